Source: an optimization exercise on an open RTL-to-GDS flow (aim: small area). Production flows keep margins and buffers that such runs may drop. The RTL was checked by simulation tests, not by an equivalence proof against the original design. Order is by start time. A run may have started before the one above it ended, and the first run may already hold edits. The series may have gaps, and a smaller design here may also do less where the tests do not look. The flow treats the clock pin as an ideal source, which a real chip does not have. No activity file was given, so power comes from the tool's default toggle rates.

`run.sh`:
```
#!/bin/bash
# synth_recipe.tcl (not shown) runs the flow's synth.tcl, then flattens the netlist and writes it again
# the make line also repeats each setting of config.mk as NAME=value (left out here)
make -C /OpenROAD-flow-scripts/flow DESIGN_CONFIG=/design/flow/config.mk WORK_HOME=/design/flow/orfs CLKGATE_MAP_FILE= SYNTH_SCRIPT=/design/flow/synth_recipe.tcl finish
```
`config.mk`:
```
export PLATFORM = sky130hd
export DESIGN_NAME = UltrasoundDME
export DESIGN_NICKNAME = UltrasoundDME
export VERILOG_FILES = /design/flow/design.v
export SDC_FILE = /design/flow/constraint.sdc
export NUM_CORES = 4
export LEC_CHECK = 0
export CAP_MARGIN = 20
export CORE_MARGIN = 2
export CORE_UTILIZATION = 40
export SLEW_MARGIN = 20
```
`constraint.sdc`:
```
create_clock -name core_clock -period 100.0 [get_ports {clk}]
set_input_delay 20.0000 -clock core_clock [delete_from_list [all_inputs] [get_ports {clk}]]
set_output_delay 20.0000 -clock core_clock [all_outputs]
set_load 0.01 [all_outputs]
```
`design.v`:
```
`timescale 1ns / 1ps
module D0_display(  
    input [3:0] D0_bits,
    input [3:0] D0_NUM,
    output reg [6:0] D0_a_to_g,
    output D0_dot,
    output [3:0] D0_led_bits
);
    assign D0_dot = D0_led_bits[1];
    assign D0_led_bits = D0_bits;
    always @(*) begin
        case(D0_NUM)
            0:D0_a_to_g=7'b1111110;
            1:D0_a_to_g=7'b0110000;
            2:D0_a_to_g=7'b1101101;
            3:D0_a_to_g=7'b1111001;
            4:D0_a_to_g=7'b0110011;
            5:D0_a_to_g=7'b1011011;
            6:D0_a_to_g=7'b1011111;
            7:D0_a_to_g=7'b1110000;
            8:D0_a_to_g=7'b1111111;
            9:D0_a_to_g=7'b1111011;
            default: D0_a_to_g=7'b1111110;
        endcase
    end
endmodule
module UltrasoundDME(
    input   clk,
    input   rst,                         
    input   start,
    input   receive,
    output  reg signal_1,
    output  reg signal_2,
    output  [6:0] a_to_g,
    output  dot,
    output  [3:0] led_bits ,
    output  reg receive_detect,          
    output  reg start_detect,            
    output  reg flag_square_detect,      
    output  reg flag_button_detect       
    );
    localparam [31:0] ultrasound_speed = 280;
    localparam [31:0] delay            = 1000;  
    localparam [6:0]  waves            = 40;    
    localparam [22:0] T_MAX            = 23'h7fffff;
    reg [3:0]   t_led_bits      ;
    reg [31:0]  clk_cnt         ;
    reg         flag_button     ;  
    reg         flag_square     ;  
    reg [6:0]   waves_cnt       ;
    reg         flag_receive    ;             
    reg [22:0]  t               ;  
    reg         t_rst           ;
    reg [31:0]  distance        ;
    reg [3:0]   num             ;
    reg [31:0]  d               ;  
    always@(posedge clk) begin  
        if (rst) begin
            clk_cnt             <=      0   ;
            flag_button         <=      0   ;
            flag_square         <=      0   ;
            d                   <=      0   ;
            waves_cnt           <=      0   ;
            flag_receive        <=      0   ;
            distance            <=      0   ;
            t                   <=      0   ;  
            t_rst               <=      0   ;
            signal_1            <=      0   ;
            signal_2            <=      0   ;
        end else begin
            clk_cnt <= clk_cnt + 1;   
            if (t_rst) begin
                t <= 0;
                t_rst <= 0;
            end else if (t != T_MAX)
                t <= t + 1;
            if (start && (~flag_button)) begin   
                flag_button <= 1;
                flag_square <= 1;
                flag_receive <= 0;
                t_rst <= 1;
                d <= 0;
            end
            if (flag_square)  
                if (d == 1250) begin  
                    d <= 0;
                    signal_1 <= signal_2;
                    signal_2 <= ~signal_2;
                    waves_cnt <= waves_cnt + 1;
                end else begin
                    d <= d+1;
                    signal_1 <= signal_1;
                    signal_2 <= signal_2;
                end
            if (waves_cnt >= waves) begin
                flag_square <= 0;
                waves_cnt <= 0;
            end
            if (flag_button && t >= delay * 1000) begin  
                flag_button <= 0;
            end
            if (receive) begin  
                if (~flag_receive) begin
                    flag_receive <= 1;
                    distance <= ultrasound_speed * {9'd0, t} / 200000;
                end
            end
        end
    end
    always@(*) begin  
        case (clk_cnt[15:14])
            0: begin
                num = distance % 10;
                t_led_bits = 4'b0001;
            end
            1: begin
                num = distance / 10 % 10;
                t_led_bits = 4'b0010;
            end
            2: begin
                num = distance / 100 % 10;
                t_led_bits = 4'b0100;
            end
            default: begin
                num = distance / 1000 % 10;
                t_led_bits = 4'b1000;
            end
        endcase
    end
    always@(*)  begin    
        receive_detect = flag_receive;
        start_detect = start;
        flag_square_detect = flag_square;
        flag_button_detect = flag_button;
    end
    D0_display myD0_display(.D0_bits(t_led_bits),.D0_NUM(num),.D0_a_to_g(a_to_g),.D0_dot(dot),.D0_led_bits(led_bits)) ;
endmodule
```
==> impl_metrics.ini, run 1 <==
[logic_synthesis]
syn_avg_cell_area_um2 = 6.86
ys_types = 169
ys.warnings.count = 2
synth_seq_area_share = 0.0558
async_flop_share = 0
netlist_area_mm2 = 0.0355
yosysTopAreaCell = ha_1
synth_seq_cells = 99
synth-main-ff-cell = dfxtp_1
synth_top_area_frac = 0.113
syn_inst = 5182
synth-edff-count = 0
synth.area.top_cells = ha_1, xnor2_1, nor2_1

[power_and_ir_drop]
p_int_w = 0.000107
p_leak_nw = 16.1
pwr-share-seq = 0.210
combinationalPowerShare = 0.589
powerDensity_mw_per_mm2 = 5.27
p_switching_w = 0.0000879
irDropWorstVdd_mv = 0.0156
netSwitchingFraction = 0.450
clkPwrFrac = 0.201

[routing]
totalWireLength_um = 108000
ant_nets = 0
wl_per_cell_um = 17.3
vias_per_cell = 6.06
drc_errors = 0
drt_iter0_drc = 2921
num_vias = 38000
first_pass_iters = 8

[timing]
clock_skew_ns = 0.0244
relSlewSlack = 0.289
period_share = 0.940
worst_slew_pin_slew_ns = 1.06
hold_violations = 0
finalSetupViolCount = 0
fin_crit_ns = 93.97
whs_ns = 0.456
slew_viol_final = 0
max_freq_ghz = 0.0106

[critical_path]
cp-startpoint = clk_cnt[14]
max_stage_delay_ns = 0.70
cp_common_cell = ha_1
cp_max_fo = 31
cp_slowest_cell = or4_4
crit_family = compound AO/OA/AOI/OAI gates
arrival_ns = 73.97
endpoint_kind = primary output
cp-start-kind = flip-flop
crit_type = flip-flop to primary output
crit_required_ns = 80.00
r2r-start = t[6]
crit_buf_inv = 14

[layout]
diodes = 0
area_delta_synth_final_pct = 4.38
postLayoutCoreUtil = 0.420
fin_nets = 5442
drive_above_1_share = 0.0684
final_common_cell = nor2_1
layout_common_cells = nor2_1, nand2_1, a21oi_1

[grt]
grt_max_degree = 70
grt_pass1_wl_um = 177000
grt_antenna_before_repair = 0
grt_use_total = 0.228
grt_pass1_vias = 34500
grt-ovfl-total = 0

[die]
rows = 109
dieHeight_um = 302
io_pins = 22
die_x_um = 302
dieArea_mm2 = 0.0912
initial_utilization = 0.403
core-area_mm2 = 0.0882

[outcome]
outcome = finished clean

[clock_tree]
htree_num_levels = 3
cts_max_path_buffers = 2
cts_root_buf = clkbuf_16
holdBufCountCts = 0
tritoncts = done
clock_sinks = 99
clock_latency_ns = 0.40
path_clk_slew_ns = 0.09
numCtsBuffers = 9

[placement]
dp_hpwl_um = 85500
io_buffers = 21
gp_congestion = 0.950

[min_path]
hold_path.class = flip-flop to flip-flop
worstHoldStart = clk_cnt[0]

[run]
drv_cap = 0
## through the flow
stage	power, W	TNS (ns)	std cells	cell area [µm²]	setup slack [ns]
after floorplan	0.000127	0	5199	35600	13.92
after global placement	0.000156	0	6243	36600	6.05
after detailed placement	0.000155	0	6243	36600	4.11
after CTS	0.000196	0	6259	36900	3.51
after global routing	0.000211	-0.0490	6268	37100	-0.0490
final	0.000195	0	6268	37100	6.03
## power groups by stage
stage	registers [W]	logic [W]	clock network (W)
floorplan	0.0000415	0.0000850	0
finish	0.0000410	0.000115	0.0000393
detailed placement	0.0000419	0.000113	0
global placement	0.0000419	0.000114	0
global route	0.0000411	0.000128	0.0000420
CTS	0.0000410	0.000114	0.0000413
## synthesized netlist by cell type, types with 19 or more instances
library cell / instances
or2_2: 52
mux2i_1: 86
fa_1: 19
dfxtp_1: 99
nor2_1: 587
o21a_1: 70
nand2_1: 469
a22oi_1: 28
o211ai_1: 59
o31a_1: 21
xnor2_1: 262
a211o_1: 25
or3_1: 70
o21ai_1: 41
nor4_1: 37
nor3b_1: 24
a311oi_1: 20
nor2b_1: 51
a211oi_1: 49
a21oi_1: 379
o22ai_1: 23
a31oi_1: 70
nor3_1: 157
or4_1: 20
o21ai_0: 321
o31ai_1: 51
a21boi_0: 27
nand2b_1: 84
xor2_1: 110
mux2_2: 50
nand4_1: 85
ha_1: 321
clkbuf_1: 96
nand3_1: 166
and2_1: 75
buf_4: 36
and3_1: 79
and4_1: 25
a21o_1: 89
inv_1: 293
o21bai_1: 27
## cell type report
| class | instances | area, µm² |
|---|---|---|
| Clock inverter | 7 | 91.3 |
| Clock buffer | 9 | 225 |
| Timing Repair Buffer | 61 | 505 |
| Sequential cell | 99 | 1980 |
| Inverter | 295 | 1110 |
| Tap cell | 1165 | 1460 |
| Multi-Input combinational cell | 4632 | 31700 |
| Fill cell | 9282 | 51200 |
## cells by family (layout without fill, tap and decap cells)
logic type               Yosys count  count (layout)  synth area share
AND/OR/NAND/NOR                 2121            2121             0.308
AO/OA/AOI/OAI                   1623            1623             0.315
buffers and inverters            468             372            0.0574
XOR/XNOR                         374             374            0.0926
adder cells (fa/ha/maj)          350             350             0.127
multiplexers                     146             146            0.0448
flip-flops                        99              99            0.0558
other                              1              18          0.000106
## worst reg2reg max path, delay by kind of cell (launching register included)
family          cells  cell delay [ns]
simple gates       20             6.97
buf+inv             4             0.60
xor+xnor            5             2.14
compound gates     52            14.49
flops               1             0.45
mux                 3             0.99
fa+ha+maj           4             1.38
## sequential cells by signal, summed over array words and instances (netlist names)
signal,cells
t,23
distance,15
d,32
signal_2,1
signal_1,1
flag_button,1
waves_cnt,7
t_rst,1
flag_receive,1
clk_cnt,16
flag_square,1
## path summary, 6_finish.rpt
kind	to	slack (ns)	depth (start not counted)
worst min-delay path	clk_cnt[0]	0.46	1
worst max register to register	distance[1]	72.86	88
worst max-delay path	a_to_g[2]	6.03	294
worst min register to register	clk_cnt[0]	0.46	1
## metal layers
metal  wire length (µm)  GRT usage
met1              52800      0.324
met2              48200      0.375
met3               4770     0.0134
met4               2410     0.0589
met5                  0          0
## what timing repair did
| item | 4_1_cts | 5_1_grt |
|---|---|---|
| setup endpoints to repair | 0 | 7 |
| buffers inserted | 0 | 9 |
| resized for setup | 0 | 20 |
==> run 2, diff against run 1 <==
==> design.v (replaced) <==
module UltrasoundDME(
    input   clk,
    input   rst,                         
    input   start,
    input   receive,
    output  reg signal_1,
    output  reg signal_2,
    output  reg [6:0] a_to_g,
    output  dot,
    output  reg [3:0] led_bits,
    output  receive_detect,
    output  start_detect,
    output  flag_square_detect,
    output  flag_button_detect
    );
    reg [15:0]  clk_cnt;
    reg         flag_button;
    reg         flag_square;
    reg         flag_receive;
    reg         t_rst;
    reg [9:0]   c;               
    reg [2:0]   p;               
    reg [3:0]   q0, q1, q2, q3;  
    reg         q4;              
    reg [3:0]   r0, r1, r2, r3;  
    reg [10:0]  d;               
    reg [4:0]   w;               
    wire press   = start & ~flag_button;
    wire d_end   = d[10] & d[7] & d[6] & d[5] & d[1];       
    wire w_end   = w[4] & w[2];                             
    wire c_end   = (c == 10'd0);
    wire q_sat   = q4 & q3[0] & q2[2] & q2[1] & q2[0] & q1[2] & q0[2];  
    wire q_1400  = q4 | q3[3] | q3[2] | q3[1] | (q3[0] & (q2[3] | q2[2]));
    wire capture = receive & ~flag_receive;
    wire q_inc   = c_end & ~q_sat;
    wire c0 = q_inc & (q0 == 4'd9);
    wire c1 = c0 & (q1 == 4'd9);
    wire c2 = c1 & (q2 == 4'd9);
    wire c3 = c2 & (q3 == 4'd9);
    always @(posedge clk) begin
        if (rst) begin
            clk_cnt      <= 0;
            flag_button  <= 0;
            flag_square  <= 0;
            flag_receive <= 0;
            t_rst        <= 0;
            w            <= 0;
            signal_1     <= 0;
            signal_2     <= 0;
            r0 <= 0; r1 <= 0; r2 <= 0; r3 <= 0;
        end else begin
            clk_cnt <= clk_cnt + 1'b1;
            t_rst   <= press;
            if (press) begin
                flag_button  <= 1;
                flag_receive <= 0;
            end
            if (flag_button & q_1400)
                flag_button <= 0;
            if (w_end) begin
                flag_square <= 0;
                w <= 0;
            end else begin
                if (press)
                    flag_square <= 1;
                if (flag_square & d_end) begin
                    signal_1 <= signal_2;
                    signal_2 <= ~signal_2;
                    if (signal_2)
                        w <= w + 1'b1;
                end
            end
            if (capture) begin
                flag_receive <= 1;
                r0 <= q0; r1 <= q1; r2 <= q2; r3 <= q3;
            end
        end
    end
    always @(posedge clk)
        if (~flag_square | d_end) d <= 0;
        else                      d <= d + 1'b1;
    always @(posedge clk) begin
        if (rst | t_rst) begin
            c <= 10'd714;
            p <= 0;
            q0 <= 0; q1 <= 0; q2 <= 0; q3 <= 0; q4 <= 0;
        end else begin
            if (c_end) begin
                c <= (p == 3'd2 || p == 3'd6) ? 10'd714 : 10'd713;
                p <= (p == 3'd6) ? 3'd0 : p + 1'b1;
            end else
                c <= c - 1'b1;
            if (q_inc) q0 <= (q0 == 4'd9) ? 4'd0 : q0 + 1'b1;
            if (c0)    q1 <= (q1 == 4'd9) ? 4'd0 : q1 + 1'b1;
            if (c1)    q2 <= (q2 == 4'd9) ? 4'd0 : q2 + 1'b1;
            if (c2)    q3 <= (q3 == 4'd9) ? 4'd0 : q3 + 1'b1;
            if (c3)    q4 <= 1'b1;
        end
    end
    reg [3:0] num;
    always @(*) begin
        case (clk_cnt[15:14])
            2'd0: begin num = r0; led_bits = 4'b0001; end
            2'd1: begin num = r1; led_bits = 4'b0010; end
            2'd2: begin num = r2; led_bits = 4'b0100; end
            default: begin num = r3; led_bits = 4'b1000; end
        endcase
        case (num)
            4'd0: a_to_g = 7'b1111110;
            4'd1: a_to_g = 7'b0110000;
            4'd2: a_to_g = 7'b1101101;
            4'd3: a_to_g = 7'b1111001;
            4'd4: a_to_g = 7'b0110011;
            4'd5: a_to_g = 7'b1011011;
            4'd6: a_to_g = 7'b1011111;
            4'd7: a_to_g = 7'b1110000;
            4'd8: a_to_g = 7'b1111111;
            4'd9: a_to_g = 7'b1111011;
            default: a_to_g = 7'b1111110;
        endcase
    end
    assign dot                = led_bits[1];
    assign receive_detect     = flag_receive;
    assign start_detect       = start;
    assign flag_square_detect = flag_square;
    assign flag_button_detect = flag_button;
endmodule
==> impl_metrics.ini, run 2 <==
[power_and_ir_drop]
combinationalPowerShare = 0.048
powerDensity_mw_per_mm2 = 13.7
p_leak_nw = 1.51
clkPwrFrac = 0.392
p_int_w = 0.0000468
netSwitchingFraction = 0.242
p_switching_w = 0.0000149
pwr-share-seq = 0.559
irDropWorstVdd_mv = 0.00631

[clock_tree]
cts_max_path_buffers = 2
clock_sinks = 84
htree_num_levels = 3
numCtsBuffers = 9
cts_setup_buffers = 0
ctsResizeCount = 0
path_clk_slew_ns = 0.08
cts_root_buf = clkbuf_8
clock_latency_ns = 0.35
tritoncts = done
holdBufCountCts = 0

[critical_path]
timing.rr.end = q2[3]
crit_buf_inv = 2
arrival_ns = 21.01
r2r-start = c[0]
r2r_cells = 6
r2r_slack_ns = 97.87
crit_family = buffers and inverters
cp_common_cell = clkdlybuf4s50_1
max_stage_delay_ns = 0.54
path_cells = clkdlybuf4s50_1, clkdlybuf4s50_1
cp_slowest_cell = clkdlybuf4s50_1
crit_type = input port to primary output
cp-start-kind = input port
crit_required_ns = 80.00
endpoint_kind = primary output
cp.depth = 2
cp_max_fo = 2

[placement]
dp_hpwl_um = 5200
gp_congestion = 0.763
place_area_mm2 = 0.00430
io_buffers = 21

[logic_synthesis]
yosysMostFrequentCell = dfxtp_1
synth_common_cells = dfxtp_1, nand2_1, nor2_1, a21oi_1, xnor2_1
syn_avg_cell_area_um2 = 8.72
ys_types = 59
synth_top_area_frac = 0.417
synth_seq_area_share = 0.417
ys.warnings.count = 1
synth.area.top_cells = dfxtp_1, nand2_1, nor2_1
netlist_area_mm2 = 0.00404
async_flop_share = 0
yosysTopAreaCell = dfxtp_1
synth_seq_cells = 84
synth-edff-count = 0
syn_inst = 463
synth-main-ff-cell = dfxtp_1

[timing]
clock_skew_ns = 0.00765
worst_slew_pin_slew_ns = 1.07
fin_crit_ns = 41.01
hold_violations = 0
slew_viol_final = 0
rsz0062_at_grt = false
relSlewSlack = 0.286
finalSetupViolCount = 0
period_share = 0.410
setup_tns_ns = 0
max_freq_ghz = 0.0244

[routing]
first_pass_iters = 4
drt_iter0_drc = 116
vias_per_cell = 5.15
ant_nets = 0
totalWireLength_um = 7540
num_vias = 3142
drc_errors = 0
wl_per_cell_um = 12.4

[grt]
grt_use_total = 0.148
busiest_layer = met2
use_met3 = 0.0457
grt_antenna_before_repair = 0
grt_pass1_wl_um = 13500
grt_pass1_vias = 2960
grt_use_met1 = 0.188
grt-ovfl-total = 0
use_met2 = 0.242
grt_max_degree = 48

[layout]
fin_nets = 487
area_delta_synth_final_pct = 11.4
layout_common_cells = dfxtp_1, nand2_1, nor2_1
diodes = 0
drive_above_1_share = 0.0818
final_area_mm2 = 0.00449
top_regs = clk_cnt x16, d x11, c x10
final_common_cell = dfxtp_1
top_register = clk_cnt
largest_reg_flops = 16

[die]
dieArea_mm2 = 0.0109
dieHeight_um = 104
io_pins = 22
rows = 36
core-area_mm2 = 0.00977
die_x_um = 104
initial_utilization = 0.413

[min_path]
worstHoldStart = r0[0]
holdPathStages = 2
hold_end = r0[0]
hold_path.class = flip-flop to flip-flop

[outcome]
outcome = finished clean

[run]
drv_cap = 0
[run 2: worst max-delay path by stage]
stage / start / end / slack, ns
after global placement: start / start_detect / 58.99
after global routing: start / start_detect / 58.97
after detailed placement: start / start_detect / 58.98
final: start / start_detect / 58.99
after CTS: start / start_detect / 58.98
after floorplan: start / start_detect / 59.88
[run 2: cells by family (layout without fill, tap and decap cells)]
| logic type | after synthesis | after routing | share of synthesized area |
|---|---|---|---|
| flops | 84 | 84 | 0.417 |
| xor+xnor | 30 | 30 | 0.0651 |
| simple gates | 217 | 217 | 0.287 |
| fa+ha+maj | 11 | 11 | 0.0341 |
| mux | 8 | 8 | 0.0326 |
| buf+inv | 35 | 49 | 0.0406 |
| compound gates | 78 | 78 | 0.124 |
[run 2: per-layer routing]
metal	vias up	wire length [µm]
met1	1436	3700
met2	46	3470
met4	0	76
met3	8	291
met5	-	0
li1	1652	-
[run 2: layout make-up]
class | instances | area, µm²
fill | 998 | 5280
sequential | 84 | 1680
inverter | 11 | 41.3
multi-input combinational | 344 | 2190
timing repair buffer | 22 | 218
tap | 133 | 166
clock inverter | 7 | 73.8
clock buffer | 9 | 124
[run 2: through the flow]
| stage | setup WS, ns | power (W) | utilization | instances | hold WS (ns) |
|---|---|---|---|---|---|
| detailed placement | 58.98 | 0.0000384 | 0.440 | 594 | 0.447 |
| floorplan | 59.88 | 0.0000374 | - | 463 | 0.418 |
| global placement | 58.99 | 0.0000383 | 0.440 | 594 | 0.431 |
| global route | 58.97 | 0.0000647 | 0.460 | 610 | 0.479 |
| finish | 58.99 | 0.0000617 | 0.460 | 610 | 0.458 |
| CTS | 58.98 | 0.0000629 | 0.460 | 610 | 0.459 |
[run 2: power by group through the flow]
stage | logic (W) | registers (W) | clock network, W
after global placement | 0.00000300 | 0.0000353 | 0
after floorplan | 0.00000215 | 0.0000353 | 0
after detailed placement | 0.00000301 | 0.0000353 | 0
after global routing | 0.00000338 | 0.0000347 | 0.0000266
final | 0.00000298 | 0.0000345 | 0.0000242
after CTS | 0.00000303 | 0.0000346 | 0.0000253
[run 2: tightest hold or removal path, stage by stage (launching register included)]
cell and delay [ns]:
dfxtp_1 0.31, nand2_1 0.05, a21oi_1 0.05
==> run 3, diff against run 2 <==
==> design.v (replaced) <==
module UltrasoundDME(
    input   clk,
    input   rst,                         
    input   start,
    input   receive,
    output  reg signal_1,
    output  reg signal_2,
    output  reg [6:0] a_to_g,
    output  dot,
    output  reg [3:0] led_bits,
    output  receive_detect,
    output  start_detect,
    output  flag_square_detect,
    output  flag_button_detect
    );
    localparam [13:0] PRE_INV = 14'b10101010101010;
    localparam [9:0]  C_INV   = 10'b1010101010;
    localparam [10:0] D_INV   = 11'b01010101010;
    reg  [13:0] pre_r;
    reg  [1:0]  sel;             
    wire [13:0] pre = pre_r ^ PRE_INV;
    wire pre_z   = ~|pre[12:0];
    wire pre_end = pre[13] & pre_z;
    always @(posedge clk) begin
        if (rst) begin
            pre_r <= PRE_INV;
            sel   <= 2'b00;
        end else begin
            pre_r <= {pre[12:0], pre[13] ^ pre[12] ^ pre[11] ^ pre[1] ^ pre_z} ^ PRE_INV;
            if (pre_end) sel <= {sel[0], ~sel[1]};
        end
    end
    reg flag_button, flag_square, flag_receive, t_rst;
    wire press   = start & ~flag_button;
    wire capture = receive & ~flag_receive;
    wire q_1400;
    wire w_end;
    always @(posedge clk) begin
        if (rst) begin
            flag_button  <= 0;
            flag_square  <= 0;
            flag_receive <= 0;
            t_rst        <= 0;
        end else begin
            t_rst        <= press;
            flag_button  <= flag_button ? ~q_1400 : start;
            flag_receive <= flag_receive ? ~press : receive;
            flag_square  <= (flag_square | press) & ~w_end;
        end
    end
    reg  [10:0] d_r;
    reg  [4:0]  w;
    wire [10:0] d = d_r ^ D_INV;
    wire d_end = d[0] & d[1] & ~d[2] & d[3] & d[4] & ~d[5] & ~d[8] & ~d[10];
    assign w_end = w[4] & ~w[2] & ~w[1] & ~w[0];
    wire toggle = flag_square & d_end;
    always @(posedge clk)
        if (~flag_square | d_end) d_r <= D_INV;
        else                      d_r <= {d[9:0], ~(d[10] ^ d[1])} ^ D_INV;
    always @(posedge clk) begin
        if (rst | w_end)
            w <= 0;
        else if (toggle & signal_2)
            w <= {w[3:0], ~(w[4] ^ w[3])};
        if (rst) begin
            signal_1 <= 0;
            signal_2 <= 0;
        end else if (toggle) begin
            signal_1 <= signal_2;
            signal_2 <= ~signal_2;
        end
    end
    reg  [9:0]  c_r;             
    reg  [2:0]  p;               
    reg  [3:0]  q0, q1, q2, q3;  
    reg         q4;              
    wire [9:0]  c = c_r ^ C_INV;
    wire c_end  = ~c[0] & c[1] & ~c[2] & c[3] & c[4] & ~c[5] & ~c[7] & ~c[9];  
    wire next_long = (p[2] ^ p[1]) & ~(p[1] ^ p[0]);    
    wire q_sat  = q4 & q3[0] & q2[2] & q2[1] & q2[0] & q1[2] & q0[2];  
    assign q_1400 = q4 | q3[3] | q3[2] | q3[1] | (q3[0] & (q2[3] | q2[2]));
    wire i0 = c_end & ~q_sat;
    wire i1 = i0 & q0[3] & q0[0];
    wire i2 = i1 & q1[3] & q1[0];
    wire i3 = i2 & q2[3] & q2[0];
    wire i4 = i3 & q3[3] & q3[0];
    function [3:0] bcd_inc(input [3:0] v);
        bcd_inc = (v[3] & v[0]) ? 4'd0 : v + 1'b1;
    endfunction
    always @(posedge clk) begin
        if (rst | t_rst) begin
            c_r <= C_INV;
            p   <= 0;
            q0 <= 0; q1 <= 0; q2 <= 0; q3 <= 0; q4 <= 0;
        end else begin
            if (c_end) begin
                c_r <= {9'd0, ~next_long} ^ C_INV;
                p   <= {p[1:0], ~(p[2] ^ p[1])};
            end else
                c_r <= {c[8:0], ~(c[9] ^ c[6])} ^ C_INV;
            if (i0) q0 <= bcd_inc(q0);
            if (i1) q1 <= bcd_inc(q1);
            if (i2) q2 <= bcd_inc(q2);
            if (i3) q3 <= bcd_inc(q3);
            if (i4) q4 <= 1'b1;
        end
    end
    reg [3:0] r0, r1, r2, r3;
    always @(posedge clk) begin
        if (rst) begin
            r0 <= 0; r1 <= 0; r2 <= 0; r3 <= 0;
        end else if (capture) begin
            r0 <= q0; r1 <= q1; r2 <= q2; r3 <= q3;
        end
    end
    reg [3:0] num;
    always @(*) begin
        case (sel)
            2'b00: begin num = r0; led_bits = 4'b0001; end
            2'b01: begin num = r1; led_bits = 4'b0010; end
            2'b11: begin num = r2; led_bits = 4'b0100; end
            default: begin num = r3; led_bits = 4'b1000; end
        endcase
        case (num)
            4'd0: a_to_g = 7'b1111110;
            4'd1: a_to_g = 7'b0110000;
            4'd2: a_to_g = 7'b1101101;
            4'd3: a_to_g = 7'b1111001;
            4'd4: a_to_g = 7'b0110011;
            4'd5: a_to_g = 7'b1011011;
            4'd6: a_to_g = 7'b1011111;
            4'd7: a_to_g = 7'b1110000;
            4'd8: a_to_g = 7'b1111111;
            4'd9: a_to_g = 7'b1111011;
            default: a_to_g = 7'b1111110;
        endcase
    end
    assign dot                = led_bits[1];
    assign receive_detect     = flag_receive;
    assign start_detect       = start;
    assign flag_square_detect = flag_square;
    assign flag_button_detect = flag_button;
endmodule
--- a/config.mk
+++ b/config.mk
@@ -5,6 +5,7 @@
 export SDC_FILE = /design/flow/constraint.sdc
 export NUM_CORES = 4
 export LEC_CHECK = 0
+export ABC_AREA = 1
 export CAP_MARGIN = 20
 export CORE_MARGIN = 2
 export CORE_UTILIZATION = 40
==> impl_metrics.ini, run 3 <==
[die]
die_x_um = 96.5
rows = 33
core-area_mm2 = 0.00826
dieArea_mm2 = 0.00931
io_pins = 22
dieHeight_um = 96.5
initial_utilization = 0.414

[grt]
grt-ovfl-total = 0
grt_pass1_vias = 2567
grt_use_total = 0.153
grt_max_degree = 28
grt_antenna_before_repair = 0
grt_pass1_wl_um = 11100

[power_and_ir_drop]
p_int_w = 0.0000463
pwr-share-seq = 0.562
netSwitchingFraction = 0.253
p_leak_nw = 1.67
p_switching_w = 0.0000157
powerDensity_mw_per_mm2 = 15.9
combinationalPowerShare = 0.080
irDropWorstVdd_mv = 0.00563
power_w = 0.0000620
clkPwrFrac = 0.358

[logic_synthesis]
yosysTopAreaCell = dfxtp_1
ys_types = 40
synth-main-ff-cell = dfxtp_1
synth_top_area_frac = 0.491
synth-edff-count = 0
async_flop_share = 0
synth_common_cells = dfxtp_1, nand2_1, nor2_1, inv_1, o21ai_0
synth_seq_cells = 84
syn_avg_cell_area_um2 = 7.94
yosysMostFrequentCell = dfxtp_1
ys.warnings.count = 1
syn_inst = 431
netlist_area_mm2 = 0.00342
synth_seq_area_share = 0.491
synth.area.top_cells = dfxtp_1, nand2_1, nor2_1

[critical_path]
cp_max_fo = 2
crit_type = input port to primary output
crit_required_ns = 80.00
crit_family = buffers and inverters
r2r_slack_ns = 98.35
max_stage_delay_ns = 0.53
cp-start-kind = input port
crit_buf_inv = 2
cp_common_cell = clkdlybuf4s50_1
path_cells = clkdlybuf4s50_1, clkdlybuf4s50_1
arrival_ns = 21.01
cp_slowest_cell = clkdlybuf4s50_1
endpoint_kind = primary output

[min_path]
hold_path.class = flip-flop to flip-flop

[clock_tree]
cts_root_buf = clkbuf_8
cts_setup_buffers = 0
clock_sinks = 84
numCtsBuffers = 9
tritoncts = done
htree_num_levels = 3
path_clk_slew_ns = 0.08
ctsResizeCount = 0
cts_max_path_buffers = 2
holdBufCountCts = 0
clock_latency_ns = 0.35

[layout]
final_area_mm2 = 0.00390
postLayoutCoreUtil = 0.473
drive_above_1_share = 0.102
largest_reg_flops = 14
area_delta_synth_final_pct = 14.1
top_regs = pre_r x14, d_r x11, c_r x10
top_register = pre_r
final_common_cell = dfxtp_1
fin_nets = 469
diodes = 0
layout_common_cells = dfxtp_1, nand2_1, nor2_1

[timing]
slew_viol_final = 0
relSlewSlack = 0.516
setup_tns_ns = 0
fin_ws_ns = 58.99
hold_violations = 0
max_freq_ghz = 0.0244
clock_skew_ns = 0.00863
worst_slew_pin_slew_ns = 0.718
finalSetupViolCount = 0
fin_crit_ns = 41.01
period_share = 0.410
rsz0062_at_grt = false

[routing]
vias_per_cell = 4.78
ant_nets = 0
first_pass_iters = 4
totalWireLength_um = 6350
drc_errors = 0
drt_iter0_drc = 91
wl_per_cell_um = 11.2
num_vias = 2700

[placement]
preCtsSetupSlack_ns = 59.00
dp_hpwl_um = 4660
gp_congestion = 0.765
place_area_mm2 = 0.00372
io_buffers = 21

[run]
drv_cap = 0

[outcome]
outcome = finished clean
run 3: cell count changes after synthesis, moves of 9 or more:
cell | previous run | this run
clkbuf_1 | 14 | 4
inv_1 | 11 | 42
nand2_1 | 61 | 80
nand2b_1 | 11 | 0
nor2_1 | 52 | 75
nor2b_1 | 9 | 0
o21ai_0 | 14 | 33
or3_1 | 9 | 0
xnor2_1 | 17 | 4
xor2_1 | 13 | 3
run 3: layout make-up:
| type | count | area, µm² |
|---|---|---|
| well taps | 105 | 131 |
| inverters | 48 | 185 |
| flip-flops and latches | 84 | 1680 |
| fillers | 848 | 4350 |
| clock inverters | 6 | 45.0 |
| clock buffers | 10 | 138 |
| repair buffers | 22 | 218 |
| multi-input cells | 290 | 1510 |
run 3: layer usage:
layer | vias to the layer above | part of all wire | GRT usage
li1 | 1429 | - | -
met1 | 1247 | 0.49 | 0.188
met2 | 18 | 0.48 | 0.259
met3 | 6 | 0.023 | 0.0396
met4 | 0 | 0.0091 | 0.0563
met5 | - | 0 | 0
run 3: power groups by stage:
stage	Sequential (W)	Combinational, W	Clock, W
after floorplan	0.0000355	0.00000323	0
after global placement	0.0000357	0.00000492	0
after detailed placement	0.0000357	0.00000499	0
after CTS	0.0000349	0.00000502	0.0000231
after global routing	0.0000350	0.00000565	0.0000245
final	0.0000349	0.00000494	0.0000222
run 3: kinds of logic after synthesis:
family          synth area share
compound gates             0.111
xor+xnor                  0.0179
fa+ha+maj                 0.0366
buf+inv                   0.0687
flops                      0.491
simple gates               0.274
run 3: worst paths after layout:
check             startpoint           end  cells after the start
setup / recovery       start  start_detect                      2
hold / removal        d_r[6]        d_r[7]                      1
setup reg to reg      c_r[9]         q3[1]                      9
hold reg to reg       d_r[6]        d_r[7]                      1
run 3: through the flow:
stage | hold WS, ns | std cells
after global placement | 0.356 | 549
after detailed placement | 0.359 | 549
after floorplan | 0.351 | 431
after CTS | 0.388 | 565
final | 0.382 | 565
after global routing | 0.402 | 565
==> run 4, diff against run 3 <==
==> flow/run.sh (new file) <==
#!/bin/bash
# Layout flow: the standard flow (standard.sh) with two changes.
#  1. Synthesis is the standard flow's synthesis script, except that Yosys's abc call maps the
#     logic with flow/area.abc (an area-oriented ABC script) instead of ORFS's
#     delay-oriented script. Every other synthesis step is unchanged, so the
#     registers, their names and their cells are those of the standard synthesis.
#  2. Port buffers are sky130_fd_sc_hd__buf_1 cells.
# Each tool's output goes to a log file in this folder (and ORFS's own logs under orfs/logs).
set -euo pipefail
W=$(pwd)
F=$W/flow
SD=$FLOW_HOME/scripts

# synthesis script: ORFS synth.tcl with only the abc call changed
sed 's#log_cmd abc {\*}\$abc_args#log_cmd abc -script '"$F"'/area.abc {*}$lib_args {*}$lib_dont_use_args#' \
    "$SD/synth.tcl" > "$W/synth_area.tcl"
grep -q 'area.abc' "$W/synth_area.tcl"
sed 's#source \$::env(SCRIPTS_DIR)/synth.tcl#source '"$W"'/synth_area.tcl#' "$W/synth_recipe.tcl" > "$W/flow_synth.tcl"
grep -q 'synth_area.tcl' "$W/flow_synth.tcl"

# standard.sh, with the synthesis script above
sed 's#SYNTH_SCRIPT=[^ ]*synth_recipe.tcl#SYNTH_SCRIPT='"$W"'/flow_synth.tcl#' "$W/standard.sh" > "$W/flow_standard.sh"
grep -q 'flow_synth.tcl' "$W/flow_standard.sh"

export BUFFER_PORTS_ARGS="-buffer_cell sky130_fd_sc_hd__buf_1"
bash "$W/flow_standard.sh" synth > "$W/synth.log" 2>&1
bash "$W/flow_standard.sh" > "$W/layout.log" 2>&1
test -s "$W/out/final.def"
==> flow/area.abc (new file) <==
strash
dch -f
amap
==> standard.sh (new file) <==
#!/bin/bash
# synth_recipe.tcl (not shown) runs the flow's synth.tcl, then flattens the netlist and writes it again
# the make line also repeats each setting of config.mk as NAME=value (left out here)
make -C /OpenROAD-flow-scripts/flow DESIGN_CONFIG=/design/flow/config.mk WORK_HOME=/design/flow/orfs CLKGATE_MAP_FILE= SYNTH_SCRIPT=/design/flow/synth_recipe.tcl "${@:-finish}"
--- a/config.mk
+++ b/config.mk
@@ -5,7 +5,6 @@
 export SDC_FILE = /design/flow/constraint.sdc
 export NUM_CORES = 4
 export LEC_CHECK = 0
-export ABC_AREA = 1
 export CAP_MARGIN = 20
 export CORE_MARGIN = 2
 export CORE_UTILIZATION = 40
removed: run.sh
==> impl_metrics.ini, run 4 <==
[routing]
dr_wl_met2_um = 2470
ant_nets = 0
drc_errors = 0
topRoutingLayerUsed = met4
wl_met1_um = 3100
first_pass_iters = 5
wl_met3_um = 223
num_vias = 2317
vias_per_cell = 5.11
drt_iter0_drc = 78
wl_per_cell_um = 13.0
totalWireLength_um = 5900

[logic_synthesis]
yosysTopAreaCell = dfxtp_1
syn_inst = 317
yosysMostFrequentCell = dfxtp_1
synth_seq_area_share = 0.553
netlist_area_mm2 = 0.00304
ys_types = 36
synth_seq_cells = 84
synth_common_cells = dfxtp_1, nor2_1, nand2_1, clkinv_1, o221a_1
synth.area.top_cells = dfxtp_1, o221a_1, nor2_1
ys.warnings.count = 1
synth-main-ff-cell = dfxtp_1
async_flop_share = 0
syn_avg_cell_area_um2 = 9.59
synth_top_area_frac = 0.553
synth-edff-count = 0

[layout]
diodes = 0
fin_nets = 363
largest_reg_flops = 14
area_delta_synth_final_pct = 12.7
layout_common_cells = dfxtp_1, nor2_1, nand2_1
final_common_cell = dfxtp_1
top_register = pre_r
top_regs = pre_r x14, d_r x11, c_r x10
drive_above_1_share = 0.0452
n_fill_cell = 738
postLayoutCoreUtil = 0.470

[clock_tree]
ctsResizeCount = 0
clock_sinks = 84
path_clk_slew_ns = 0.08
cts_max_path_buffers = 2
holdBufCountCts = 0
cts_setup_buffers = 0
htree_num_levels = 3
tritoncts = done
clock_latency_ns = 0.35
cts_root_buf = clkbuf_8
numCtsBuffers = 9

[grt]
grt_max_degree = 24
grt-ovfl-total = 0
grt_pass1_vias = 2271
grt_antenna_before_repair = 0
grt_pass1_wl_um = 10500
grt_use_total = 0.156

[critical_path]
max_stage_delay_ns = 0.16
r2r_cells = 12
cp_slowest_cell = buf_1
cp.depth = 2
crit_required_ns = 80.00
path_cells = buf_1, buf_1
endpoint_kind = primary output
crit_buf_inv = 2
cp_common_cell = buf_1
arrival_ns = 20.26
cp_max_fo = 2
cp-start-kind = input port
crit_type = input port to primary output
crit_family = buffers and inverters

[timing]
hold_violations = 0
slew_viol_final = 0
fin_crit_ns = 40.26
worst_slew_pin_slew_ns = 0.835
rsz0062_at_grt = false
relSlewSlack = 0.438
clock_skew_ns = 0.00557
fin_ws_ns = 59.74
setup_tns_ns = 0
finalSetupViolCount = 0
max_freq_ghz = 0.0248
period_share = 0.403

[min_path]
hold_path.class = flip-flop to flip-flop
holdPathStages = 1

[die]
rows = 31
io_pins = 22
core-area_mm2 = 0.00729
initial_utilization = 0.417
die_x_um = 91.2
dieHeight_um = 91.2
dieArea_mm2 = 0.00831

[placement]
preCtsSetupSlack_ns = 59.75
io_buffers = 21
dp_hpwl_um = 3920
gp_congestion = 0.782

[run]
drv_cap = 0

[power_and_ir_drop]
irDropWorstVdd_mv = 0.00836
powerDensity_mw_per_mm2 = 18.1
p_leak_nw = 1.25

[outcome]
outcome = finished clean
## run 4: changes by cell type in the layout (fill, tap and decap cells not counted), moves of 25 or more
cell	delta
o21ai_0	-25
clkinv_1	+28
nor2_1	-25
nand2_1	-45
inv_1	-42
## run 4: kinds of logic (layout without fill, tap and decap cells)
| kind of cell | count (synthesis) | in the layout | share of synthesized area |
|---|---|---|---|
| AND/OR/NAND/NOR | 115 | 115 | 0.164 |
| flip-flops | 84 | 84 | 0.553 |
| AO/OA/AOI/OAI | 77 | 77 | 0.201 |
| buffers and inverters | 31 | 68 | 0.0407 |
| adder cells (fa/ha/maj) | 10 | 10 | 0.0412 |
## run 4: worst paths after layout
| path | start | to | slack (ns) |
|---|---|---|---|
| max reg2reg | c_r[5] | q3[2] | 97.17 |
| max | start | start_detect | 59.74 |
| min | d_r[6] | d_r[7] | 0.37 |
| min reg2reg | d_r[6] | d_r[7] | 0.37 |
## run 4: stage by stage
step	hold slack (ns)	power, W	instances	cell area (µm²)
after floorplan	0.343	0.0000384	317	3040
after global placement	0.344	0.0000397	437	3240
after detailed placement	0.348	0.0000398	437	3240
after CTS	0.368	0.0000627	453	3430
after global routing	0.393	0.0000650	453	3430
final	0.366	0.0000620	453	3430
## run 4: layout make-up
class	count	area (µm²)	share of cell area
flip-flops and latches	84	1680	0.491
multi-input cells	202	1230	0.360
clock buffers	11	131	0.0383
well taps	99	124	0.0361
inverters	29	109	0.0318
repair buffers	23	93.8	0.0274
clock inverters	5	52.6	0.0153
## run 4: layer usage
layer  global-route usage  vias up
li1                     -     1221
met1                0.209     1053
met2                0.233       34
met3               0.0423        9
met4               0.0745        0
met5                    0        -
## run 4: power by group
group	switching [W]	internal (W)
logic	0.00000252	0.00000151
registers	0.000000604	0.0000344
clock network	0.0000116	0.0000114
total	0.0000147	0.0000473
==> run 5, diff against run 4 <==
--- a/flow/run.sh
+++ b/flow/run.sh
@@ -5,6 +5,7 @@
 #     delay-oriented script. Every other synthesis step is unchanged, so the
 #     registers, their names and their cells are those of the standard synthesis.
 #  2. Port buffers are sky130_fd_sc_hd__buf_1 cells.
+#  3. Clock tree synthesis runs with the arguments in flow/cts_args.
 # Each tool's output goes to a log file in this folder (and ORFS's own logs under orfs/logs).
 set -euo pipefail
 W=$(pwd)
@@ -23,6 +24,8 @@
 grep -q 'flow_synth.tcl' "$W/flow_standard.sh"
 
 export BUFFER_PORTS_ARGS="-buffer_cell sky130_fd_sc_hd__buf_1"
+# clock tree: small buffers, no dummy loads
+export CTS_ARGS="$(cat "$F/cts_args")"
 bash "$W/flow_standard.sh" synth > "$W/synth.log" 2>&1
 bash "$W/flow_standard.sh" > "$W/layout.log" 2>&1
 test -s "$W/out/final.def"
==> flow/cts_args (new file) <==
-sink_clustering_enable -repair_clock_nets -dont_use_dummy_load -buf_list sky130_fd_sc_hd__clkbuf_4 -root_buf sky130_fd_sc_hd__clkbuf_4 -sink_clustering_size 30
==> impl_metrics.ini, run 5 <==
[clock_tree]
path_clk_slew_ns = 0.12
holdBufCountCts = 0
clock_latency_ns = 0.41
cts_root_buf = clkbuf_4
clock_sinks = 84
ctsResizeCount = 0
cts_max_path_buffers = 2
tritoncts = done
numCtsBuffers = 9
htree_num_levels = 3
cts_setup_buffers = 0

[power_and_ir_drop]
pwr-share-seq = 0.663
irDropWorstVdd_mv = 0.00804
netSwitchingFraction = 0.240
p_leak_nw = 1.20
powerDensity_mw_per_mm2 = 15.9
power_w = 0.0000527
p_switching_w = 0.0000126
p_int_w = 0.0000401
combinationalPowerShare = 0.076
clkPwrFrac = 0.261

[logic_synthesis]
yosysMostFrequentCell = dfxtp_1
ys.warnings.count = 1
synth-main-ff-cell = dfxtp_1
synth_seq_area_share = 0.553
synth.area.top_cells = dfxtp_1, o221a_1, nor2_1
async_flop_share = 0
synth-edff-count = 0
syn_avg_cell_area_um2 = 9.59
synth_seq_cells = 84
yosysTopAreaCell = dfxtp_1
ys_types = 36
synth_common_cells = dfxtp_1, nor2_1, nand2_1, clkinv_1, o221a_1
netlist_area_mm2 = 0.00304
syn_inst = 317
synth_top_area_frac = 0.553

[min_path]
hold_path.class = flip-flop to flip-flop
holdPathStages = 1

[critical_path]
crit_family = buffers and inverters
r2r_cells = 12
cp.depth = 2
max_stage_delay_ns = 0.16
arrival_ns = 20.26
crit_required_ns = 80.00
cp_common_cell = buf_1
cp_slowest_cell = buf_1
cp-start-kind = input port
path_cells = buf_1, buf_1
crit_buf_inv = 2
endpoint_kind = primary output
cp_max_fo = 2
crit_type = input port to primary output

[timing]
setup_tns_ns = 0
fin_crit_ns = 40.26
worst_slew_pin_slew_ns = 0.788
hold_violations = 0
finalSetupViolCount = 0
period_share = 0.403
clock_skew_ns = 0.0262
max_freq_ghz = 0.0248
rsz0062_at_grt = false
slew_viol_final = 0
relSlewSlack = 0.470

[grt]
grt_pass1_wl_um = 10200
grt-ovfl-total = 0
grt_pass1_vias = 2228
grt_use_total = 0.151
grt_max_degree = 24
grt_antenna_before_repair = 0

[die]
dieArea_mm2 = 0.00831
rows = 31
initial_utilization = 0.417
core-area_mm2 = 0.00729
io_pins = 22
die_x_um = 91.2
dieHeight_um = 91.2

[layout]
final_area_mm2 = 0.00331
drive_above_1_share = 0.0317
final_common_cell = dfxtp_1
area_delta_synth_final_pct = 8.89
postLayoutCoreUtil = 0.454
layout_common_cells = dfxtp_1, nor2_1, nand2_1
top_register = pre_r
diodes = 0
top_regs = pre_r x14, d_r x11, c_r x10
largest_reg_flops = 14
fin_nets = 363
final_cells = 446

[routing]
vias_per_cell = 5.14
drt_iter0_drc = 107
totalWireLength_um = 5700
ant_nets = 0
wl_per_cell_um = 12.8
num_vias = 2294
first_pass_iters = 4
drc_errors = 0

[outcome]
outcome = finished clean

[placement]
io_buffers = 21
place_area_mm2 = 0.00324
place_inst = 437
dp_hpwl_um = 3920
gp_congestion = 0.782

[run]
drv_cap = 0
## run 5: stage by stage
| stage | setup slack, ns | hold WS [ns] |
|---|---|---|
| 2_1_floorplan | 59.88 | 0.343 |
| 3_3_place_gp | 59.76 | 0.344 |
| 3_5_place_dp | 59.75 | 0.348 |
| 4_1_cts | 59.74 | 0.378 |
| 5_1_grt | 59.72 | 0.403 |
| 6_report | 59.74 | 0.374 |
## run 5: final cells by class
class	instances	area (µm²)
Fill cell	747	3980
Sequential cell	84	1680
Multi-Input combinational cell	202	1230
Tap cell	99	124
Inverter	29	109
Timing Repair Buffer	23	93.8
Clock buffer	9	67.6
## run 5: cells by family after synthesis
| family | synth area share |
|---|---|
| simple gates | 0.164 |
| buf+inv | 0.0407 |
| fa+ha+maj | 0.0412 |
| flops | 0.553 |
| compound gates | 0.201 |
## run 5: power groups by stage
stage	clock, W	combinational [W]	sequential, W
after floorplan	0	0.00000285	0.0000356
after global placement	0	0.00000400	0.0000357
after detailed placement	0	0.00000404	0.0000357
after CTS	0.0000144	0.00000405	0.0000350
after global routing	0.0000160	0.00000453	0.0000351
final	0.0000137	0.00000401	0.0000350
## run 5: metal layers
metal  vias to the layer above  GRT usage  share of wire
met2                        35      0.222           0.42
met3                         9     0.0448          0.035
met5                         -          0              0
met1                      1041      0.204           0.53
li1                       1209          -              -
met4                         0     0.0682          0.016
## run 5: final timing paths
path	slack [ns]	from	end
worst max-delay path	59.74	start	start_detect
worst min-delay path	0.37	d_r[6]	d_r[7]
worst max register to register	97.20	c_r[5]	q3[2]
worst min register to register	0.37	d_r[6]	d_r[7]
==> run 6, diff against run 5 <==
==> flow/cts_args (replaced) <==
-sink_clustering_enable -repair_clock_nets -dont_use_dummy_load -buf_list sky130_fd_sc_hd__clkbuf_2 -root_buf sky130_fd_sc_hd__clkbuf_4 -sink_clustering_size 20
==> impl_metrics.ini, run 6 <==
[outcome]
outcome = finished clean

[logic_synthesis]
synth-main-ff-cell = dfxtp_1
ys.warnings.count = 1
synth.area.top_cells = dfxtp_1, o221a_1, nor2_1
synth_common_cells = dfxtp_1, nor2_1, nand2_1, clkinv_1, o221a_1
syn_inst = 317
synth_seq_area_share = 0.553
synth_seq_cells = 84
synth_top_area_frac = 0.553
syn_avg_cell_area_um2 = 9.59
synth-edff-count = 0
async_flop_share = 0
netlist_area_mm2 = 0.00304
yosysTopAreaCell = dfxtp_1
ys_types = 36
yosysMostFrequentCell = dfxtp_1

[layout]
final_common_cell = dfxtp_1
n_fill_cell = 747
area_delta_synth_final_pct = 8.89
fin_nets = 363
top_register = pre_r
largest_reg_flops = 14
top_regs = pre_r x14, d_r x11, c_r x10
diodes = 0
layout_common_cells = dfxtp_1, nor2_1, nand2_1
postLayoutCoreUtil = 0.454
drive_above_1_share = 0.0317

[run]
drv_cap = 0

[routing]
wl_per_cell_um = 12.8
first_pass_iters = 4
drt_iter0_drc = 107
ant_nets = 0
num_vias = 2294
drc_errors = 0
vias_per_cell = 5.14
totalWireLength_um = 5700

[timing]
worst_slew_pin_slew_ns = 0.788
clock_skew_ns = 0.0262
setup_tns_ns = 0
slew_viol_final = 0
relSlewSlack = 0.470
period_share = 0.403
fin_ws_ns = 59.74
rsz0062_at_grt = false
whs_ns = 0.374
finalSetupViolCount = 0
hold_violations = 0
max_freq_ghz = 0.0248
fin_crit_ns = 40.26

[critical_path]
arrival_ns = 20.26
cp_max_fo = 2
cp-start-kind = input port
cp_slowest_cell = buf_1
cp.depth = 2
max_stage_delay_ns = 0.16
crit_family = buffers and inverters
endpoint_kind = primary output
cp_common_cell = buf_1
timing.rr.end = q3[2]
crit_buf_inv = 2
path_cells = buf_1, buf_1
r2r-start = c_r[5]
r2r_cells = 12
crit_required_ns = 80.00
r2r_slack_ns = 97.20
crit_type = input port to primary output

[placement]
preCtsSetupSlack_ns = 59.75
gp_congestion = 0.782
io_buffers = 21
dp_hpwl_um = 3920

[min_path]
holdPathStages = 1
worstHoldStart = d_r[6]
hold_path.class = flip-flop to flip-flop
hold_end = d_r[7]

[grt]
grt_pass1_vias = 2228
grt_antenna_before_repair = 0
grt_max_degree = 24
grt_use_total = 0.151
grt-ovfl-total = 0
grt_pass1_wl_um = 10200

[clock_tree]
clock_sinks = 84
numCtsBuffers = 9
ctsResizeCount = 0
htree_num_levels = 3
tritoncts = done
holdBufCountCts = 0
cts_max_path_buffers = 2
path_clk_slew_ns = 0.12
clock_latency_ns = 0.41
cts_root_buf = clkbuf_4
cts_setup_buffers = 0

[die]
initial_utilization = 0.417
die_x_um = 91.2
io_pins = 22
dieArea_mm2 = 0.00831
rows = 31
core-area_mm2 = 0.00729
dieHeight_um = 91.2

[power_and_ir_drop]
irDropWorstVdd_mv = 0.00804
powerDensity_mw_per_mm2 = 15.9
p_leak_nw = 1.20
-- run 6: power by group --
part	switching, W	leakage (nW)	internal, W
Clock	0.00000954	0.0414	0.00000420
Combinational	0.00000250	0.474	0.00000151
Sequential	0.000000599	0.683	0.0000344
-- run 6: cell families (layout without fill, tap and decap cells) --
kind of cell / Yosys count / after routing / share of synthesized area
and+or+nand+nor: 115 / 115 / 0.164
DFF: 84 / 84 / 0.553
adders and majority gates: 10 / 10 / 0.0412
buffers and inverters: 31 / 61 / 0.0407
AOI/OAI and AO/OA: 77 / 77 / 0.201
-- run 6: per-layer routing --
layer  global-route usage  routed length (µm)  up-vias
met3               0.0448                 200        9
met4               0.0682                  94        0
li1                     -                   -     1209
met1                0.204                3040     1041
met2                0.222                2370       35
met5                    0                   0        -
-- run 6: worst reg2reg max path, stage by stage, from the launching register on --
cell and delay, ns:
dfxtp_1 0.34, nand2_1 0.06, nor3_1 0.12, nand4_1 0.36, clkinv_1 0.24, o31ai_1 0.14, clkinv_1 0.15, nand3_1 0.14
nor2_1 0.38, nand2_1 0.22, clkinv_1 0.12, nand2_1 0.07, a2111oi_0 0.35
-- run 6: through the flow --
| step | cells | instance area, µm² | total power [W] |
|---|---|---|---|
| finish | 446 | 3310 | 0.0000527 |
| global route | 446 | 3310 | 0.0000556 |
| CTS | 446 | 3310 | 0.0000534 |
| detailed placement | 437 | 3240 | 0.0000398 |
| global placement | 437 | 3240 | 0.0000397 |
| floorplan | 317 | 3040 | 0.0000384 |
-- run 6: cell type report --
type / instances / area, µm² / area share
Clock buffer: 9 / 67.6 / 0.0204
Inverter: 29 / 109 / 0.0329
Multi-Input combinational cell: 202 / 1230 / 0.373
Timing Repair Buffer: 23 / 93.8 / 0.0283
Sequential cell: 84 / 1680 / 0.508
Tap cell: 99 / 124 / 0.0374
-- run 6: worst max-delay path by stage --
stage	start	endpoint
6_report	start	start_detect
2_1_floorplan	start	start_detect
3_5_place_dp	start	start_detect
5_1_grt	start	start_detect
4_1_cts	start	start_detect
3_3_place_gp	start	start_detect
==> run 7, diff against run 6 <==
==> design.v (replaced) <==
module UltrasoundDME(
    input   clk,
    input   rst,                         
    input   start,
    input   receive,
    output  reg signal_1,
    output  reg signal_2,
    output  reg [6:0] a_to_g,
    output  dot,
    output  [3:0] led_bits,
    output  receive_detect,
    output  start_detect,
    output  flag_square_detect,
    output  flag_button_detect
    );
    reg  [14:0] pre;
    reg  [1:0]  sel;             
    wire pre_end = ~pre[0] & pre[3] & ~pre[4] & pre[5] & ~pre[6] & pre[7] & pre[11] & ~pre[12] & pre[13] & ~pre[14];
    always @(posedge clk) begin
        if (rst | pre_end) pre <= 15'd0;
        else               pre <= {~pre[13:0], pre[14] ^ pre[6]};
        if (rst)           sel <= 2'b00;
        else if (pre_end)  sel <= {sel[0], ~sel[1]};
    end
    reg  flag_button, flag_square, flag_receive, t_rst;
    wire press   = start & ~flag_button;
    wire capture = receive & ~flag_receive;
    wire q_1400;                 
    wire w_end;                  
    always @(posedge clk) begin
        if (rst) begin
            flag_button  <= 1'b0;
            flag_square  <= 1'b0;
            flag_receive <= 1'b0;
            t_rst        <= 1'b0;
        end else begin
            t_rst        <= press;
            flag_button  <= flag_button ? ~q_1400 : start;
            flag_receive <= flag_receive ? ~press : receive;
            flag_square  <= (flag_square | press) & ~w_end;
        end
    end
    reg  [10:0] d;
    reg  [4:0]  w;
    wire d_end  = ~d[0] & ~d[1] & ~d[2] & d[4] & d[6] & ~d[7] & ~d[8] & d[10];
    assign w_end = w[0] & w[1] & w[2];
    wire toggle = flag_square & d_end;
    always @(posedge clk) begin
        if (~flag_square | d_end) d <= 11'd0;
        else                      d <= {~d[9:0], d[10] ^ d[7]};
        if (rst | w_end)              w <= 5'd0;
        else if (toggle & signal_2)   w <= {~w[3:0], w[4] ^ w[1]};
        if (rst) begin
            signal_1 <= 1'b0;
            signal_2 <= 1'b0;
        end else if (toggle) begin
            signal_1 <= signal_2;
            signal_2 <= ~signal_2;
        end
    end
    reg  [9:0]  c;
    reg  [2:0]  p;
    wire p_long = (~p[1] & ~p[2]);
    wire c_end  = c[0] & ~c[1] & c[2] & ~c[3] & c[4] & ~c[9] & (p_long ? ~c[5] : c[8]);
    wire t_clr  = rst | t_rst;
    always @(posedge clk) begin
        if (t_clr | c_end) c <= 10'd0;
        else               c <= {~c[8:0], c[9] ^ c[2]};
        if (t_clr)         p <= 3'd0;
        else if (c_end)    p <= {~p[1:0], p[2] ^ p[0]};
    end
    reg  [3:0]  q0, q1, q2, q3;
    reg         q4;
    wire q_sat  = q4 & ((q3[0])) & ((q2[0] & q2[1] & q2[2])) & ((q1[2])) & ((q0[2]));    
    assign q_1400 = q4 | ((q3[3]) | (q3[2]) | (q3[1])) | (((q3[0] & ~q3[1] & ~q3[2] & ~q3[3])) & ((q2[3]) | (q2[2])));
    wire i0 = c_end & ~q_sat;
    wire i1 = i0 & ((q0[0] & q0[3]));
    wire i2 = i1 & ((q1[0] & q1[3]));
    wire i3 = i2 & ((q2[0] & q2[3]));
    wire i4 = i3 & ((q3[0] & q3[3]));
    wire [3:0] q0_inc = {((q0[0] & q0[1] & q0[2]) | (~q0[0] & q0[3])), ((~q0[0] & q0[2]) | (q0[0] & q0[1] & ~q0[2]) | (~q0[1] & q0[2])), ((~q0[0] & q0[1]) | (q0[0] & ~q0[1] & ~q0[3])), ((~q0[0]))};
    wire [3:0] q1_inc = {((q1[0] & q1[1] & q1[2]) | (~q1[0] & q1[3])), ((~q1[0] & q1[2]) | (q1[0] & q1[1] & ~q1[2]) | (~q1[1] & q1[2])), ((~q1[0] & q1[1]) | (q1[0] & ~q1[1] & ~q1[3])), ((~q1[0]))};
    wire [3:0] q2_inc = {((q2[0] & q2[1] & q2[2]) | (~q2[0] & q2[3])), ((~q2[0] & q2[2]) | (q2[0] & q2[1] & ~q2[2]) | (~q2[1] & q2[2])), ((~q2[0] & q2[1]) | (q2[0] & ~q2[1] & ~q2[3])), ((~q2[0]))};
    wire [3:0] q3_inc = {((q3[0] & q3[1] & q3[2]) | (~q3[0] & q3[3])), ((~q3[0] & q3[2]) | (q3[0] & q3[1] & ~q3[2]) | (~q3[1] & q3[2])), ((~q3[0] & q3[1]) | (q3[0] & ~q3[1] & ~q3[3])), ((~q3[0]))};
    always @(posedge clk) begin
        if (t_clr) begin
            q0 <= 4'd0; q1 <= 4'd0; q2 <= 4'd0; q3 <= 4'd0; q4 <= 1'b0;
        end else begin
            if (i0) q0 <= q0_inc;
            if (i1) q1 <= q1_inc;
            if (i2) q2 <= q2_inc;
            if (i3) q3 <= q3_inc;
            if (i4) q4 <= 1'b1;
        end
    end
    reg  [3:0] r0, r1, r2, r3;
    always @(posedge clk) begin
        if (rst) begin
            r0 <= 4'd0; r1 <= 4'd0; r2 <= 4'd0; r3 <= 4'd0;
        end else if (capture) begin
            r0 <= q0; r1 <= q1; r2 <= q2; r3 <= q3;
        end
    end
    assign led_bits = {sel == 2'b10, sel == 2'b11, sel == 2'b01, sel == 2'b00};
    reg [3:0] num;
    always @(*) begin
        case (sel)
            2'b00:   num = r0;
            2'b01:   num = r1;
            2'b11:   num = r2;
            default: num = r3;
        endcase
        a_to_g = {((num[3]) | (num[0] & num[2]) | (~num[0] & ~num[2]) | (num[1])),
                  ((~num[0] & ~num[1]) | (~num[2]) | (num[0] & num[1])),
                  ((~num[1]) | (num[2]) | (num[0])),
                  ((num[1] & ~num[2]) | (~num[0] & ~num[2]) | (~num[0] & num[1]) | (num[0] & ~num[1] & num[2]) | (num[3])),
                  ((~num[0] & ~num[2]) | (~num[0] & num[1])),
                  ((~num[1] & num[2]) | (~num[0] & num[2]) | (~num[0] & ~num[1]) | (num[3])),
                  ((~num[0] & num[2]) | (num[1] & ~num[2]) | (~num[1] & num[2]) | (num[3]))};
    end
    assign dot                = led_bits[1];
    assign receive_detect     = flag_receive;
    assign start_detect       = start;
    assign flag_square_detect = flag_square;
    assign flag_button_detect = flag_button;
endmodule
==> flow/cts_args (replaced) <==
-sink_clustering_enable -repair_clock_nets -dont_use_dummy_load -buf_list sky130_fd_sc_hd__clkbuf_4 -root_buf sky130_fd_sc_hd__clkbuf_4
--- a/config.mk
+++ b/config.mk
@@ -7,5 +7,6 @@
 export LEC_CHECK = 0
 export CAP_MARGIN = 20
 export CORE_MARGIN = 2
-export CORE_UTILIZATION = 40
+export CORE_UTILIZATION = 65
+export PLACE_DENSITY = 0.8
 export SLEW_MARGIN = 20
==> impl_metrics.ini, run 7 <==
[layout]
fin_nets = 330
drive_above_1_share = 0.0340
final_cells = 376
postLayoutCoreUtil = 0.715
area_delta_synth_final_pct = 7.44
top_register = pre
final_common_cell = dfxtp_1
largest_reg_flops = 15
top_regs = pre x15, d x11, c x10
diodes = 0
layout_common_cells = dfxtp_1, nor2_1, clkinv_1
final_area_mm2 = 0.00307

[min_path]
hold_end = pre[11]
hold_path.class = flip-flop to flip-flop
holdPathStages = 1
worstHoldStart = pre[10]

[grt]
use_met2 = 0.368
grt_use_met1 = 0.318
grt_pass1_vias = 2068
busiest_layer = met2
grt_antenna_before_repair = 0
grt_max_degree = 19
grt_pass1_wl_um = 9260
grt_use_total = 0.238
use_met3 = 0.0433
grt-ovfl-total = 0

[routing]
ant_nets = 0
drt_iter0_drc = 113
vias_per_cell = 5.76
num_vias = 2165
wl_per_cell_um = 14.1
first_pass_iters = 4
drc_errors = 0
totalWireLength_um = 5320

[critical_path]
crit_buf_inv = 2
cp-start-kind = input port
crit_required_ns = 80.00
endpoint_kind = primary output
r2r-start = c[2]
crit_family = buffers and inverters
timing.rr.end = q3[3]
cp_max_fo = 2
path_cells = buf_1, buf_1
cp_common_cell = buf_1
max_stage_delay_ns = 0.15
cp_slowest_cell = buf_1
crit_type = input port to primary output
r2r_cells = 13
r2r_slack_ns = 96.68
arrival_ns = 20.24

[die]
dieHeight_um = 70.3
rows = 24
dieArea_mm2 = 0.00494
die_x_um = 70.3
core-area_mm2 = 0.00429
io_pins = 22
initial_utilization = 0.666

[logic_synthesis]
synth_common_cells = dfxtp_1, nor2_1, clkinv_1, o221a_1, nand2_1
syn_inst = 294
synth-compound-area-share = 0.201
netlist_area_mm2 = 0.00286
ys_types = 33
synth_top_family_by_area = compound AO/OA/AOI/OAI gates
synth-edff-count = 0
synth_seq_cells = 85
synthXorXnorAreaFrac = 0
yosys.area_share.simple = 0.160
synthMuxAreaShare = 0
synthAdderAreaFrac = 0
synth-main-ff-cell = dfxtp_1
synth_seq_area_share = 0.595
syn_avg_cell_area_um2 = 9.72
yosysTopAreaCell = dfxtp_1
async_flop_share = 0
synth_top_area_frac = 0.595
synth.area.top_cells = dfxtp_1, nor2_1, o221a_1
ys.warnings.count = 1
yosysMostFrequentCell = dfxtp_1

[placement]
io_buffers = 21
dp_hpwl_um = 3710
preCtsSetupSlack_ns = 59.76
place_inst = 367
place_area_mm2 = 0.00300
gp_congestion = 0.778

[power_and_ir_drop]
p_int_w = 0.0000414
netSwitchingFraction = 0.237
p_switching_w = 0.0000129
p_leak_nw = 1.14
clkPwrFrac = 0.251
combinationalPowerShare = 0.073
pwr-share-seq = 0.676
powerDensity_mw_per_mm2 = 17.7
irDropWorstVdd_mv = 0.0139

[timing]
finalSetupViolCount = 0
slew_viol_final = 0
max_freq_ghz = 0.0249
worst_slew_pin_slew_ns = 0.707
period_share = 0.402
fin_crit_ns = 40.24
relSlewSlack = 0.522
clock_skew_ns = 0.0344
hold_violations = 0
setup_tns_ns = 0
fin_ws_ns = 59.76
rsz0062_at_grt = false

[clock_tree]
cts_root_buf = clkbuf_4
numCtsBuffers = 9
cts_setup_buffers = 0
clock_sinks = 85
path_clk_slew_ns = 0.12
tritoncts = done
htree_num_levels = 3
clock_latency_ns = 0.40
cts_max_path_buffers = 2
holdBufCountCts = 0
ctsResizeCount = 0

[run]
drv_cap = 0

[outcome]
outcome = finished clean
## run 7: changes by cell type after synthesis, sizes merged, moves of 3 or more
cell	delta
a211oi	+3
a221oi	+3
nand2	-20
or2	+3
ha	-10
nand3	-9
a21oi	-3
nor2	+17
o22ai	-3
## run 7: routing by layer
| metal | routed length, µm | part of all wire | up-vias |
|---|---|---|---|
| met3 | 192 | 0.036 | 13 |
| li1 | - | - | 1114 |
| met5 | 0 | 0 | - |
| met4 | 136 | 0.026 | 0 |
| met1 | 2610 | 0.49 | 989 |
| met2 | 2380 | 0.45 | 49 |
## run 7: final cells by class
type / instances / area (µm²)
Clock buffer: 9 / 67.6
Timing Repair Buffer: 23 / 93.8
Multi-Input combinational cell: 178 / 1030
Inverter: 29 / 109
Tap cell: 52 / 65.1
Sequential cell: 85 / 1700
Fill cell: 339 / 1220
## run 7: worst max path at each step
stage | cells past startpoint | from | slack, ns | to
4_1_cts | 2 | start | 59.76 | start_detect
3_3_place_gp | 2 | start | 59.76 | start_detect
2_1_floorplan | 1 | start | 59.88 | start_detect
3_5_place_dp | 2 | start | 59.76 | start_detect
5_1_grt | 2 | start | 59.73 | start_detect
6_report | 2 | start | 59.76 | start_detect
## run 7: power by group through the flow
stage / logic [W] / registers [W] / clock network [W]
finish: 0.00000395 / 0.0000367 / 0.0000136
global route: 0.00000449 / 0.0000369 / 0.0000153
CTS: 0.00000397 / 0.0000367 / 0.0000140
detailed placement: 0.00000395 / 0.0000374 / 0
global placement: 0.00000384 / 0.0000374 / 0
floorplan: 0.00000284 / 0.0000372 / 0
## run 7: logic make-up (layout without fill, tap and decap cells)
family,after synthesis,in the layout
AOI/OAI and AO/OA,72,72
DFF,85,85
and+or+nand+nor,106,106
buffers and inverters,31,61
## run 7: stage by stage
step	power [W]	hold slack (ns)
6_report	0.0000543	0.348
5_1_grt	0.0000567	0.365
4_1_cts	0.0000547	0.357
3_5_place_dp	0.0000414	0.374
3_3_place_gp	0.0000412	0.370
2_1_floorplan	0.0000400	0.368
==> run 8, diff against run 7 <==
==> flow/run.sh (replaced) <==
#!/bin/bash
# Layout flow: the standard flow (standard.sh) with these changes.
#  1. Synthesis is the standard flow's synthesis script, except that Yosys's abc call maps the
#     logic with an area-oriented ABC script instead of ORFS's delay-oriented one.
#     Synthesis is tried once with each flow/abc*.abc script (in synth_*/), and the
#     script giving the least cell area is used for the layout. Every other synthesis step is unchanged, so the registers,
#     their names and their cells are those of the standard synthesis.
#  2. Port buffers are sky130_fd_sc_hd__buf_1 cells.
#  3. Clock tree synthesis runs with the arguments in flow/cts_args (clkbuf_4 cells,
#     no dummy loads); flow/post_cts.tcl then makes any clock buffer with a slow
#     output slew a clkbuf_8.
# Each tool's output goes to a log file in this folder (and ORFS's own logs under
# orfs/logs and synth_*/logs).
set -euo pipefail
W=$(pwd)
F=$W/flow
SD=$FLOW_HOME/scripts
RES=orfs/results/$FLOW_PLATFORM/UltrasoundDME/base
grep -q 'WORK_HOME=[^ ]*/orfs ' "$W/standard.sh"
grep -q 'SYNTH_SCRIPT=[^ ]*synth_recipe.tcl' "$W/standard.sh"

best=""; best_area=""
for abc in "$F"/abc*.abc; do
    n=$(basename "$abc" .abc)
    sed 's#log_cmd abc {\*}\$abc_args#log_cmd abc -script '"$abc"' {*}$lib_args {*}$lib_dont_use_args#' \
        "$SD/synth.tcl" > "$W/synth_$n.tcl"
    grep -q "$abc" "$W/synth_$n.tcl"
    sed 's#source \$::env(SCRIPTS_DIR)/synth.tcl#source '"$W/synth_$n.tcl"'#' \
        "$W/synth_recipe.tcl" > "$W/flow_synth_$n.tcl"
    grep -q "synth_$n.tcl" "$W/flow_synth_$n.tcl"
    sed -e 's#SYNTH_SCRIPT=[^ ]*synth_recipe.tcl#SYNTH_SCRIPT='"$W/flow_synth_$n.tcl"'#' \
        -e 's#WORK_HOME=[^ ]*/orfs #WORK_HOME='"$W/synth_$n"' #' "$W/standard.sh" > "$W/standard_$n.sh"
    if bash "$W/standard_$n.sh" synth > "$W/synth_$n.log" 2>&1; then
        a=$(grep 'Chip area for module' "$W/synth_$n/reports/$FLOW_PLATFORM/UltrasoundDME/base/synth_stat.txt" \
            | tail -n 1 | awk '{print $NF}')
        echo "synthesis with $n: area $a" | tee -a "$W/synth_choice.log"
        if [[ -z "$best" ]] || awk -v a="$a" -v b="$best_area" 'BEGIN{exit !(a < b)}'; then
            best=$n; best_area=$a
        fi
    else
        echo "synthesis with $n failed" | tee -a "$W/synth_choice.log"
    fi
done
test -n "$best"
echo "kept: $best" | tee -a "$W/synth_choice.log"

# the layout: standard.sh with the kept synthesis script
sed 's#SYNTH_SCRIPT=[^ ]*synth_recipe.tcl#SYNTH_SCRIPT='"$W/flow_synth_$best.tcl"'#' "$W/standard.sh" > "$W/flow_standard.sh"
grep -q "flow_synth_$best.tcl" "$W/flow_standard.sh"
export BUFFER_PORTS_ARGS="-buffer_cell sky130_fd_sc_hd__buf_1"
export CTS_ARGS="$(cat "$F/cts_args")"
export POST_CTS_TCL="$F/post_cts.tcl"
bash "$W/flow_standard.sh" > "$W/layout.log" 2>&1
test -s "$W/out/final.def"
==> flow/abc1.abc (new file) <==
strash
dch -f
amap
==> flow/abc2.abc (new file) <==
strash
&get -n
&dch -f
&nf -R 1000 -E 1
&put
==> flow/abc3.abc (new file) <==
strash
dch -f
map -a
amap
==> flow/post_cts.tcl (new file) <==
proc post_cts_upsize {} {
  estimate_parasitics -placement
  foreach inst [get_cells clkbuf_*] {
    set s [get_property [get_pins [get_name $inst]/X] slew_max]
    if {$s > 0.100 && [get_property $inst ref_name] eq "sky130_fd_sc_hd__clkbuf_4"} {
      puts "post cts: [get_name $inst] output slew $s, now clkbuf_8"
      replace_cell $inst sky130_fd_sc_hd__clkbuf_8
    }
  }
  detailed_placement
  estimate_parasitics -placement
}
post_cts_upsize
removed: flow/area.abc
==> impl_metrics.ini, run 8 <==
[critical_path]
cp.depth = 2
cp_max_fo = 2
crit_end = start_detect
crit_buf_inv = 2
arrival_ns = 20.24
cp_common_cell = buf_1
cp-startpoint = start
r2r_cells = 13
r2r_slack_ns = 96.71
cp-start-kind = input port
crit_type = input port to primary output
timing.rr.end = q3[1]
max_stage_delay_ns = 0.15
r2r-start = c[2]
cp_slowest_cell = buf_1
endpoint_kind = primary output
path_cells = buf_1, buf_1
crit_family = buffers and inverters
crit_required_ns = 80.00

[logic_synthesis]
ys_types = 33
yosysMostFrequentCell = dfxtp_1
synth_seq_cells = 85
synth_top_area_frac = 0.595
synth_seq_area_share = 0.595
syn_inst = 294
ys.warnings.count = 1
synth-edff-count = 0
synth-main-ff-cell = dfxtp_1
async_flop_share = 0
synth.area.top_cells = dfxtp_1, nor2_1, o221a_1
synth_common_cells = dfxtp_1, nor2_1, clkinv_1, o221a_1, nand2_1
netlist_area_mm2 = 0.00286
syn_avg_cell_area_um2 = 9.72
yosysTopAreaCell = dfxtp_1

[power_and_ir_drop]
powerDensity_mw_per_mm2 = 18.5
irDropWorstVdd_mv = 0.0143
p_leak_nw = 1.16

[grt]
grt_pass1_vias = 2089
grt-ovfl-total = 0
grt_pass1_wl_um = 9360
grt_max_degree = 19
grt_antenna_before_repair = 0
grt_use_total = 0.239

[routing]
drt_iter0_drc = 123
totalWireLength_um = 5390
vias_per_cell = 5.69
wl_per_cell_um = 14.3
ant_nets = 0
num_vias = 2141
drc_errors = 0
first_pass_iters = 4

[timing]
finalSetupViolCount = 0
clock_skew_ns = 0.0341
period_share = 0.402
fin_crit_ns = 40.24
worst_slew_pin_slew_ns = 0.707
setup_tns_ns = 0
relSlewSlack = 0.522
slew_viol_final = 0
max_freq_ghz = 0.0249
rsz0062_at_grt = false
hold_violations = 0

[layout]
final_cells = 376
area_delta_synth_final_pct = 8.75
top_regs = pre x15, d x11, c x10
fin_nets = 330
final_common_cell = dfxtp_1
postLayoutCoreUtil = 0.724
top_register = pre
largest_reg_flops = 15
drive_above_1_share = 0.0340
diodes = 0
layout_common_cells = dfxtp_1, nor2_1, clkinv_1

[placement]
io_buffers = 21
gp_congestion = 0.778
dp_hpwl_um = 3710
place_inst = 367

[die]
core-area_mm2 = 0.00429
dieArea_mm2 = 0.00494
initial_utilization = 0.666
rows = 24
io_pins = 22
die_x_um = 70.3
dieHeight_um = 70.3

[outcome]
outcome = finished clean

[clock_tree]
tritoncts = done
clock_latency_ns = 0.36
path_clk_slew_ns = 0.08
clock_sinks = 85

[min_path]
hold_path.class = flip-flop to flip-flop
holdPathStages = 1

[run]
drv_cap = 0
[run 8: cell counts after synthesis]
No cell type changed its count.
[run 8: worst min-delay path by stage]
stage	start	to
2_1_floorplan	c[6]	c[7]
3_3_place_gp	pre[10]	pre[11]
3_5_place_dp	c[6]	c[7]
5_1_grt	pre[2]	pre[3]
6_report	c[7]	c[8]
[run 8: kinds of logic after synthesis]
| logic type | count (synthesis) | synth area share |
|---|---|---|
| buffers and inverters | 31 | 0.0433 |
| AO/OA/AOI/OAI | 72 | 0.201 |
| AND/OR/NAND/NOR | 106 | 0.160 |
| flip-flops | 85 | 0.595 |
[run 8: power breakdown]
group / switching, W / internal [W] / leakage (nW)
clock network: 0.00000996 / 0.00000680 / 0.0569
registers: 0.000000994 / 0.0000357 / 0.699
logic: 0.00000248 / 0.00000148 / 0.402
total: 0.0000134 / 0.0000440 / 1.16
[run 8: routing by layer]
| layer | wire (µm) | track usage | share of wire | up-vias |
|---|---|---|---|---|
| li1 | - | - | - | 1106 |
| met1 | 2680 | 0.321 | 0.50 | 982 |
| met2 | 2400 | 0.374 | 0.44 | 41 |
| met3 | 188 | 0.0433 | 0.035 | 12 |
| met4 | 125 | 0.113 | 0.023 | 0 |
| met5 | 0 | 0 | 0 | - |
[run 8: final cells by class]
cell class	instances	area, µm²
inverters	29	109
fillers	331	1180
multi-input cells	178	1030
clock buffers	9	105
repair buffers	23	93.8
well taps	52	65.1
flip-flops and latches	85	1700
[run 8: metrics by stage]
stage	hold WS (ns)	setup WS [ns]	power, W	cell area [µm²]
finish	0.376	59.76	0.0000574	3110
detailed placement	0.374	59.76	0.0000414	3000
global placement	0.370	59.76	0.0000412	3000
floorplan	0.368	59.88	0.0000400	2860
global route	0.397	59.73	0.0000597	3110
==> run 9, diff against run 8 <==
==> design.v (replaced) <==
module UltrasoundDME(
    input   clk,
    input   rst,                         
    input   start,
    input   receive,
    output  reg signal_1,
    output  reg signal_2,
    output  reg [6:0] a_to_g,
    output  dot,
    output  [3:0] led_bits,
    output  receive_detect,
    output  start_detect,
    output  flag_square_detect,
    output  flag_button_detect
    );
    reg  [14:0] pre_q;
    reg  [1:0]  sel_q;
    wire [14:0] pre = pre_q ^ 15'd0;
    wire [1:0]  sel = sel_q ^ 2'd2;   
    wire pre_end = ~pre[0] & pre[3] & ~pre[4] & pre[5] & ~pre[6] & pre[7] & pre[11] & ~pre[12] & pre[13] & ~pre[14];
    always @(posedge clk) begin
        if (rst | pre_end) pre_q <= 15'd0;
        else               pre_q <= {~pre[13:0], pre[14] ^ pre[6]} ^ 15'd0;
        if (rst)           sel_q <= 2'd2;
        else if (pre_end)  sel_q <= {sel[0], ~sel[1]} ^ 2'd2;
    end
    reg  flag_button, flag_square, flag_receive, t_rst_q;
    wire t_rst   = t_rst_q ^ 1'b0;
    wire press   = start & ~flag_button;
    wire capture = receive & ~flag_receive;
    wire q_1400;                 
    wire w_end;                  
    always @(posedge clk) begin
        if (rst) begin
            flag_button  <= 1'b0;
            flag_square  <= 1'b0;
            flag_receive <= 1'b0;
            t_rst_q      <= 1'b0;
        end else begin
            t_rst_q      <= press ^ 1'b0;
            flag_button  <= flag_button ? ~q_1400 : start;
            flag_receive <= flag_receive ? ~press : receive;
            flag_square  <= (flag_square | press) & ~w_end;
        end
    end
    reg  [10:0] d_q;
    reg  [4:0]  w_q;
    wire [10:0] d = d_q ^ 11'd1;
    wire [4:0]  w = w_q ^ 5'd16;
    wire d_end  = ~d[0] & ~d[1] & ~d[2] & d[4] & d[6] & ~d[7] & ~d[8] & d[10];
    assign w_end = w[0] & w[1] & w[2];
    wire toggle = flag_square & d_end;
    always @(posedge clk) begin
        if (~flag_square | d_end) d_q <= 11'd1;
        else                      d_q <= {~d[9:0], d[10] ^ d[7]} ^ 11'd1;
        if (rst | w_end)              w_q <= 5'd16;
        else if (toggle & signal_2)   w_q <= {~w[3:0], w[4] ^ w[1]} ^ 5'd16;
        if (rst) begin
            signal_1 <= 1'b0;
            signal_2 <= 1'b0;
        end else if (toggle) begin
            signal_1 <= signal_2;
            signal_2 <= ~signal_2;
        end
    end
    reg  [9:0]  c_q;
    reg  [2:0]  p_q;
    wire [9:0]  c = c_q ^ 10'd3;
    wire [2:0]  p = p_q ^ 3'd0;
    wire p_long = (~p[1] & ~p[2]);
    wire c_end  = c[0] & ~c[1] & c[2] & ~c[3] & c[4] & ~c[9] & (p_long ? ~c[5] : c[8]);
    wire t_clr  = rst | t_rst;
    always @(posedge clk) begin
        if (t_clr | c_end) c_q <= 10'd3;
        else               c_q <= {~c[8:0], c[9] ^ c[2]} ^ 10'd3;
        if (t_clr)         p_q <= 3'd0;
        else if (c_end)    p_q <= {~p[1:0], p[2] ^ p[0]} ^ 3'd0;
    end
    reg  [3:0]  q0, q1, q2, q3;
    reg         q4_q;
    wire        q4 = q4_q ^ 1'b0;
    wire q_sat  = q4 & ((~q3[1])) & ((q2[0] & q2[2])) & ((q1[0])) & ((q0[0]));    
    assign q_1400 = q4 | ((~q3[3]) | (q3[0]) | (~q3[2])) | (((~q3[0] & ~q3[1] & q3[2])) & ((q2[1] & ~q2[3]) | (q2[0])));
    wire i0 = c_end & ~q_sat;
    wire i1 = i0 & ((q0[0] & q0[2] & ~q0[3]));
    wire i2 = i1 & ((q1[0] & q1[2] & ~q1[3]));
    wire i3 = i2 & ((q2[0] & q2[2] & ~q2[3]));
    wire i4 = i3 & ((q3[0] & q3[2] & ~q3[3]));
    wire [3:0] q0_inc = {((q0[2])), ((q0[1])), ((q0[0])), ((q0[0] & ~q0[1]) | (~q0[0] & ~q0[3]) | (q0[0] & q0[3]))};
    wire [3:0] q1_inc = {((q1[2])), ((q1[1])), ((q1[0])), ((q1[0] & ~q1[1]) | (~q1[0] & ~q1[3]) | (q1[0] & q1[3]))};
    wire [3:0] q2_inc = {((q2[2])), ((q2[1])), ((q2[0])), ((q2[0] & ~q2[1]) | (~q2[0] & ~q2[3]) | (q2[0] & q2[3]))};
    wire [3:0] q3_inc = {((q3[2])), ((q3[1])), ((q3[0])), ((q3[0] & ~q3[1]) | (~q3[0] & ~q3[3]) | (q3[0] & q3[3]))};
    always @(posedge clk) begin
        if (t_clr) begin
            q0 <= 4'd14; q1 <= 4'd14; q2 <= 4'd14; q3 <= 4'd14; q4_q <= 1'b0;
        end else begin
            if (i0) q0 <= q0_inc;
            if (i1) q1 <= q1_inc;
            if (i2) q2 <= q2_inc;
            if (i3) q3 <= q3_inc;
            if (i4) q4_q <= 1'b1;
        end
    end
    reg  [3:0] r0, r1, r2, r3;
    always @(posedge clk) begin
        if (rst) begin
            r0 <= 4'd14; r1 <= 4'd14; r2 <= 4'd14; r3 <= 4'd14;
        end else if (capture) begin
            r0 <= q0; r1 <= q1; r2 <= q2; r3 <= q3;
        end
    end
    assign led_bits = {sel == 2'b10, sel == 2'b11, sel == 2'b01, sel == 2'b00};
    reg [3:0] num;
    always @(*) begin
        case (sel)
            2'b00:   num = r0;
            2'b01:   num = r1;
            2'b11:   num = r2;
            default: num = r3;
        endcase
        a_to_g = {((num[0] & num[2]) | (~num[0] & ~num[2]) | (num[1])),
                  ((num[3]) | (~num[1]) | (num[0] & num[2])),
                  ((~num[3]) | (num[2]) | (num[0])),
                  ((~num[0] & ~num[2]) | (num[1])),
                  ((~num[2] & num[3]) | (~num[0] & num[1])),
                  ((num[0] & ~num[3]) | (num[1])),
                  ((~num[3]) | (~num[2]))};
    end
    assign dot                = led_bits[1];
    assign receive_detect     = flag_receive;
    assign start_detect       = start;
    assign flag_square_detect = flag_square;
    assign flag_button_detect = flag_button;
endmodule
==> impl_metrics.ini, run 9 <==
[logic_synthesis]
ys.warnings.count = 1
netlist_area_mm2 = 0.00283
synth-edff-count = 0
yosysMostFrequentCell = dfxtp_1
syn_inst = 287
yosysTopAreaCell = dfxtp_1
synth-main-ff-cell = dfxtp_1
synth_top_area_frac = 0.602
synth.area.top_cells = dfxtp_1, nor2_1, a221o_1
synth_seq_area_share = 0.602
synth_common_cells = dfxtp_1, nor2_1, clkinv_1, nand2_1, a221o_1
syn_avg_cell_area_um2 = 9.84
async_flop_share = 0
synth_seq_cells = 85
ys_types = 35

[routing]
vias_per_cell = 5.94
first_pass_iters = 6
drt_iter0_drc = 154
num_vias = 2179
ant_nets = 0
wl_per_cell_um = 13.9
totalWireLength_um = 5100
drc_errors = 0

[critical_path]
max_stage_delay_ns = 0.15
cp_common_cell = buf_1
crit_required_ns = 80.00
r2r-start = c_q[2]
crit_buf_inv = 2
cp_slowest_cell = buf_1
cp-startpoint = start
cp-start-kind = input port
endpoint_kind = primary output
crit_type = input port to primary output
cp_max_fo = 2
path_cells = buf_1, buf_1
arrival_ns = 20.24
crit_family = buffers and inverters

[power_and_ir_drop]
powerDensity_mw_per_mm2 = 18.4
irDropWorstVdd_mv = 0.0135
p_leak_nw = 1.13
power_w = 0.0000567

[timing]
slew_viol_final = 0
hold_violations = 0
setup_tns_ns = 0
clock_skew_ns = 0.0340
period_share = 0.402
finalSetupViolCount = 0
worst_slew_pin_slew_ns = 0.787
fin_ws_ns = 59.76
max_freq_ghz = 0.0249
rsz0062_at_grt = false
relSlewSlack = 0.471
fin_crit_ns = 40.24

[layout]
final_cells = 367
layout_common_cells = dfxtp_1, nor2_1, clkinv_1
diodes = 0
drive_above_1_share = 0.0410
final_common_cell = dfxtp_1
top_register = pre_q
final_area_mm2 = 0.00308
top_regs = pre_q x15, d_q x11, c_q x10
largest_reg_flops = 15
area_delta_synth_final_pct = 8.99
fin_nets = 325

[placement]
place_inst = 358
place_area_mm2 = 0.00297
preCtsSetupSlack_ns = 59.76
gp_congestion = 0.803
dp_hpwl_um = 3620
io_buffers = 21

[run]
drv_cap = 0

[grt]
grt_antenna_before_repair = 0
grt_pass1_wl_um = 8560
grt_max_degree = 25
grt-ovfl-total = 0
grt_pass1_vias = 1887
grt_use_total = 0.224

[die]
core-area_mm2 = 0.00409
die_x_um = 69.9
dieArea_mm2 = 0.00489
initial_utilization = 0.691
dieHeight_um = 69.9
io_pins = 22
rows = 23

[clock_tree]
clock_latency_ns = 0.36
path_clk_slew_ns = 0.09
tritoncts = done
clock_sinks = 85

[outcome]
outcome = finished clean

[min_path]
worstHoldStart = c_q[0]
hold_path.class = flip-flop to flip-flop
-- run 9: cell types whose count changed in the layout (fill, tap and decap cells not counted), sizes merged, moves of 4 or more --
cell / previous run / this run
nor2: 67 / 52
o22ai: 1 / 7
a211oi: 7 / 2
nor4: 1 / 6
nand3: 1 / 5
a221oi: 6 / 2
a221o: 0 / 14
a21oi: 13 / 8
o221a: 18 / 6
nand2: 15 / 24
-- run 9: cell families (layout without fill, tap and decap cells) --
family | count (synthesis) | count (layout) | synth area share
adders and majority gates | 2 | 2 | 0.00886
AOI/OAI and AO/OA | 67 | 67 | 0.188
DFF | 85 | 85 | 0.602
buffers and inverters | 29 | 59 | 0.0412
and+or+nand+nor | 104 | 104 | 0.160
-- run 9: worst paths after layout --
check | to | slack [ns] | cells after the start
max | start_detect | 59.76 | 2
min | c_q[1] | 0.38 | 1
max reg2reg | q3[2] | 94.73 | 12
min reg2reg | c_q[1] | 0.38 | 1
-- run 9: final cells by class --
cell class	instances	area, µm²
Sequential cell	85	1700
Multi-Input combinational cell	173	1010
Fill cell	314	1010
Tap cell	50	62.6
Timing Repair Buffer	23	93.8
Clock buffer	9	105
Inverter	27	101
-- run 9: metrics by stage --
step	util	hold WS (ns)
3_3_place_gp	0.726	0.369
2_1_floorplan	-	0.368
3_5_place_dp	0.726	0.380
6_report	0.754	0.384
5_1_grt	0.754	0.392
-- run 9: where the power goes --
| group | internal, W | leakage (nW) | switching [W] |
|---|---|---|---|
| Clock | 0.00000678 | 0.0569 | 0.00000959 |
| Combinational | 0.00000141 | 0.369 | 0.00000217 |
| Sequential | 0.0000357 | 0.700 | 0.00000104 |
| Total | 0.0000439 | 1.13 | 0.0000128 |
-- run 9: routing by layer --
layer	routed length (µm)	vias up	global-route usage
met5	0	-	0
met4	129	0	0.132
met3	217	12	0.0519
met2	2320	56	0.331
met1	2440	1018	0.300
li1	-	1093	-
==> run 10, diff against run 9 <==
--- a/config.mk
+++ b/config.mk
@@ -7,6 +7,6 @@
 export LEC_CHECK = 0
 export CAP_MARGIN = 20
 export CORE_MARGIN = 2
-export CORE_UTILIZATION = 65
-export PLACE_DENSITY = 0.8
+export CORE_UTILIZATION = 75
+export PLACE_DENSITY = 0.92
 export SLEW_MARGIN = 20
==> impl_metrics.ini, run 10 <==
[outcome]
outcome = finished clean

[timing]
relSlewSlack = 0.298
max_freq_ghz = 0.0249
setup_tns_ns = 0
clock_skew_ns = 0.0282
period_share = 0.402
rsz0062_at_grt = false
hold_violations = 0
fin_ws_ns = 59.76
worst_slew_pin_slew_ns = 1.05
finalSetupViolCount = 0
slew_viol_final = 0
fin_crit_ns = 40.24

[logic_synthesis]
yosysTopAreaCell = dfxtp_1
syn_inst = 287
yosysMostFrequentCell = dfxtp_1
netlist_area_mm2 = 0.00283
synth.area.top_cells = dfxtp_1, nor2_1, a221o_1
synth-main-ff-cell = dfxtp_1
synth_top_area_frac = 0.602
synth_seq_area_share = 0.602
syn_avg_cell_area_um2 = 9.84
ys.warnings.count = 1
async_flop_share = 0
synth_common_cells = dfxtp_1, nor2_1, clkinv_1, nand2_1, a221o_1
ys_types = 35
synth-edff-count = 0
synth_seq_cells = 85

[layout]
regArea_mm2 = 0.00170
n_fill_cell = 219
fin_nets = 325
layout_common_cells = dfxtp_1, nor2_1, clkinv_1
largest_reg_flops = 15
final_common_cell = dfxtp_1
top_regs = pre_q x15, d_q x11, c_q x10
area_delta_synth_final_pct = 8.59
multi_input_area_mm2 = 0.00101
diodes = 0
top_register = pre_q
drive_above_1_share = 0.0379

[critical_path]
max_stage_delay_ns = 0.15
arrival_ns = 20.24
path_cells = buf_1, buf_1
crit_type = input port to primary output
cp_common_cell = buf_1
cp_max_fo = 2
cp_slowest_cell = buf_1
cp-start-kind = input port
endpoint_kind = primary output
crit_buf_inv = 2
crit_family = buffers and inverters
crit_required_ns = 80.00

[routing]
wl_per_cell_um = 13.9
num_vias = 2148
first_pass_iters = 5
ant_nets = 0
drt_iter0_drc = 144
drc_errors = 0
totalWireLength_um = 5060
vias_per_cell = 5.88

[power_and_ir_drop]
netSwitchingFraction = 0.225
pwr-share-seq = 0.655
p_leak_nw = 1.12
p_int_w = 0.0000435
powerDensity_mw_per_mm2 = 18.3
irDropWorstVdd_mv = 0.0154
combinationalPowerShare = 0.064
p_switching_w = 0.0000126
clkPwrFrac = 0.281

[die]
initial_utilization = 0.778
core-area_mm2 = 0.00363
dieArea_mm2 = 0.00427
die_x_um = 65.4
io_pins = 22
rows = 22
dieHeight_um = 65.4

[placement]
preCtsSetupSlack_ns = 59.76
dp_hpwl_um = 3610
io_buffers = 21
gp_congestion = 0.793

[grt]
grt_use_total = 0.264
grt_antenna_before_repair = 0
grt_max_degree = 25
grt_pass1_vias = 2039
use_met3 = 0.0753
busiest_layer = met2
grt_pass1_wl_um = 8710
grt-ovfl-total = 0
use_met2 = 0.426
grt_use_met1 = 0.332

[clock_tree]
clock_sinks = 85
clock_latency_ns = 0.35
path_clk_slew_ns = 0.09
tritoncts = done

[min_path]
hold_path.class = flip-flop to flip-flop

[run]
drv_cap = 0
[run 10: cell type report]
| type | count | share of cell area |
|---|---|---|
| Clock buffer | 9 | 0.0322 |
| Inverter | 27 | 0.0330 |
| Tap cell | 48 | 0.0196 |
| Timing Repair Buffer | 23 | 0.0306 |
| Multi-Input combinational cell | 173 | 0.330 |
| Sequential cell | 85 | 0.555 |
[run 10: logic make-up (layout without fill, tap and decap cells)]
kind of cell | after synthesis | count (layout) | synth area share
buffers and inverters | 29 | 59 | 0.0412
flip-flops | 85 | 85 | 0.602
AND/OR/NAND/NOR | 104 | 104 | 0.160
AO/OA/AOI/OAI | 67 | 67 | 0.188
adder cells (fa/ha/maj) | 2 | 2 | 0.00886
[run 10: power by group through the flow]
| stage | Clock [W] | Sequential (W) | Combinational [W] |
|---|---|---|---|
| detailed placement | 0 | 0.0000375 | 0.00000358 |
| global placement | 0 | 0.0000374 | 0.00000347 |
| finish | 0.0000158 | 0.0000368 | 0.00000359 |
| floorplan | 0 | 0.0000373 | 0.00000254 |
| global route | 0.0000177 | 0.0000369 | 0.00000406 |
[run 10: through the flow]
step / cells / hold WS [ns] / total power, W / util / instance area, µm²
5_1_grt: 365 / 0.391 / 0.0000587 / 0.844 / 3070
2_1_floorplan: 287 / 0.368 / 0.0000398 / - / 2830
3_5_place_dp: 356 / 0.376 / 0.0000411 / 0.816 / 2960
6_report: 365 / 0.373 / 0.0000561 / 0.844 / 3070
3_3_place_gp: 356 / 0.369 / 0.0000409 / 0.816 / 2960
[run 10: final timing paths]
kind	from	end	slack [ns]	cells past startpoint
min	pre_q[2]	pre_q[3]	0.37	1
max reg2reg	p_q[2]	q3[3]	94.91	14
min reg2reg	pre_q[2]	pre_q[3]	0.37	1
max	start	start_detect	59.76	2
[run 10: layer usage]
metal  share of wire  wire, µm
met4           0.016        81
met1            0.47      2370
met5               0         0
met3           0.047       240
met2            0.47      2370
==> run 11, diff against run 10 <==
--- a/config.mk
+++ b/config.mk
@@ -7,6 +7,6 @@
 export LEC_CHECK = 0
 export CAP_MARGIN = 20
 export CORE_MARGIN = 2
-export CORE_UTILIZATION = 75
-export PLACE_DENSITY = 0.92
+export CORE_UTILIZATION = 85
+export PLACE_DENSITY = 0.95
 export SLEW_MARGIN = 20
==> impl_metrics.ini, run 11 <==
[logic_synthesis]
synthAdderAreaFrac = 0.00886
ys_types = 35
netlist_area_mm2 = 0.00283
synth.area.top_cells = dfxtp_1, nor2_1, a221o_1
synth_seq_area_share = 0.602
synth_top_family_by_area = compound AO/OA/AOI/OAI gates
yosysTopAreaCell = dfxtp_1
synth-edff-count = 0
yosys.area_share.simple = 0.160
syn_avg_cell_area_um2 = 9.84
synth-main-ff-cell = dfxtp_1
syn_inst = 287
synth_common_cells = dfxtp_1, nor2_1, clkinv_1, nand2_1, a221o_1
synthMuxAreaShare = 0
yosysMostFrequentCell = dfxtp_1
synth_seq_cells = 85
synthXorXnorAreaFrac = 0
ys.warnings.count = 1
async_flop_share = 0
synth_top_area_frac = 0.602
synth-compound-area-share = 0.188

[die]
die_x_um = 61.7
initial_utilization = 0.910
rows = 20
dieHeight_um = 61.7

[outcome]
outcome = aborted with a tool error
stop_stage = global placement without I/O
tool.error = [ERROR GPL-0301] Utilization 101.237 % exceeds 100%.
[run 11: cells by family after synthesis]
group           after synthesis
buf+inv                      29
simple gates                104
fa+ha+maj                     2
compound gates               67
flops                        85
==> run 12, diff against run 11 <==
--- a/design.v
+++ b/design.v
@@ -16,13 +16,13 @@
     reg  [14:0] pre_q;
     reg  [1:0]  sel_q;
     wire [14:0] pre = pre_q ^ 15'd0;
-    wire [1:0]  sel = sel_q ^ 2'd2;   
+    wire [1:0]  sel = sel_q ^ 2'd0;   
     wire pre_end = ~pre[0] & pre[3] & ~pre[4] & pre[5] & ~pre[6] & pre[7] & pre[11] & ~pre[12] & pre[13] & ~pre[14];
     always @(posedge clk) begin
         if (rst | pre_end) pre_q <= 15'd0;
         else               pre_q <= {~pre[13:0], pre[14] ^ pre[6]} ^ 15'd0;
-        if (rst)           sel_q <= 2'd2;
-        else if (pre_end)  sel_q <= {sel[0], ~sel[1]} ^ 2'd2;
+        if (rst)           sel_q <= 2'd0;
+        else if (pre_end)  sel_q <= {sel[0], ~sel[1]} ^ 2'd0;
     end
     reg  flag_button, flag_square, flag_receive, t_rst_q;
     wire t_rst   = t_rst_q ^ 1'b0;
@@ -46,15 +46,15 @@
     reg  [10:0] d_q;
     reg  [4:0]  w_q;
     wire [10:0] d = d_q ^ 11'd1;
-    wire [4:0]  w = w_q ^ 5'd16;
+    wire [4:0]  w = w_q ^ 5'd18;
     wire d_end  = ~d[0] & ~d[1] & ~d[2] & d[4] & d[6] & ~d[7] & ~d[8] & d[10];
-    assign w_end = w[0] & w[1] & w[2];
+    assign w_end = w[0] & w[1] & w[2] & w[3];
     wire toggle = flag_square & d_end;
     always @(posedge clk) begin
         if (~flag_square | d_end) d_q <= 11'd1;
         else                      d_q <= {~d[9:0], d[10] ^ d[7]} ^ 11'd1;
-        if (rst | w_end)              w_q <= 5'd16;
-        else if (toggle & signal_2)   w_q <= {~w[3:0], w[4] ^ w[1]} ^ 5'd16;
+        if (rst | w_end)              w_q <= 5'd18;
+        else if (toggle & signal_2)   w_q <= {~w[3:0], w[4] ^ w[0]} ^ 5'd18;
         if (rst) begin
             signal_1 <= 1'b0;
             signal_2 <= 1'b0;
@@ -65,14 +65,14 @@
     end
     reg  [9:0]  c_q;
     reg  [2:0]  p_q;
-    wire [9:0]  c = c_q ^ 10'd3;
+    wire [9:0]  c = c_q ^ 10'd1;
     wire [2:0]  p = p_q ^ 3'd0;
     wire p_long = (~p[1] & ~p[2]);
     wire c_end  = c[0] & ~c[1] & c[2] & ~c[3] & c[4] & ~c[9] & (p_long ? ~c[5] : c[8]);
     wire t_clr  = rst | t_rst;
     always @(posedge clk) begin
-        if (t_clr | c_end) c_q <= 10'd3;
-        else               c_q <= {~c[8:0], c[9] ^ c[2]} ^ 10'd3;
+        if (t_clr | c_end) c_q <= 10'd1;
+        else               c_q <= {~c[8:0], c[9] ^ c[2]} ^ 10'd1;
         if (t_clr)         p_q <= 3'd0;
         else if (c_end)    p_q <= {~p[1:0], p[2] ^ p[0]} ^ 3'd0;
     end
--- a/config.mk
+++ b/config.mk
@@ -7,6 +7,6 @@
 export LEC_CHECK = 0
 export CAP_MARGIN = 20
 export CORE_MARGIN = 2
-export CORE_UTILIZATION = 85
-export PLACE_DENSITY = 0.95
+export CORE_UTILIZATION = 75
+export PLACE_DENSITY = 0.92
 export SLEW_MARGIN = 20
==> impl_metrics.ini, run 12 <==
[outcome]
outcome = finished clean

[logic_synthesis]
synth_top_area_frac = 0.605
synth_top_family_by_area = compound AO/OA/AOI/OAI gates
synthAdderAreaFrac = 0.00889
ys.warnings.count = 1
synth-edff-count = 0
synth-main-ff-cell = dfxtp_1
syn_inst = 288
synth.area.top_cells = dfxtp_1, nor2_1, a221o_1
yosys.area_share.simple = 0.162
syn_avg_cell_area_um2 = 9.77
yosysMostFrequentCell = dfxtp_1
synthMuxAreaShare = 0
netlist_area_mm2 = 0.00281
yosysTopAreaCell = dfxtp_1
synth_seq_area_share = 0.605
synth-compound-area-share = 0.181
synth_common_cells = dfxtp_1, nor2_1, clkinv_1, nand2_1, a221o_1
synth_seq_cells = 85
async_flop_share = 0
ys_types = 32
synthXorXnorAreaFrac = 0.00311

[critical_path]
path_cells = buf_1, buf_1
crit_buf_inv = 2
cp_max_fo = 2
max_stage_delay_ns = 0.15
crit_required_ns = 80.00
endpoint_kind = primary output
arrival_ns = 20.24
cp-start-kind = input port
crit_type = input port to primary output
cp_slowest_cell = buf_1
cp_common_cell = buf_1
crit_family = buffers and inverters

[grt]
grt_pass1_vias = 2109
grt-ovfl-total = 0
grt_max_degree = 23
grt_use_total = 0.287
grt_pass1_wl_um = 9200
grt_antenna_before_repair = 0

[die]
rows = 22
die_x_um = 65.3
dieArea_mm2 = 0.00426
initial_utilization = 0.774
io_pins = 22
core-area_mm2 = 0.00363
dieHeight_um = 65.3

[layout]
area_delta_synth_final_pct = 8.45
drive_above_1_share = 0.0346
top_regs = pre_q x15, d_q x11, c_q x10
top_register = pre_q
layout_common_cells = dfxtp_1, nor2_1, clkinv_1
postLayoutCoreUtil = 0.840
fin_nets = 326
largest_reg_flops = 15
final_common_cell = dfxtp_1
diodes = 0

[timing]
hold_violations = 0
max_freq_ghz = 0.0249
relSlewSlack = 0.304
slew_viol_final = 0
setup_tns_ns = 0
period_share = 0.402
worst_slew_pin_slew_ns = 1.02
rsz0062_at_grt = false
clock_skew_ns = 0.0309
fin_crit_ns = 40.24
finalSetupViolCount = 0

[run]
drv_cap = 0

[routing]
drc_errors = 0
drt_iter0_drc = 238
wl_per_cell_um = 15.0
ant_nets = 0
totalWireLength_um = 5490
first_pass_iters = 5
vias_per_cell = 6.19
num_vias = 2264

[placement]
io_buffers = 21
dp_hpwl_um = 3900
gp_congestion = 0.839

[power_and_ir_drop]
irDropWorstVdd_mv = 0.0124
p_leak_nw = 1.12
powerDensity_mw_per_mm2 = 18.5

[min_path]
hold_path.class = flip-flop to flip-flop

[clock_tree]
path_clk_slew_ns = 0.08
tritoncts = done
clock_latency_ns = 0.36
clock_sinks = 85
[run 12: changes by cell type after synthesis, sizes merged, moves of 2 or more]
cell   delta
nor2      +8
o22ai     -3
a221o     +3
nor4      -2
nor3      +2
[run 12: cell type report]
cell class	count	area [µm²]
Multi-Input combinational cell	175	1000
Fill cell	218	582
Sequential cell	85	1700
Tap cell	48	60.1
Clock buffer	9	98.8
Timing Repair Buffer	23	93.8
Inverter	26	97.6
[run 12: through the flow]
stage          power (W)  hold slack (ns)  instances  setup slack [ns]  cell area, µm²
5_1_grt        0.0000585            0.387        366             59.76            3050
3_5_place_dp   0.0000411            0.373        357             59.76            2950
6_report       0.0000565            0.373        366             59.76            3050
3_3_place_gp   0.0000408            0.370        357             59.76            2950
2_1_floorplan  0.0000397            0.368        288             59.88            2810
[run 12: logic make-up after synthesis]
group | count (synthesis)
buf+inv | 28
flops | 85
simple gates | 108
compound gates | 64
fa+ha+maj | 2
xor+xnor | 1
[run 12: worst paths after layout]
path	from	endpoint	slack, ns	cells past startpoint
hold reg to reg	pre_q[9]	pre_q[10]	0.37	1
setup / recovery	start	start_detect	59.76	2
hold / removal	pre_q[9]	pre_q[10]	0.37	1
setup reg to reg	p_q[2]	q3[3]	94.43	13
[run 12: power by group]
part / switching, W / internal, W
clock network: 0.00000976 / 0.00000637
logic: 0.00000227 / 0.00000134
registers: 0.00000105 / 0.0000357
[run 12: layer usage]
metal  track usage  part of all wire  vias to the layer above  wire (µm)
li1              -                 -                     1086          -
met1         0.328              0.43                     1069       2360
met3        0.0925             0.066                       11        360
met5             0                 0                        -          0
met4         0.125             0.017                        0         91
met2         0.491              0.49                       98       2680
==> run 13, diff against run 12 <==
--- a/config.mk
+++ b/config.mk
@@ -8,5 +8,6 @@
 export CAP_MARGIN = 20
 export CORE_MARGIN = 2
 export CORE_UTILIZATION = 75
+export GPL_TIMING_DRIVEN = 0
 export PLACE_DENSITY = 0.92
 export SLEW_MARGIN = 20
==> impl_metrics.ini, run 13 <==
[layout]
fin_nets = 326
n_fill_cell = 201
largest_reg_flops = 15
top_regs = pre_q x15, d_q x11, c_q x10
final_common_cell = dfxtp_1
layout_common_cells = dfxtp_1, nor2_1, clkinv_1
diodes = 0
drive_above_1_share = 0.0377
area_delta_synth_final_pct = 8.76
top_register = pre_q

[timing]
max_freq_ghz = 0.0248
rsz0062_at_grt = false
relSlewSlack = 0.280
fin_crit_ns = 40.34
worst_slew_pin_slew_ns = 1.05
clock_skew_ns = 0.0269
setup_tns_ns = 0
hold_violations = 0
period_share = 0.403
finalSetupViolCount = 0
slew_viol_final = 0

[critical_path]
cp-start-kind = input port
cp_max_fo = 2
crit_type = input port to primary output
endpoint_kind = primary output
crit_required_ns = 80.00
arrival_ns = 20.34

[power_and_ir_drop]
clkPwrFrac = 0.287
p_switching_w = 0.0000130
power_w = 0.0000568
pwr-share-seq = 0.648
p_int_w = 0.0000438
combinationalPowerShare = 0.065
irDropWorstVdd_mv = 0.0138
p_leak_nw = 1.13
netSwitchingFraction = 0.228
powerDensity_mw_per_mm2 = 18.6

[logic_synthesis]
yosysMostFrequentCell = dfxtp_1
synth_top_area_frac = 0.605
synth.area.top_cells = dfxtp_1, nor2_1, a221o_1
synth_seq_area_share = 0.605
synth-edff-count = 0
ys.warnings.count = 1
netlist_area_mm2 = 0.00281
async_flop_share = 0
yosysTopAreaCell = dfxtp_1
syn_avg_cell_area_um2 = 9.77
ys_types = 32
synth_seq_cells = 85
syn_inst = 288
synth_common_cells = dfxtp_1, nor2_1, clkinv_1, nand2_1, a221o_1
synth-main-ff-cell = dfxtp_1

[routing]
vias_per_cell = 6.12
ant_nets = 0
wl_per_cell_um = 15.6
first_pass_iters = 5
num_vias = 2239
drt_iter0_drc = 219
drc_errors = 0
totalWireLength_um = 5720

[grt]
grt_max_degree = 23
grt_use_met1 = 0.372
use_met2 = 0.500
busiest_layer = met2
grt_pass1_vias = 2067
grt-ovfl-total = 0
use_met3 = 0.0531
grt_pass1_wl_um = 9630
grt_antenna_before_repair = 0
grt_use_total = 0.300

[die]
io_pins = 22
initial_utilization = 0.774
rows = 22
dieHeight_um = 65.3
dieArea_mm2 = 0.00426
core-area_mm2 = 0.00363
die_x_um = 65.3

[clock_tree]
tritoncts = done
clock_sinks = 85
clock_latency_ns = 0.35
path_clk_slew_ns = 0.07

[placement]
gp_congestion = 0.849
dp_hpwl_um = 3960
io_buffers = 21

[min_path]
hold_path.class = flip-flop to flip-flop

[run]
drv_cap = 0

[outcome]
outcome = finished clean
-- run 13: worst max-delay path, cell delays in order --
cell   delay [ns]
buf_1        0.09
buf_4        0.11
buf_1        0.13
-- run 13: worst paths after layout --
kind	startpoint	to	slack [ns]	depth (start not counted)
setup reg to reg	p_q[2]	q3[2]	94.46	13
hold reg to reg	c_q[7]	c_q[8]	0.38	1
setup / recovery	start	start_detect	59.66	3
hold / removal	c_q[7]	c_q[8]	0.38	1
-- run 13: cells by family after synthesis --
| logic type | count (synthesis) | share of synthesized area |
|---|---|---|
| and+or+nand+nor | 108 | 0.162 |
| DFF | 85 | 0.605 |
| AOI/OAI and AO/OA | 64 | 0.181 |
| buffers and inverters | 28 | 0.0400 |
| adders and majority gates | 2 | 0.00889 |
| xor gates and xnor gates | 1 | 0.00311 |
-- run 13: power groups by stage --
| stage | Clock [W] | Combinational, W | Sequential, W |
|---|---|---|---|
| floorplan | 0 | 0.00000247 | 0.0000373 |
| global placement | 0 | 0.00000335 | 0.0000374 |
| detailed placement | 0 | 0.00000360 | 0.0000375 |
| global route | 0.0000178 | 0.00000415 | 0.0000370 |
| finish | 0.0000163 | 0.00000369 | 0.0000368 |
-- run 13: cell type report --
cell class | instances | area, µm² | share of cell area
Buffer | 2 | 15.0 | 0.00491
Clock buffer | 9 | 105 | 0.0343
Inverter | 26 | 97.6 | 0.0319
Multi-Input combinational cell | 175 | 1000 | 0.327
Sequential cell | 85 | 1700 | 0.556
Tap cell | 48 | 60.1 | 0.0196
Timing Repair Buffer | 21 | 78.8 | 0.0258
-- run 13: per-layer routing --
layer,vias up,part of all wire
li1,1099,-
met1,1041,0.43
met2,86,0.49
met3,13,0.056
met4,0,0.019
met5,-,0
-- run 13: per-stage QoR --
| step | cells | utilization | worst slack [ns] | instance area [µm²] | hold slack (ns) |
|---|---|---|---|---|---|
| finish | 366 | 0.842 | 59.66 | 3060 | 0.382 |
| global placement | 357 | 0.813 | 59.68 | 2950 | 0.369 |
| floorplan | 288 | - | 59.88 | 2810 | 0.368 |
| global route | 366 | 0.842 | 59.62 | 3060 | 0.387 |
| detailed placement | 357 | 0.813 | 59.66 | 2950 | 0.372 |
==> run 14, diff against run 13 <==
--- a/config.mk
+++ b/config.mk
@@ -5,9 +5,8 @@
 export SDC_FILE = /design/flow/constraint.sdc
 export NUM_CORES = 4
 export LEC_CHECK = 0
-export CAP_MARGIN = 20
+export CAP_MARGIN = 0
 export CORE_MARGIN = 2
 export CORE_UTILIZATION = 75
-export GPL_TIMING_DRIVEN = 0
 export PLACE_DENSITY = 0.92
-export SLEW_MARGIN = 20
+export SLEW_MARGIN = 0
==> impl_metrics.ini, run 14 <==
[outcome]
outcome = finished clean

[clock_tree]
tritoncts = done
clock_latency_ns = 0.36
clock_sinks = 85
path_clk_slew_ns = 0.08

[power_and_ir_drop]
clkPwrFrac = 0.285
p_int_w = 0.0000434
irDropWorstVdd_mv = 0.0124
p_switching_w = 0.0000131
p_leak_nw = 1.12
powerDensity_mw_per_mm2 = 18.5
netSwitchingFraction = 0.232
pwr-share-seq = 0.651
combinationalPowerShare = 0.064

[layout]
final_common_cell = dfxtp_1
top_register = pre_q
n_fill_cell = 218
drive_above_1_share = 0.0346
area_delta_synth_final_pct = 8.45
layout_common_cells = dfxtp_1, nor2_1, clkinv_1
diodes = 0
fin_nets = 326
final_area_mm2 = 0.00305
largest_reg_flops = 15
top_regs = pre_q x15, d_q x11, c_q x10

[min_path]
hold_path.class = flip-flop to flip-flop
holdPathStages = 1

[logic_synthesis]
synth_top_family_by_area = compound AO/OA/AOI/OAI gates
synth-edff-count = 0
synthXorXnorAreaFrac = 0.00311
synthMuxAreaShare = 0
synthAdderAreaFrac = 0.00889
synth_common_cells = dfxtp_1, nor2_1, clkinv_1, nand2_1, a221o_1
synth_seq_cells = 85
netlist_area_mm2 = 0.00281
synth-compound-area-share = 0.181
async_flop_share = 0
yosysMostFrequentCell = dfxtp_1
synth_seq_area_share = 0.605
syn_avg_cell_area_um2 = 9.77
yosysTopAreaCell = dfxtp_1
synth-main-ff-cell = dfxtp_1
synth_top_area_frac = 0.605
synth.area.top_cells = dfxtp_1, nor2_1, a221o_1
syn_inst = 288
yosys.area_share.simple = 0.162
ys_types = 32
ys.warnings.count = 1

[placement]
place_area_mm2 = 0.00295
io_buffers = 21
dp_hpwl_um = 3900
preCtsSetupSlack_ns = 59.76
gp_congestion = 0.839

[timing]
relSlewSlack = 0.304
fin_ws_ns = 59.76
clock_skew_ns = 0.0309
setup_tns_ns = 0
slew_viol_final = 0
finalSetupViolCount = 0
max_freq_ghz = 0.0249
hold_violations = 0
period_share = 0.402
fin_crit_ns = 40.24
rsz0062_at_grt = false
worst_slew_pin_slew_ns = 1.02

[routing]
totalWireLength_um = 5490
drc_errors = 0
first_pass_iters = 5
num_vias = 2264
drt_iter0_drc = 238
vias_per_cell = 6.19
ant_nets = 0
wl_per_cell_um = 15.0

[critical_path]
cp_slowest_cell = buf_1
max_stage_delay_ns = 0.15
r2r_slack_ns = 94.43
cp-start-kind = input port
endpoint_kind = primary output
path_cells = buf_1, buf_1
crit_family = buffers and inverters
cp_common_cell = buf_1
arrival_ns = 20.24
crit_required_ns = 80.00
r2r_cells = 13
crit_buf_inv = 2
crit_type = input port to primary output
cp.depth = 2
cp_max_fo = 2

[die]
io_pins = 22
dieHeight_um = 65.3
rows = 22
core-area_mm2 = 0.00363
die_x_um = 65.3
dieArea_mm2 = 0.00426
initial_utilization = 0.774

[grt]
grt_pass1_vias = 2109
grt-ovfl-total = 0
grt_use_total = 0.287
grt_pass1_wl_um = 9200
grt_max_degree = 23
grt_antenna_before_repair = 0

[run]
drv_cap = 0
==> run 14: cell types whose count changed in the layout (fill, tap and decap cells not counted) <==
cell,before,now
clkbuf_8,6,5
nor2b_1,0,1
nor2b_2,1,0
clkbuf_4,3,4
==> run 14: area by class of cell <==
| class | count | area (µm²) | share of cell area |
|---|---|---|---|
| multi-input combinational | 175 | 1000 | 0.328 |
| timing repair buffer | 23 | 93.8 | 0.0308 |
| clock buffer | 9 | 98.8 | 0.0324 |
| sequential | 85 | 1700 | 0.558 |
| tap | 48 | 60.1 | 0.0197 |
| inverter | 26 | 97.6 | 0.0320 |
==> run 14: kinds of logic after synthesis <==
logic type,Yosys count
adder cells (fa/ha/maj),2
AO/OA/AOI/OAI,64
AND/OR/NAND/NOR,108
buffers and inverters,28
XOR/XNOR,1
flip-flops,85
==> run 14: power by group through the flow <==
stage | logic, W | clock network (W) | registers, W
6_report | 0.00000361 | 0.0000161 | 0.0000368
5_1_grt | 0.00000409 | 0.0000174 | 0.0000369
3_5_place_dp | 0.00000361 | 0 | 0.0000375
3_3_place_gp | 0.00000341 | 0 | 0.0000374
2_1_floorplan | 0.00000247 | 0 | 0.0000373
==> run 14: worst paths after layout <==
check | from | to
worst min-delay path | pre_q[9] | pre_q[10]
worst min register to register | pre_q[9] | pre_q[10]
worst max register to register | p_q[2] | q3[3]
worst max-delay path | start | start_detect
==> run 14: worst register-to-register path, delay by kind of cell (launching register included) <==
kind	cells	cell delay, ns
and+or+nand+nor	5	1.88
DFF	1	0.35
buffers and inverters	5	1.54
AOI/OAI and AO/OA	3	1.70
==> run 14: metrics by stage <==
| stage | power [W] | hold slack [ns] | std cells | util |
|---|---|---|---|---|
| after floorplan | 0.0000397 | 0.368 | 288 | - |
| after global placement | 0.0000408 | 0.370 | 357 | 0.813 |
| after detailed placement | 0.0000411 | 0.373 | 357 | 0.813 |
| after global routing | 0.0000585 | 0.387 | 366 | 0.840 |
| final | 0.0000565 | 0.373 | 366 | 0.840 |
==> run 14: metal layers <==
metal	up-vias	global-route usage	part of all wire
met2	98	0.491	0.49
met1	1069	0.328	0.43
met5	-	0	0
met4	0	0.125	0.017
li1	1086	-	-
met3	11	0.0925	0.066
==> run 15, diff against run 14 <==
--- a/flow/run.sh
+++ b/flow/run.sh
@@ -5,6 +5,8 @@
 #     Synthesis is tried once with each flow/abc*.abc script (in synth_*/), and the
 #     script giving the least cell area is used for the layout. Every other synthesis step is unchanged, so the registers,
 #     their names and their cells are those of the standard synthesis.
+#     Synthesis also skips ORFS's full/half adder extraction (ADDER_MAP_FILE empty):
+#     the design has no adders, and ABC maps those few gates in less area.
 #  2. Port buffers are sky130_fd_sc_hd__buf_1 cells.
 #  3. Clock tree synthesis runs with the arguments in flow/cts_args (clkbuf_4 cells,
 #     no dummy loads); flow/post_cts.tcl then makes any clock buffer with a slow
@@ -30,7 +32,7 @@
     grep -q "synth_$n.tcl" "$W/flow_synth_$n.tcl"
     sed -e 's#SYNTH_SCRIPT=[^ ]*synth_recipe.tcl#SYNTH_SCRIPT='"$W/flow_synth_$n.tcl"'#' \
         -e 's#WORK_HOME=[^ ]*/orfs #WORK_HOME='"$W/synth_$n"' #' "$W/standard.sh" > "$W/standard_$n.sh"
-    if bash "$W/standard_$n.sh" synth > "$W/synth_$n.log" 2>&1; then
+    if bash "$W/standard_$n.sh" ADDER_MAP_FILE= synth > "$W/synth_$n.log" 2>&1; then
         a=$(grep 'Chip area for module' "$W/synth_$n/reports/$FLOW_PLATFORM/UltrasoundDME/base/synth_stat.txt" \
             | tail -n 1 | awk '{print $NF}')
         echo "synthesis with $n: area $a" | tee -a "$W/synth_choice.log"
@@ -50,5 +52,5 @@
 export BUFFER_PORTS_ARGS="-buffer_cell sky130_fd_sc_hd__buf_1"
 export CTS_ARGS="$(cat "$F/cts_args")"
 export POST_CTS_TCL="$F/post_cts.tcl"
-bash "$W/flow_standard.sh" > "$W/layout.log" 2>&1
+bash "$W/flow_standard.sh" ADDER_MAP_FILE= finish > "$W/layout.log" 2>&1
 test -s "$W/out/final.def"
--- a/config.mk
+++ b/config.mk
@@ -5,8 +5,8 @@
 export SDC_FILE = /design/flow/constraint.sdc
 export NUM_CORES = 4
 export LEC_CHECK = 0
-export CAP_MARGIN = 0
+export CAP_MARGIN = 20
 export CORE_MARGIN = 2
 export CORE_UTILIZATION = 75
 export PLACE_DENSITY = 0.92
-export SLEW_MARGIN = 0
+export SLEW_MARGIN = 20
==> impl_metrics.ini, run 15 <==
[layout]
diodes = 0
n_fill_cell = 221
layout_common_cells = dfxtp_1, nor2_1, clkinv_1
area_delta_synth_final_pct = 8.85
largest_reg_flops = 15
drive_above_1_share = 0.0377
fin_nets = 324
final_cells = 366
top_register = pre_q
postLayoutCoreUtil = 0.839
final_common_cell = dfxtp_1
top_regs = pre_q x15, d_q x11, c_q x10

[power_and_ir_drop]
clkPwrFrac = 0.292
powerDensity_mw_per_mm2 = 18.7
p_leak_nw = 1.12
irDropWorstVdd_mv = 0.0154
combinationalPowerShare = 0.062
power_w = 0.0000569
netSwitchingFraction = 0.231
pwr-share-seq = 0.646
p_int_w = 0.0000437
p_switching_w = 0.0000131

[timing]
rsz0062_at_grt = false
whs_ns = 0.366
worst_slew_pin_slew_ns = 0.979
period_share = 0.402
fin_crit_ns = 40.23
slew_viol_final = 0
clock_skew_ns = 0.0370
setup_tns_ns = 0
relSlewSlack = 0.346
hold_violations = 0
max_freq_ghz = 0.0249
finalSetupViolCount = 0

[placement]
io_buffers = 21
place_inst = 357
dp_hpwl_um = 4010
gp_congestion = 0.838

[die]
core-area_mm2 = 0.00363
die_x_um = 65.1
initial_utilization = 0.771
rows = 22
io_pins = 22
dieArea_mm2 = 0.00424
dieHeight_um = 65.1

[routing]
wl_met1_um = 2460
topRoutingLayerUsed = met4
wl_per_cell_um = 15.6
num_vias = 2222
first_pass_iters = 5
totalWireLength_um = 5710
vias_per_cell = 6.07
dr_wl_met2_um = 2870
drc_errors = 0
ant_nets = 0
wl_met3_um = 282
drt_iter0_drc = 243

[critical_path]
cp-start-kind = input port
max_stage_delay_ns = 0.15
crit_family = buffers and inverters
endpoint_kind = primary output
crit_required_ns = 80.00
r2r_cells = 13
r2r_slack_ns = 94.23
cp_common_cell = buf_1
crit_buf_inv = 2
timing.rr.end = q3[3]
cp_max_fo = 2
crit_type = input port to primary output
path_cells = buf_1, buf_1
arrival_ns = 20.23
r2r-start = p_q[2]
cp_slowest_cell = buf_1

[logic_synthesis]
synth_seq_cells = 85
yosysMostFrequentCell = dfxtp_1
synth_top_area_frac = 0.608
syn_inst = 288
syn_avg_cell_area_um2 = 9.72
ys_types = 32
synth_common_cells = dfxtp_1, nor2_1, clkinv_1, nand2_1, a221o_1
yosysTopAreaCell = dfxtp_1
synth.area.top_cells = dfxtp_1, nor2_1, a221o_1
synth_seq_area_share = 0.608
async_flop_share = 0
netlist_area_mm2 = 0.00280
synth-main-ff-cell = dfxtp_1
synth-edff-count = 0
ys.warnings.count = 1

[min_path]
worstHoldStart = c_q[7]
hold_path.class = flip-flop to flip-flop
hold_end = c_q[8]
holdPathStages = 1

[clock_tree]
clock_sinks = 85
clock_latency_ns = 0.36
path_clk_slew_ns = 0.10
tritoncts = done

[grt]
grt_pass1_wl_um = 9450
grt_use_total = 0.301
grt_pass1_vias = 2079
grt_antenna_before_repair = 0
grt-ovfl-total = 0
grt_max_degree = 22

[outcome]
outcome = finished clean

[run]
drv_cap = 0
## run 15: layer usage
metal | global-route usage | vias to the layer above
li1 | - | 1098
met1 | 0.365 | 1052
met2 | 0.509 | 63
met3 | 0.0753 | 9
met4 | 0.135 | 0
met5 | 0 | -
## run 15: how the worst max path moves through the flow
stage | from | endpoint | slack [ns] | depth (start not counted)
after detailed placement | start | start_detect | 59.77 | 2
after global placement | start | start_detect | 59.77 | 2
final | start | start_detect | 59.77 | 2
after floorplan | start | start_detect | 59.88 | 1
after global routing | start | start_detect | 59.75 | 2
## run 15: cell families after synthesis
kind of cell	Yosys count	share of synthesized area
and+or+nand+nor	111	0.168
DFF	85	0.608
AOI/OAI and AO/OA	63	0.181
buffers and inverters	28	0.0402
xor gates and xnor gates	1	0.00313
## run 15: layout make-up
| cell class | instances | area, µm² | share of cell area |
|---|---|---|---|
| Tap cell | 48 | 60.1 | 0.0197 |
| Multi-Input combinational cell | 175 | 990 | 0.325 |
| Timing Repair Buffer | 23 | 93.8 | 0.0308 |
| Sequential cell | 85 | 1700 | 0.558 |
| Clock buffer | 9 | 105 | 0.0345 |
| Inverter | 26 | 97.6 | 0.0320 |
## run 15: power groups by stage
stage,Sequential [W],Combinational (W),Clock [W]
after global placement,0.0000373,0.00000328,0
final,0.0000367,0.00000353,0.0000166
after floorplan,0.0000372,0.00000238,0
after global routing,0.0000369,0.00000396,0.0000180
after detailed placement,0.0000375,0.00000350,0
## run 15: per-stage QoR
stage | instance area [µm²] | worst slack [ns]
after global routing | 3050 | 59.75
after global placement | 2940 | 59.77
final | 3050 | 59.77
after floorplan | 2800 | 59.88
after detailed placement | 2940 | 59.77
==> run 16, diff against run 15 <==
--- a/design.v
+++ b/design.v
@@ -16,13 +16,13 @@
     reg  [14:0] pre_q;
     reg  [1:0]  sel_q;
     wire [14:0] pre = pre_q ^ 15'd0;
-    wire [1:0]  sel = sel_q ^ 2'd0;   
+    wire [1:0]  sel = sel_q ^ 2'd2;   
     wire pre_end = ~pre[0] & pre[3] & ~pre[4] & pre[5] & ~pre[6] & pre[7] & pre[11] & ~pre[12] & pre[13] & ~pre[14];
     always @(posedge clk) begin
         if (rst | pre_end) pre_q <= 15'd0;
         else               pre_q <= {~pre[13:0], pre[14] ^ pre[6]} ^ 15'd0;
-        if (rst)           sel_q <= 2'd0;
-        else if (pre_end)  sel_q <= {sel[0], ~sel[1]} ^ 2'd0;
+        if (rst)           sel_q <= 2'd2;
+        else if (pre_end)  sel_q <= {sel[0], ~sel[1]} ^ 2'd2;
     end
     reg  flag_button, flag_square, flag_receive, t_rst_q;
     wire t_rst   = t_rst_q ^ 1'b0;
@@ -46,15 +46,15 @@
     reg  [10:0] d_q;
     reg  [4:0]  w_q;
     wire [10:0] d = d_q ^ 11'd1;
-    wire [4:0]  w = w_q ^ 5'd18;
+    wire [4:0]  w = w_q ^ 5'd24;
     wire d_end  = ~d[0] & ~d[1] & ~d[2] & d[4] & d[6] & ~d[7] & ~d[8] & d[10];
-    assign w_end = w[0] & w[1] & w[2] & w[3];
+    assign w_end = w[0] & w[1] & w[2];
     wire toggle = flag_square & d_end;
     always @(posedge clk) begin
         if (~flag_square | d_end) d_q <= 11'd1;
         else                      d_q <= {~d[9:0], d[10] ^ d[7]} ^ 11'd1;
-        if (rst | w_end)              w_q <= 5'd18;
-        else if (toggle & signal_2)   w_q <= {~w[3:0], w[4] ^ w[0]} ^ 5'd18;
+        if (rst | w_end)              w_q <= 5'd24;
+        else if (toggle & signal_2)   w_q <= {~w[3:0], w[4] ^ w[1]} ^ 5'd24;
         if (rst) begin
             signal_1 <= 1'b0;
             signal_2 <= 1'b0;
@@ -65,40 +65,36 @@
     end
     reg  [9:0]  c_q;
     reg  [2:0]  p_q;
-    wire [9:0]  c = c_q ^ 10'd1;
-    wire [2:0]  p = p_q ^ 3'd0;
+    wire [9:0]  c = c_q ^ 10'd3;
+    wire [2:0]  p = p_q ^ 3'd2;
     wire p_long = (~p[1] & ~p[2]);
     wire c_end  = c[0] & ~c[1] & c[2] & ~c[3] & c[4] & ~c[9] & (p_long ? ~c[5] : c[8]);
     wire t_clr  = rst | t_rst;
     always @(posedge clk) begin
-        if (t_clr | c_end) c_q <= 10'd1;
-        else               c_q <= {~c[8:0], c[9] ^ c[2]} ^ 10'd1;
-        if (t_clr)         p_q <= 3'd0;
-        else if (c_end)    p_q <= {~p[1:0], p[2] ^ p[0]} ^ 3'd0;
+        if (t_clr | c_end) c_q <= 10'd3;
+        else               c_q <= {~c[8:0], c[9] ^ c[2]} ^ 10'd3;
+        if (t_clr)         p_q <= 3'd2;
+        else if (c_end)    p_q <= {~p[1:0], p[2] ^ p[0]} ^ 3'd2;
     end
     reg  [3:0]  q0, q1, q2, q3;
-    reg         q4_q;
-    wire        q4 = q4_q ^ 1'b0;
-    wire q_sat  = q4 & ((~q3[1])) & ((q2[0] & q2[2])) & ((q1[0])) & ((q0[0]));    
-    assign q_1400 = q4 | ((~q3[3]) | (q3[0]) | (~q3[2])) | (((~q3[0] & ~q3[1] & q3[2])) & ((q2[1] & ~q2[3]) | (q2[0])));
+    wire q_sat  = ((~q3[1] & q3[2] & ~q3[3])) & ((q2[0] & q2[2])) & ((q1[0])) & ((q0[0]));    
+    assign q_1400 = ((~q3[3]) | (q3[0]) | (~q3[2])) | (((~q3[0] & ~q3[1] & q3[2] & q3[3])) & ((q2[1] & ~q2[3]) | (q2[0])));
     wire i0 = c_end & ~q_sat;
     wire i1 = i0 & ((q0[0] & q0[2] & ~q0[3]));
     wire i2 = i1 & ((q1[0] & q1[2] & ~q1[3]));
     wire i3 = i2 & ((q2[0] & q2[2] & ~q2[3]));
-    wire i4 = i3 & ((q3[0] & q3[2] & ~q3[3]));
     wire [3:0] q0_inc = {((q0[2])), ((q0[1])), ((q0[0])), ((q0[0] & ~q0[1]) | (~q0[0] & ~q0[3]) | (q0[0] & q0[3]))};
     wire [3:0] q1_inc = {((q1[2])), ((q1[1])), ((q1[0])), ((q1[0] & ~q1[1]) | (~q1[0] & ~q1[3]) | (q1[0] & q1[3]))};
     wire [3:0] q2_inc = {((q2[2])), ((q2[1])), ((q2[0])), ((q2[0] & ~q2[1]) | (~q2[0] & ~q2[3]) | (q2[0] & q2[3]))};
-    wire [3:0] q3_inc = {((q3[2])), ((q3[1])), ((q3[0])), ((q3[0] & ~q3[1]) | (~q3[0] & ~q3[3]) | (q3[0] & q3[3]))};
+    wire [3:0] q3_inc = {((q3[2])), ((q3[1] & ~q3[2]) | (~q3[0] & q3[1])), ((q3[0])), ((q3[0] & ~q3[1]) | (q3[0] & q3[3]) | (~q3[0] & ~q3[3]))};
     always @(posedge clk) begin
         if (t_clr) begin
-            q0 <= 4'd14; q1 <= 4'd14; q2 <= 4'd14; q3 <= 4'd14; q4_q <= 1'b0;
+            q0 <= 4'd14; q1 <= 4'd14; q2 <= 4'd14; q3 <= 4'd14;
         end else begin
             if (i0) q0 <= q0_inc;
             if (i1) q1 <= q1_inc;
             if (i2) q2 <= q2_inc;
             if (i3) q3 <= q3_inc;
-            if (i4) q4_q <= 1'b1;
         end
     end
     reg  [3:0] r0, r1, r2, r3;
@@ -120,11 +116,11 @@
         endcase
         a_to_g = {((num[0] & num[2]) | (~num[0] & ~num[2]) | (num[1])),
                   ((num[3]) | (~num[1]) | (num[0] & num[2])),
-                  ((~num[3]) | (num[2]) | (num[0])),
+                  ((~num[3]) | (num[2]) | (num[1])),
                   ((~num[0] & ~num[2]) | (num[1])),
                   ((~num[2] & num[3]) | (~num[0] & num[1])),
                   ((num[0] & ~num[3]) | (num[1])),
-                  ((~num[3]) | (~num[2]))};
+                  ((num[1] & ~num[3]) | (num[0] & ~num[2]) | (~num[1] & ~num[2]))};
     end
     assign dot                = led_bits[1];
     assign receive_detect     = flag_receive;
==> impl_metrics.ini, run 16 <==
[outcome]
outcome = finished clean

[routing]
ant_nets = 0
wl_per_cell_um = 15.0
vias_per_cell = 6.02
num_vias = 2184
first_pass_iters = 4
drc_errors = 0
drt_iter0_drc = 142
totalWireLength_um = 5430

[placement]
place_inst = 354
gp_congestion = 0.820
dp_hpwl_um = 3780
io_buffers = 21

[logic_synthesis]
synth_top_area_frac = 0.602
syn_avg_cell_area_um2 = 9.79
yosysTopAreaCell = dfxtp_1
synth_common_cells = dfxtp_1, nor2_1, clkinv_1, nand2_1, a221o_1
netlist_area_mm2 = 0.00279
yosysMostFrequentCell = dfxtp_1
ys_types = 33
synth.area.top_cells = dfxtp_1, nor2_1, a221o_1
synth-main-ff-cell = dfxtp_1
synth_seq_area_share = 0.602
synth-edff-count = 0
synth_seq_cells = 84
syn_inst = 285
ys.warnings.count = 1
async_flop_share = 0

[timing]
rsz0062_at_grt = false
finalSetupViolCount = 0
relSlewSlack = 0.494
clock_skew_ns = 0.0312
period_share = 0.402
max_freq_ghz = 0.0249
hold_violations = 0
setup_tns_ns = 0
worst_slew_pin_slew_ns = 0.753
fin_crit_ns = 40.23
slew_viol_final = 0

[critical_path]
crit_buf_inv = 2
max_stage_delay_ns = 0.15
crit_required_ns = 80.00
arrival_ns = 20.23
crit_family = buffers and inverters
cp-start-kind = input port
endpoint_kind = primary output
cp_slowest_cell = buf_1
cp_max_fo = 2
path_cells = buf_1, buf_1
crit_type = input port to primary output
cp_common_cell = buf_1

[power_and_ir_drop]
p_leak_nw = 1.09
irDropWorstVdd_mv = 0.0150
powerDensity_mw_per_mm2 = 18.3

[layout]
layout_common_cells = dfxtp_1, nor2_1, clkinv_1
top_register = pre_q
top_regs = pre_q x15, d_q x11, c_q x10
largest_reg_flops = 15
n_fill_cell = 211
fin_nets = 321
final_common_cell = dfxtp_1
drive_above_1_share = 0.0413
diodes = 0
final_cells = 363
area_delta_synth_final_pct = 8.79

[grt]
grt_max_degree = 23
grt_use_total = 0.280
grt_pass1_vias = 1983
grt_pass1_wl_um = 8800
grt-ovfl-total = 0
grt_antenna_before_repair = 0

[clock_tree]
path_clk_slew_ns = 0.09
clock_sinks = 84
tritoncts = done
clock_latency_ns = 0.36

[min_path]
hold_path.class = flip-flop to flip-flop

[die]
dieArea_mm2 = 0.00423
core-area_mm2 = 0.00361
die_x_um = 65.0
rows = 22
io_pins = 22
dieHeight_um = 65.0
initial_utilization = 0.774

[run]
drv_cap = 0
## run 16: cell types whose count changed after synthesis, sizes merged, moves of 3 or more
cell    change
a22o        +3
nor4        +4
a222oi      -3
clkinv      +5
o221ai      +3
o22ai       +4
nand2       -4
nor2       -10
## run 16: report_power, final
part | internal, W | switching [W]
Clock | 0.00000636 | 0.00000930
Combinational | 0.00000138 | 0.00000229
Sequential | 0.0000353 | 0.00000107
Total | 0.0000431 | 0.0000127
## run 16: layer usage
metal | track usage | wire length (µm) | vias up
met2 | 0.452 | 2590 | 62
met3 | 0.0833 | 283 | 12
met5 | 0 | 0 | -
li1 | - | - | 1091
met4 | 0.128 | 102 | 0
met1 | 0.346 | 2450 | 1019
## run 16: final timing paths
check | from | endpoint | slack [ns] | depth (start not counted)
max | start | start_detect | 59.77 | 2
min | c_q[3] | c_q[4] | 0.37 | 1
max reg2reg | p_q[1] | q3[0] | 94.79 | 15
min reg2reg | c_q[3] | c_q[4] | 0.37 | 1
## run 16: kinds of logic (layout without fill, tap and decap cells)
family / Yosys count / in the layout / synth area share
AOI/OAI and AO/OA: 69 / 69 / 0.195
buffers and inverters: 33 / 63 / 0.0471
DFF: 84 / 84 / 0.602
and+or+nand+nor: 99 / 99 / 0.156
## run 16: stage by stage
stage	instance area (µm²)	total power (W)	util	setup slack, ns	hold WS [ns]
2_1_floorplan	2790	0.0000393	-	59.88	0.368
3_3_place_gp	2930	0.0000404	0.813	59.77	0.369
3_5_place_dp	2930	0.0000407	0.813	59.76	0.375
5_1_grt	3040	0.0000579	0.842	59.74	0.393
6_report	3040	0.0000557	0.842	59.77	0.371
## run 16: area by class of cell
| class | count | area [µm²] | share of cell area |
|---|---|---|---|
| sequential | 84 | 1680 | 0.554 |
| multi-input combinational | 168 | 986 | 0.325 |
| inverter | 31 | 116 | 0.0383 |
| clock buffer | 9 | 98.8 | 0.0326 |
| timing repair buffer | 23 | 93.8 | 0.0309 |
| tap | 48 | 60.1 | 0.0198 |

==> what the ideal ports hide <==
How much do the figures lean on ideal ports? The routed layouts below were timed once more, with nothing changed but the port constraints.
Step 1 assumes that a clkbuf_16 drives the clock port and a buf_2 every other input.
Step 2 moves the port delays by t, midway between the first and last clock arrival at a register: inputs arrive t later, outputs are due t later. That takes back most of the time a late clock gives input paths.
Slacks: no drivers / after step 1 / after step 2; pairs: no drivers / after step 1.
| run | t (ns) | slack for setup (ns) | worst setup path after step 2 | worst slew at a driven data input, ns | pins driven straight from the clock port |
|---|---|---|---|---|---|
| run 1 | 0.451 | 6.026 / 5.966 / 6.417 | register to output | 0.03 | 1 |
| run 2 | 0.374 | 58.991 / 58.968 / 58.968 | input to output | 0.03 | 1 |
| run 3 | 0.372 | 58.993 / 58.969 / 58.969 | input to output | 0.03 | 1 |
| run 4 | 0.378 | 59.741 / 59.718 / 59.718 | input to output | 0.03 | 1 |
| run 5 | 0.426 | 59.741 / 59.718 / 59.718 | input to output | 0.03 | 1 |
| run 6 | 0.426 | 59.741 / 59.718 / 59.718 | input to output | 0.03 | 1 |
| run 7 | 0.412 | 59.760 / 59.739 / 59.739 | input to output | 0.04 | 1 |
| run 8 | 0.368 | 59.759 / 59.738 / 59.738 | input to output | 0.04 | 1 |
| run 9 | 0.376 | 59.760 / 59.735 / 59.735 | input to output | 0.03 | 1 |
| run 10 | 0.357 | 59.764 / 59.741 / 59.741 | input to output | 0.03 | 1 |
| run 12 | 0.370 | 59.764 / 59.741 / 59.741 | input to output | 0.03 | 1 |
| run 13 | 0.363 | 59.663 / 59.639 / 59.639 | input to output | 0.03 | 1 |
| run 14 | 0.370 | 59.764 / 59.741 / 59.741 | input to output | 0.03 | 1 |
| run 15 | 0.373 | 59.774 / 59.752 / 59.752 | input to output | 0.03 | 1 |
| run 16 | 0.372 | 59.768 / 59.746 / 59.746 | input to output | 0.03 | 1 |
After both steps every run listed still meets setup and hold. For run 9, which loses most, drivers alone change the setup slack by -0.025 ns; drivers and shift together by -0.025 ns.
